From an optimization exercise on the open Yosys and OpenROAD flow, aimed at small area; shortcuts taken in it are not production practice.
At most, simulation tests tie the RTL to the original design; equivalence was not proved.
The runs stand in the order in which they began. Some may have run side by side, so a run need not build on the results above it, and the first need not be the original design.
Not every run is shown, and edits may drop behaviour that the tests do not exercise.
The RTL of run 9 was laid out without a check of its function.
No driver is modelled on the clock port, so clocking that relies on it looks cheaper here than on a real chip.

==> design/flow/design.v <==
`timescale 1ns / 1ns
module HD44780U_phy #(
    parameter int DATA_WIDTH             = 8,
    parameter int INSTR_WIDTH            = 10,
    parameter int PRESCALER_WIDTH        = 16,
    parameter int CHECK_BUSY_ERROR_WIDTH = 16
) (
    input clk_i,
    input rst_ni,
    input        [PRESCALER_WIDTH-1:0] prescaler_10ns_i,
    input                              phy_enable_i,
    output logic [     DATA_WIDTH-1:0] lcd_data_o,
    input        [INSTR_WIDTH-1:0] lcd_instr_i,     
    input                          valid_instr_i,
    output logic                   ready_instr_o,
    output logic [DATA_WIDTH-1:0] data_out_o,
    input        [DATA_WIDTH-1:0] data_in_i,
    output logic                  rs_o,
    output logic                  rwb_o,
    output logic                  e_o,
    output logic                  data_oe_o
);
  localparam bit [6:0] AddrSetupCnt  = 6;
  localparam bit [6:0] EnPwCnt       = 45;
  localparam bit [6:0] EnCycleCnt    = 100;
  localparam bit [6:0] RDataDelayCnt = 36;
  logic [6:0] cnt;
  logic [PRESCALER_WIDTH-1:0] prescaler_cnt;
  typedef enum {
    IDLE,
    ADDR_PHASE,
    WDATA_PHASE,
    RDATA_PHASE,
    CAPTURE_RDATA,
    E_HOLD
  } state_e;
  state_e curr_state, next_state;
  logic [           1:0] lcd_addr;
  logic [DATA_WIDTH-1:0] data_out_d;
  logic                  e_d;
  logic                  data_oe_d;
  always_ff @(posedge clk_i or negedge rst_ni) begin
    if (!rst_ni) begin
      rs_o       <= 1'b0;
      rwb_o      <= 1'b0;
      e_o        <= 1'b0;
      data_out_o <= '0;
      data_oe_o  <= '0;
    end else begin
      {rs_o, rwb_o} <= lcd_addr;
      e_o           <= e_d;
      data_out_o    <= data_out_d;
      data_oe_o     <= data_oe_d;
    end
  end
  always_ff @(posedge clk_i or negedge rst_ni) begin
    if (!rst_ni) begin
      lcd_data_o <= '0;
    end else if (next_state == CAPTURE_RDATA) begin
      lcd_data_o <= data_in_i;
    end
  end
  logic pipe_in_advance;
  logic pipe_in_valid;
  assign pipe_in_advance = valid_instr_i & ready_instr_o;
  assign ready_instr_o   = pipe_in_valid & phy_enable_i;
  always_ff @(posedge clk_i or negedge rst_ni) begin
    if (!rst_ni) begin
      pipe_in_valid <= 1'b1;
    end else if (pipe_in_advance) begin
      pipe_in_valid <= 1'b0;
    end else if (curr_state == E_HOLD && (cnt == (EnCycleCnt - EnPwCnt) - 1)) begin
      pipe_in_valid <= 1'b1;
    end
  end
  logic rs_instr;
  logic rwb_instr;
  logic [INSTR_WIDTH-3:0] wdata_instr;
  always_ff @(posedge clk_i or negedge rst_ni) begin
    if (!rst_ni) begin
      rs_instr    <= '0;
      rwb_instr   <= '0;
      wdata_instr <= '0;
    end else if (pipe_in_advance) begin
      rs_instr    <= lcd_instr_i[INSTR_WIDTH-1];
      rwb_instr   <= lcd_instr_i[INSTR_WIDTH-2];
      wdata_instr <= lcd_instr_i[INSTR_WIDTH-3:0];
    end
  end
  always_ff @(posedge clk_i or negedge rst_ni) begin
    if (!rst_ni) begin
      cnt           <= '0;
      prescaler_cnt <= '0;
    end else if ((next_state == IDLE) || (next_state != curr_state)) begin
      cnt           <= '0;
      prescaler_cnt <= '0;
    end else if (prescaler_cnt == prescaler_10ns_i - 1) begin
      cnt           <= cnt + 1;
      prescaler_cnt <= '0;
    end else begin
      prescaler_cnt <= prescaler_cnt + 1;
    end
  end
  always_ff @(posedge clk_i or negedge rst_ni) begin
    if (!rst_ni) begin
      curr_state <= IDLE;
    end else begin
      curr_state <= next_state;
    end
  end
  always_comb begin
    e_d = 1'b0;
    lcd_addr   = {rs_o, rwb_o};
    data_out_d = data_out_o;
    data_oe_d  = data_oe_o;
    next_state = curr_state;
    case (curr_state)
      IDLE: begin
        data_oe_d = 1'b0;
        if (pipe_in_advance) begin
          next_state = ADDR_PHASE;
        end
      end
      ADDR_PHASE: begin
        lcd_addr = {rs_instr, rwb_instr};
        if (cnt == AddrSetupCnt) begin
          next_state = WDATA_PHASE;
          if (rwb_instr) begin
            next_state = RDATA_PHASE;
          end
        end
      end
      WDATA_PHASE: begin
        e_d = 1'b1;
        data_out_d = wdata_instr;
        data_oe_d = 1'b1;
        if (cnt == EnPwCnt) begin
          next_state = E_HOLD;
        end
      end
      RDATA_PHASE: begin
        e_d       = 1'b1;
        data_oe_d = 1'b0;
        if (cnt == RDataDelayCnt) begin
          next_state = CAPTURE_RDATA;
        end
      end
      CAPTURE_RDATA: begin
        e_d = 1'b1;
        if (cnt == (EnPwCnt - RDataDelayCnt)) begin
          next_state = E_HOLD;
        end
      end
      E_HOLD: begin
        if (cnt == (EnCycleCnt - EnPwCnt)) begin
          next_state = IDLE;
          if (pipe_in_advance) begin
            next_state = ADDR_PHASE;
          end
        end
      end
      default: begin
        next_state = IDLE;
      end
    endcase
  end
endmodule
`timescale 1ns / 1ns
module lcd_cntrl_cfg #(
    parameter int DATA_WIDTH      = 8,
    parameter int INSTR_WIDTH     = 10,
    parameter int PRESCALER_WIDTH = 16
) (
    input clk_i,
    input rst_ni,
    input        [11:0] haddr_i,
    input        [31:0] hwdata_i,
    input               hwrite_i,
    input        [ 1:0] htrans_i,
    output logic [31:0] hrdata_o,
    output logic        hready_out_o,
    output logic        hresp_o,
    input        [     DATA_WIDTH-1:0] lcd_rdata_i,
    output logic [PRESCALER_WIDTH-1:0] prescaler_10ns_o,
    output logic                       phy_enable_o,
    output logic [    INSTR_WIDTH-1:0] lcd_instr_o,
    input  logic                       phy_ready_i,
    output logic                       valid_instr_o
);
  logic        read_trans;
  logic        write_trans;
  logic        wait_trans;
  logic        ahblite_error_state;
  logic        invalid_trans;
  logic [11:0] haddr_capture;
  logic        hwrite_capture;
  logic        valid_trans;
  logic        lcd_instr_overwritten;
  typedef enum bit [1:0] {
    OKAY   = 2'b10,
    ERROR1 = 2'b01,
    ERROR2 = 2'b11
  } resp_state_e;
  resp_state_e curr_resp_state, next_resp_state;
  always_ff @(posedge clk_i) begin
    if (!rst_ni) begin
      haddr_capture  <= '0;
      hwrite_capture <= '0;
    end else if (htrans_i[1]) begin
      haddr_capture  <= haddr_i;
      hwrite_capture <= hwrite_i;
    end else begin
      hwrite_capture <= 1'b0;
    end
  end
  assign invalid_trans = (
    htrans_i[1] &
    (
        (haddr_i >= 12'hc + 4) |
        (haddr_i == 12'h4) & hwrite_i & !phy_ready_i
    )
);
  always_ff @(posedge clk_i) begin : sm_sync
    if (!rst_ni) begin
      curr_resp_state <= OKAY;
    end else begin
      curr_resp_state <= next_resp_state;
    end
  end
  assign hresp_o      = curr_resp_state[0];
  assign hready_out_o = curr_resp_state[1];
  always_comb begin
    next_resp_state = curr_resp_state;
    case (curr_resp_state)
      OKAY: begin
        if (invalid_trans) begin
          next_resp_state = ERROR1;
        end
      end
      ERROR1: begin
        next_resp_state = ERROR2;
      end
      ERROR2: begin
        next_resp_state = OKAY;
      end
      default: next_resp_state = OKAY;
    endcase
  end
  logic lcd_ctrl_wen;
  logic lcd_ctrl_ren;
  logic lcd_instr_ren;
  logic lcd_instr_wen;
  logic prescaler_wen;
  logic prescaler_ren;
  assign lcd_ctrl_wen  = (haddr_capture == 12'h0) & hwrite_capture & !hresp_o;
  assign lcd_ctrl_ren  = (haddr_capture == 12'h0) & !hwrite_capture & !hresp_o;
  assign lcd_instr_wen = (haddr_capture == 12'h4) & hwrite_capture & !hresp_o;
  assign lcd_instr_ren = (haddr_capture == 12'h4) & !hwrite_capture & !hresp_o;
  assign prescaler_wen = (haddr_capture == 12'hc) & hwrite_capture & !hresp_o;
  assign prescaler_ren = (haddr_capture == 12'hc) & !hwrite_capture & !hresp_o;
  logic lcd_rdata_ren;
  assign lcd_rdata_ren = (haddr_capture == 12'h8) & !hwrite_capture & !hresp_o;
  always_ff @(posedge clk_i) begin : lcd_ctrl_write_reg
    if (!rst_ni) begin
      phy_enable_o <= '0;
    end else if (lcd_ctrl_wen) begin
      phy_enable_o <= hwdata_i[0];
    end
  end
  always_ff @(posedge clk_i) begin : lcd_instr_write_reg
    if (!rst_ni) begin
      lcd_instr_o   <= '0;
      valid_instr_o <= 1'b0;
    end else if (valid_instr_o) begin
      valid_instr_o <= 1'b0;
    end else if (lcd_instr_wen) begin
      lcd_instr_o   <= hwdata_i[INSTR_WIDTH-1:0];
      valid_instr_o <= 1'b1;
    end
  end
  always_ff @(posedge clk_i) begin : prescaler_100n_reg
    if (!rst_ni) begin
      prescaler_10ns_o <= 'd10;
    end else if (prescaler_wen) begin
      prescaler_10ns_o <= hwdata_i[PRESCALER_WIDTH-1:0];
    end
  end
  always_comb begin : read_reg
    case (1)
      lcd_ctrl_ren:  hrdata_o = {30'h0, phy_ready_i, phy_enable_o};
      lcd_instr_ren: hrdata_o = {{(32 - INSTR_WIDTH) {1'b0}}, lcd_instr_o};
      lcd_rdata_ren: hrdata_o = {{(32 - DATA_WIDTH) {1'b0}}, lcd_rdata_i};
      prescaler_ren: hrdata_o = {{(32 - PRESCALER_WIDTH) {1'b0}}, prescaler_10ns_o};
      default:       hrdata_o = 32'h0;
    endcase
  end
endmodule
`timescale 1ns / 1ns
module lcd_cntrl_top #(
    parameter int DATA_WIDTH = 8,
    parameter int INSTR_WIDTH = 10,
    parameter int PRESCALER_WIDTH = 16
) (
    input clk_i,
    input rst_ni,
    input        [11:0] haddr_i,
    input        [ 1:0] htrans_i,
    input        [31:0] hwdata_i,
    input               hwrite_i,
    output logic [31:0] hrdata_o,
    output logic        hready_out_o,
    output logic        hresp_o,
    input  [DATA_WIDTH-1:0] data_in_i,
    output [DATA_WIDTH-1:0] data_out_o,
    output                  data_oe_o,
    output                  rs_o,
    output                  rwb_o,
    output                  e_o
);
  localparam bit [INSTR_WIDTH-1:0] NopCmd = {INSTR_WIDTH{1'b1}};
  logic                       output_en;
  logic [    INSTR_WIDTH-1:0] lcd_instr;   
  logic                       phy_ready;
  logic                       valid_instr;
  logic [PRESCALER_WIDTH-1:0] prescaler_10ns;
  logic [     DATA_WIDTH-1:0] lcd_rdata;
  logic                       phy_enable;
  logic                       pc_clear;
  lcd_cntrl_cfg #(
      .DATA_WIDTH(DATA_WIDTH),
      .INSTR_WIDTH(INSTR_WIDTH),
      .PRESCALER_WIDTH(PRESCALER_WIDTH)
  ) lcd_cntrl_cfg (
      .clk_i (clk_i),
      .rst_ni(rst_ni),
      .haddr_i     (haddr_i),
      .hrdata_o    (hrdata_o),
      .hresp_o     (hresp_o),
      .htrans_i    (htrans_i),
      .hwdata_i    (hwdata_i),
      .hwrite_i    (hwrite_i),
      .hready_out_o(hready_out_o),
      .prescaler_10ns_o(prescaler_10ns),
      .phy_enable_o    (phy_enable),
      .lcd_instr_o     (lcd_instr),
      .phy_ready_i     (phy_ready),
      .valid_instr_o   (valid_instr),
      .lcd_rdata_i     (lcd_rdata)
  );
  HD44780U_phy #(
      .DATA_WIDTH(DATA_WIDTH),
      .INSTR_WIDTH(INSTR_WIDTH),
      .PRESCALER_WIDTH(PRESCALER_WIDTH)
  ) lcd_phy (
      .clk_i (clk_i),
      .rst_ni(rst_ni),
      .prescaler_10ns_i(prescaler_10ns),
      .phy_enable_i    (phy_enable),
      .lcd_data_o      (lcd_rdata),
      .lcd_instr_i  (lcd_instr),
      .valid_instr_i(valid_instr),
      .ready_instr_o(phy_ready),
      .data_in_i (data_in_i),
      .data_out_o(data_out_o),
      .data_oe_o (data_oe_o),
      .rs_o      (rs_o),
      .rwb_o     (rwb_o),
      .e_o       (e_o)
  );
endmodule
==> design/flow/run.sh <==
#!/bin/bash
# synth_recipe.tcl (not shown) runs the flow's synth.tcl, then flattens the netlist and writes it again
# the make line also repeats each setting of config.mk as NAME=value (left out here)
make -C /OpenROAD-flow-scripts/flow DESIGN_CONFIG=/design/flow/config.mk WORK_HOME=/design/flow/orfs CLKGATE_MAP_FILE= SYNTH_SCRIPT=/design/flow/synth_recipe.tcl finish
==> design/flow/config.mk <==
export PLATFORM = sky130hd
export DESIGN_NAME = lcd_cntrl_top
export DESIGN_NICKNAME = lcd_cntrl_top
export VERILOG_FILES = /design/flow/design.v
export SDC_FILE = /design/flow/constraint.sdc
export NUM_CORES = 4
export LEC_CHECK = 0
export CAP_MARGIN = 20
export CORE_MARGIN = 2
export CORE_UTILIZATION = 40
export PLACE_DENSITY = 0.6
export SLEW_MARGIN = 20
==> design/flow/constraint.sdc <==
create_clock -name core_clock -period 10.0 [get_ports {clk_i}]
set_input_delay 2.0000 -clock core_clock [delete_from_list [all_inputs] [get_ports {clk_i}]]
set_output_delay 2.0000 -clock core_clock [all_outputs]
set_load 0.01 [all_outputs]
==> run notes, run 1 <==
Layout Nets 738; number of distinct library cells after synthesis 61; Ys Warns 2; TritonCTS Buffers 17; Worst Path Max Fanout 14; GRT Util Overall a little under a fifth; Non-Filler Instances 871; die height ~130 µm; core footprint 0.0146 mm²; sequential cell area 0.00301 mm²; maximum clock frequency 0.188 GHz; full die area between 0.015 and 0.02 mm²; FF-to-FF Start lcd_cntrl_cfg.prescaler_10ns_o[0]; Final period util 53.1%; placed cells around 840; worst setup path startpoint lcd_cntrl_cfg.haddr_capture[0]; synth top area cells dfrtp_1 (36%), dfxtp_1 (14%), mux2i_1 (6.5%), mux2_2 (5.5%), nor2_1 (5.0%); CTS Hold Bufs 0; post-cts resize count 0; Slew headroom 28.7%; total gr overflow 0; maxcap violations 0; Post-synth top cells dfrtp_1 (85), nor2_1 (79), dfxtp_1 (43); Final Hold Viols 0; n_diodes 0; CP Class reg -> out; count leader, synth dfrtp_1; Filler Cell Count 1,297; H-tree depth 4; status no timing/DRC/antenna violations; Synth Area in Compound Gates 8.90%; main flop type after synthesis dfrtp_1; FF+latch count, synth between 100 and 150; crit-path max cell delay 0.80 ns; post-route minimum period 5.31 ns; Worst-Skew Late Latency 0.42 ns; DP Worst Slack 5.18 ns; area leader, netlist dfrtp_1; first-pass GRT wire length 23.1 mm; I/O pin total 103; Post-DRT Antenna Nets 0; final wirelength 13.5 mm; CP max-delay cell nor2_1; Core Util, Final 51.4%; critical hold path startpoint lcd_phy.data_oe_o; vias per cell 5.22; Post-Synth Simple-Gate Area 17.3%; mux cell area share after synthesis 12.0%; FP Rows 44; Initial DRT Pass Iterations 6; sequential area share after synthesis 50.3%; Area growth syn-to-layout 25.2%; Max Buffers Root-to-Sink 2; clock slew at reported path FFs 0.06 ns; worst slew pin tran 1.07 ns; Initial DRC Count 236; gpl congestion 0.844; Avg Cell Area, Syn 10.4 µm²; postcts setup bufs 0; critical path data required time around 8 ns; Adder-Cell Fraction of Synth Area under 10%; async set or reset register ratio after synthesis 66.7%; synthesized instance count 576; Worst Setup Slack, final 4.69 ns; share of cells above drive strength 1 10.6%; largest net degree at the start of global routing 67; CP delay by family, top simple AND/OR/NAND/NOR gates; initial antenna violation count 0; top-area cell type share of the netlist area 35.5%; CP Buf/Inv Count 1; Post-synth EDFFs 0; Die W approximately 130 µm; Slew Limit Fails 0; RSZ-0062 raised after global routing no; vias in the first global route 4,626; CTS Sinks 129; CP cell instances nor4_1 -> nand4_1 -> nor2_1 -> a222oi_1 -> mux2i_1 -> clkdlybuf4s50_1; Post-Synth XOR/XNOR Area roughly 4.7%; DRC 0; crit end category output pin; routed length per instance approximately 15 µm; area occupied by multi-input gates 0.00283 mm²; initial core utilization 41.0%; crit path DAT 3.31 ns; Post-DP HPWL 9.83 mm; main combinational cell family by area after synthesis simple AND/OR/NAND/NOR gates; critical path startpoint category flip-flop; setup TNS 0 ns; skew final between 0.007 and 0.008 ns; via count between 4k and 5k; worst min-delay path category reg -> reg; Synth Cell Area ~0.006 mm²; Final Setup Violations 0; IO Port Bufs 69; CTS tree built; CTS root buf clkbuf_16
-- metrics by stage --
step / hold slack [ns] / instance area [µm²]
detailed placement: 0.488 / 6910
floorplan: 0.403 / 6150
global placement: 0.477 / 6880
global route: 0.514 / 7500
CTS: 0.495 / 7500
finish: 0.496 / 7500
-- final timing paths --
check,to,slack [ns],cells past startpoint
max,hrdata_o[0],4.69,6
min reg2reg,lcd_phy.data_oe_o,0.50,2
min in group asynchronous,lcd_phy.data_out_o[4],1.47,1
max in group asynchronous,lcd_phy.prescaler_cnt[12],7.41,2
min,lcd_phy.data_oe_o,0.50,2
max reg2reg,lcd_phy.cnt[5],6.38,9
-- registers in the layout, summed over array words and instances, names as in the netlist, 2 cells and up --
register                        cells
lcd_cntrl_cfg.curr_resp_state       2
lcd_cntrl_cfg.haddr_capture        12
lcd_cntrl_cfg.lcd_instr_o          10
lcd_cntrl_cfg.prescaler_10ns_o     16
lcd_phy.cnt                         7
lcd_phy.curr_state                 32
lcd_phy.data_out_o                  8
lcd_phy.lcd_data_o                  8
lcd_phy.prescaler_cnt              16
lcd_phy.wdata_instr                 8
-- metal layers --
layer | global-route usage (%) | share of wire [%]
met1 | 24.1 | 47
met2 | 28.6 | 48
met3 | 4.18 | 4.1
met4 | 7.05 | 1.8
met5 | 0 | 0
-- kinds of logic after synthesis --
group / Yosys count
and+or+nand+nor: 204
DFF: 129
AOI/OAI and AO/OA: 71
muxes: 68
buffers and inverters: 64
xor gates and xnor gates: 32
adders and majority gates: 7
other: 1
-- final cells by class --
class                   instances  share of cell area [%]
well taps                     184                    3.07
clock buffers                  20                    6.09
repair buffers                 74                    9.94
inverters                      25                    1.25
clock inverters                12                    1.75
multi-input cells             427                    37.7
flip-flops and latches        129                    40.2
-- worst min-delay path, cell delays in order, from the launching register on --
cell	delay, ns
dfrtp_1	0.34
o41ai_1	0.07
nand2_1	0.05
-- layout by cell type, fill, tap and decap left out, drive strengths merged, types with 27 or more instances in the layout --
master and instances:
clkdlybuf4s50 68, conb 45, dfrtp 85, dfxtp 43
inv 27, mux2 29, mux2i 39, nand3 27
nor2 79
Power of run 1 is not shown: the default activity estimate is doubtful for this run.
==> run 2: changes to the inputs <==
==> design/flow/design.v (replaced) <==
`timescale 1ns / 1ns
module lcd_cntrl_top #(
    parameter int DATA_WIDTH = 8,
    parameter int INSTR_WIDTH = 10,
    parameter int PRESCALER_WIDTH = 16
) (
    input clk_i,
    input rst_ni,
    input        [11:0] haddr_i,
    input        [ 1:0] htrans_i,
    input        [31:0] hwdata_i,
    input               hwrite_i,
    output logic [31:0] hrdata_o,
    output logic        hready_out_o,
    output logic        hresp_o,
    input  [DATA_WIDTH-1:0] data_in_i,
    output logic [DATA_WIDTH-1:0] data_out_o,
    output logic                  data_oe_o,
    output logic                  rs_o,
    output logic                  rwb_o,
    output logic                  e_o
);
  logic        a_ok;     
  logic [ 1:0] a_idx;    
  logic        a_wr;     
  logic        err;      
  logic        err1;     
  logic        phy_en;
  logic [ 9:0] instr;
  logic        valid;
  logic [15:0] presc;
  logic [ 7:0] rdata;
  logic        phy_ready;
  logic        addr_hi;
  logic        invalid_trans;
  assign addr_hi       = |haddr_i[11:4];
  assign invalid_trans = htrans_i[1] & (addr_hi |
                         ((haddr_i[3:0] == 4'h4) & hwrite_i & !phy_ready));
  assign hresp_o      = err;
  assign hready_out_o = !err1;
  always_ff @(posedge clk_i) begin
    if (!rst_ni) begin
      a_ok <= 1'b0;
      err  <= 1'b0;
      err1 <= 1'b0;
    end else begin
      if (htrans_i[1]) a_ok <= !addr_hi & (haddr_i[1:0] == 2'b00);
      err1 <= !err & invalid_trans;
      err  <= err1 | (!err & invalid_trans);
    end
  end
  always_ff @(posedge clk_i) begin
    if (htrans_i[1]) begin
      a_idx <= haddr_i[3:2];
      a_wr  <= hwrite_i;
    end else begin
      a_wr  <= 1'b0;
    end
  end
  logic wsel, rsel;
  assign wsel = a_ok & a_wr & !err;
  assign rsel = a_ok & !a_wr & !err;
  always_ff @(posedge clk_i) begin
    if (!rst_ni) begin
      phy_en <= 1'b0;
    end else if (wsel && a_idx == 2'd0) begin
      phy_en <= hwdata_i[0];
    end
  end
  always_ff @(posedge clk_i) begin
    if (!rst_ni) begin
      instr <= '0;
      valid <= 1'b0;
    end else if (valid) begin
      valid <= 1'b0;
    end else if (wsel && a_idx == 2'd1) begin
      instr <= hwdata_i[9:0];
      valid <= 1'b1;
    end
  end
  always_ff @(posedge clk_i) begin
    if (!rst_ni) begin
      presc <= 16'd10;
    end else if (wsel && a_idx == 2'd3) begin
      presc <= hwdata_i[15:0];
    end
  end
  always_comb begin
    hrdata_o = 32'h0;
    if (rsel) begin
      case (a_idx)
        2'd0: hrdata_o[1:0] = {phy_ready, phy_en};
        2'd1: hrdata_o[9:0] = instr;
        2'd2: hrdata_o[7:0] = rdata;
        2'd3: hrdata_o[15:0] = presc;
      endcase
    end
  end
  localparam logic [2:0] S_IDLE = 3'd0;
  localparam logic [2:0] S_AF   = 3'd1;   
  localparam logic [2:0] S_ADDR = 3'd2;
  localparam logic [2:0] S_WD   = 3'd3;
  localparam logic [2:0] S_RD   = 3'd4;
  localparam logic [2:0] S_CAP  = 3'd5;
  localparam logic [2:0] S_EH   = 3'd6;
  logic [ 2:0] state;
  logic [ 5:0] cnt;
  logic [15:0] pcnt;
  logic        piv;       
  logic [ 7:0] wdata;
  logic        adv;
  assign phy_ready = piv & phy_en;
  assign adv       = valid & phy_ready;
  logic        term;
  always_comb begin
    case (state)
      S_ADDR:  term = (cnt == 6'd6);
      S_WD:    term = (cnt == 6'd45);
      S_RD:    term = (cnt == 6'd36);
      S_CAP:   term = (cnt == 6'd9);
      S_EH:    term = (cnt == 6'd55);
      default: term = 1'b0;
    endcase
  end
  logic [16:0] pinc;
  logic        tick, clr;
  assign pinc = {1'b0, pcnt} + 17'd1;
  assign tick = (pinc == {1'b0, presc});
  assign clr  = (state == S_IDLE) | term;
  always_ff @(posedge clk_i) begin
    if (clr) begin
      cnt  <= '0;
      pcnt <= '0;
    end else if (tick) begin
      cnt  <= cnt + 6'd1;
      pcnt <= '0;
    end else begin
      pcnt <= pinc[15:0];
    end
  end
  always_ff @(posedge clk_i or negedge rst_ni) begin
    if (!rst_ni) begin
      state <= S_IDLE;
    end else begin
      case (state)
        S_IDLE:  if (adv) state <= S_AF;
        S_AF:    state <= S_ADDR;
        S_ADDR:  if (term) state <= rwb_o ? S_RD : S_WD;
        S_WD:    if (term) state <= S_EH;
        S_RD:    if (term) state <= S_CAP;
        S_CAP:   if (term) state <= S_EH;
        S_EH:    if (term) state <= adv ? S_AF : S_IDLE;
        default: state <= S_IDLE;
      endcase
    end
  end
  always_ff @(posedge clk_i or negedge rst_ni) begin
    if (!rst_ni) begin
      piv <= 1'b1;
    end else if (adv) begin
      piv <= 1'b0;
    end else if (state == S_EH && cnt == 6'd54) begin
      piv <= 1'b1;
    end
  end
  always_ff @(posedge clk_i) begin
    if (state == S_AF) wdata <= instr[7:0];
  end
  always_ff @(posedge clk_i or negedge rst_ni) begin
    if (!rst_ni) begin
      rs_o       <= 1'b0;
      rwb_o      <= 1'b0;
      e_o        <= 1'b0;
      data_out_o <= '0;
      data_oe_o  <= 1'b0;
    end else begin
      if (state == S_AF) {rs_o, rwb_o} <= instr[9:8];
      e_o <= (state == S_WD) | (state == S_RD) | (state == S_CAP);
      if (state == S_WD) data_out_o <= wdata;
      if (state == S_IDLE || state == S_RD) data_oe_o <= 1'b0;
      else if (state == S_WD) data_oe_o <= 1'b1;
    end
  end
  always_ff @(posedge clk_i or negedge rst_ni) begin
    if (!rst_ni) begin
      rdata <= '0;
    end else if ((state == S_RD && term) || (state == S_CAP && !term)) begin
      rdata <= data_in_i;
    end
  end
endmodule
==> run notes, run 2 <==
Post-synth top cells dfxtp_1 (54), nor2_1 (49), nand2_1 (48); post-cts resize count 0 (unchanged); Final Hold Viols 0 (unchanged); Post-DP HPWL 7.95 mm (-19%); Regs by FF count pcnt x16, presc x16, instr x10; most common cell after layout, fill and taps aside clkdlybuf4s50_1; maximum clock frequency 0.220 GHz (+17%); postcts setup bufs 0 (unchanged); synth top area cells dfxtp_1 (24%), dfrtp_1 (13%), edfxtp_1 (6.5%), mux2_2 (6.1%), nor2_1 (4.0%); vias per cell 5.30 (+1.5%); final wirelength 10.7 mm (-20%); dpl cell area 0.00531 mm² (-23%); Post-DRT Antenna Nets 0 (unchanged); FF+latch count, synth 88 (-32%); Filler Cell Count 1,053 (-19%); main flop type after synthesis dfxtp_1; post-route minimum period 4.54 ns (-0.775 ns); worst slew pin tran 0.791 ns (-0.278 ns); sequential area share after synthesis 43.2% (-7.2 points); Max Buffers Root-to-Sink 2 (unchanged); Avg Cell Area, Syn 9.53 µm² (-8.3%); crit path DAT 2.54 ns (-0.77 ns); routed length per instance 15.6 µm (+1.0%); n_diodes 0 (unchanged); total gr overflow 0 (unchanged); count leader, synth dfxtp_1; share of cells above drive strength 1 11.2% (+0.61 points); top-area cell type share of the netlist area 23.5% (-12 points); I/O pin total 103 (unchanged); largest net degree at the start of global routing 30 (-55%); sequential cell area 0.00198 mm² (-34%); Slew headroom 47.0% (+18 points); H-tree depth 3 (-1); Area growth syn-to-layout 22.4%; initial core utilization 40.6% (-0.47 points); Post-synth EDFFs 10 (+10); Layout Nets 598 (-19%); Initial DRC Count 184 (-22%); DRC 0 (unchanged); Final period util 45.4% (-7.8 points); vias in the first global route 3,514 (-24%); critical path data required time 8.00 ns (about the same); GRT Util Overall 17.8% (-0.19 points); FP Rows 39 (-11%); Synth Cell Area 0.00459 mm² (-23%); CTS Hold Bufs 0 (unchanged); CTS Sinks 88 (-32%); gpl congestion 0.864 (+2.4%); area occupied by multi-input gates 0.00239 mm² (-15%); crit end category output pin; initial antenna violation count 0 (unchanged); fin area 0.00562 mm² (-25%); placed cells 670 (-20%); Core Util, Final 49.7% (-1.7 points); Ys Warns 1 (-1); area leader, netlist dfxtp_1; die height 111 µm (-12%); Slew Limit Fails 0 (unchanged); Worst Path Max Fanout 16 (+2); maxcap violations 0 (unchanged); setup TNS 0 ns (unchanged); CTS root buf clkbuf_16; CP Class reg -> out; CTS tree built; worst min-delay path category reg -> reg; commonest non-fill, non-tap cells in the layout clkdlybuf4s50_1 (69), dfxtp_1 (54), nor2_1 (49); RSZ-0062 raised after global routing no; core footprint 0.0113 mm² (-22%); Initial DRT Pass Iterations 7 (+1); Worst-Skew Late Latency 0.34 ns (-0.08 ns); synthesized instance count 482 (-16%); status no timing/DRC/antenna violations; number of distinct library cells after synthesis 71 (+16%); full die area 0.0124 mm² (-23%); async set or reset register ratio after synthesis 27.3% (-39 points); IO Port Bufs 69 (unchanged); via count 3,636 (-20%); Die W 111 µm (-12%); skew final 0.00922 ns (+0.00147 ns); Final Setup Violations 0 (unchanged); clock slew at reported path FFs 0.07 ns (about the same); Non-Filler Instances 686 (-21%); critical path startpoint category flip-flop; r2r setup slk 6.35 ns (-0.03 ns); first-pass GRT wire length 17.7 mm (-23%); TritonCTS Buffers 9 (-8)
[run 2: changes by cell type after synthesis, moves of 8 or more]
cell      delta
dfxtp_1     +11
a222oi_1     -8
dfrtp_1     -62
inv_1       -10
xor2_1       -9
mux2i_1     -24
a21oi_1     +14
nor2_1      -30
nor4_1      -10
nand3_1     -11
edfxtp_1    +10
nand2_1     +28
[run 2: worst max-delay path: stages, from the launching register on]
cell	delay [ns]
edfxtp_1	0.77
nor2b_1	0.49
a22oi_1	0.17
nor2_1	0.19
clkdlybuf4s50_1	0.56
[run 2: cells by family (layout without fill, tap and decap cells)]
family          Yosys count  after routing  synth area share (%)
simple gates            191            191                  21.7
flops                    88             88                  43.2
compound gates           75             75                  11.0
buf+inv                  56            102                  6.07
xor+xnor                 27             27                  7.30
other cells               1             16                0.0816
mux                      41             41                  9.89
fa+ha+maj                 3              3                 0.817
[run 2: final cells by class]
cell class / count / share of cell area, %
clock buffers: 9 / 4.01
clock inverters: 7 / 1.51
inverters: 16 / 1.07
multi-input cells: 353 / 42.5
flip-flops and latches: 88 / 35.3
well taps: 143 / 3.18
repair buffers: 70 / 12.4
[run 2: worst paths after layout]
path | cells after the start | end | startpoint
min reg2reg | 1 | piv | valid
max reg2reg | 8 | cnt[3] | pcnt[0]
max | 4 | hrdata_o[3] | a_idx[0]
min in group asynchronous | 2 | rdata[7] | rst_ni
max in group asynchronous | 2 | piv | rst_ni
min | 1 | piv | valid
[run 2: metrics by stage]
stage / setup WS (ns) / hold slack (ns)
final: 5.46 / 0.446
after global routing: 5.36 / 0.465
after CTS: 5.52 / 0.457
after detailed placement: 5.90 / 0.445
after global placement: 5.91 / 0.437
after floorplan: 6.59 / 0.402
[run 2: metal layers]
metal / vias up / wire length (µm) / global-route usage, %
met1: 1747 / 4960 / 23.5
met4: 0 / 222 / 6.67
met5: - / 0 / 0
li1: 1801 / - / -
met2: 69 / 5160 / 29.1
met3: 19 / 391 / 3.61
Power of run 2 is not shown: the default activity estimate is doubtful for this run.
==> run 3: changes to the inputs <==
==> design/flow/flow/run.sh (new file) <==
#!/bin/bash
set -euo pipefail
export BUFFER_PORTS_ARGS="-buffer_cell sky130_fd_sc_hd__buf_1"
export CTS_ARGS="-sink_clustering_enable -sink_clustering_size 100 -sink_clustering_max_diameter 500 -buf_list sky130_fd_sc_hd__clkbuf_16 -dont_use_dummy_load -repair_clock_nets"
bash standard.sh > standard_flow.log 2>&1
==> design/flow/standard.sh (new file) <==
#!/bin/bash
# synth_recipe.tcl (not shown) runs the flow's synth.tcl, then flattens the netlist and writes it again
# the make line also repeats each setting of config.mk as NAME=value (left out here)
make -C /OpenROAD-flow-scripts/flow DESIGN_CONFIG=/design/flow/config.mk WORK_HOME=/design/flow/orfs CLKGATE_MAP_FILE= SYNTH_SCRIPT=/design/flow/synth_recipe.tcl "${@:-finish}"
removed: design/flow/run.sh
==> run notes, run 3 <==
initial antenna violation count 0 (unchanged); Initial DRC Count 226 (+23%); postcts setup bufs 0 (unchanged); CP cell instances nor2b_1 -> a22oi_1 -> nor2_1 -> buf_1; largest net degree at the start of global routing 30 (unchanged); Die W 111 µm (unchanged); full die area 0.0124 mm² (unchanged); gpl congestion 0.887 (+2.6%); n_diodes 0 (unchanged); routed length per instance 15.4 µm (-1.4%); dpl cell area 0.00488 mm² (-8.0%); Final Hold Viols 0 (unchanged); clock slew at reported path FFs 0.07 ns (about the same); FF-to-FF Start pcnt[0]; worst setup path startpoint a_idx[0]; post-route minimum period 4.08 ns (-0.459 ns); critical path data required time 8.00 ns (about the same); Initial DRT Pass Iterations 5 (-2); final wirelength 10.5 mm (-2.2%); async set or reset register ratio after synthesis 27.3% (unchanged); GRT Util Overall 17.3% (-0.55 points); area leader, netlist dfxtp_1; Synth Cell Area 0.00459 mm² (unchanged); share of cells above drive strength 1 10.2% (-0.99 points); Worst-Skew Late Latency 0.35 ns (about the same); hold path cells 1 (unchanged); CTS Sinks 88 (unchanged); IO Port Bufs 69 (unchanged); main flop type after synthesis dfxtp_1; top-area cell type share of the netlist area 23.5% (unchanged); initial core utilization 40.6% (unchanged); Slew headroom 47.2% (+0.25 points); Slew Limit Fails 0 (unchanged); crit end category output pin; core footprint 0.0113 mm² (unchanged); most common cell after layout, fill and taps aside buf_1; FP Rows 39 (unchanged); status no timing/DRC/antenna violations; setup TNS 0 ns (unchanged); crit-path max cell delay 0.75 ns (-0.02 ns); post-cts resize count 0 (unchanged); total gr overflow 0 (unchanged); r2r setup slk 6.32 ns (-0.03 ns); FF+latch count, synth 88 (unchanged); Core Util, Final 45.1% (-4.5 points); Area growth syn-to-layout 11.3%; Avg Cell Area, Syn 9.53 µm² (unchanged); Regs by FF count pcnt x16, presc x16, instr x10; CTS root buf clkbuf_16; RSZ-0062 raised after global routing no; Final period util 40.8% (-4.6 points); sequential area share after synthesis 43.2% (unchanged); Worst Path Max Fanout 16 (unchanged); vias per cell 5.28 (-0.42%); synth top area cells dfxtp_1 (24%), dfrtp_1 (13%), edfxtp_1 (6.5%), mux2_2 (6.1%), nor2_1 (4.0%); Ys Warns 1 (unchanged); critical path startpoint category flip-flop; vias in the first global route 3,397 (-3.3%); number of distinct library cells after synthesis 71 (unchanged); TritonCTS Buffers 9 (unchanged); CP Class reg -> out; count leader, synth dfxtp_1; DRC 0 (unchanged); synthesized instance count 482 (unchanged); skew final 0.0194 ns (+0.0102 ns); hold endpoint piv; fin area 0.00511 mm² (-9.1%); die height 111 µm (unchanged); H-tree depth 3 (unchanged); I/O pin total 103 (unchanged); CTS Hold Bufs 0 (unchanged); maxcap violations 0 (unchanged); first-pass GRT wire length 17.1 mm (-3.5%); worst slew pin tran 0.788 ns (-0.00235 ns); Reg2Reg Capture Point cnt[3]; Final Setup Violations 0 (unchanged); maximum clock frequency 0.245 GHz (+11%); Post-DRT Antenna Nets 0 (unchanged); CTS tree built; CP max-delay cell edfxtp_1; Post-synth top cells dfxtp_1 (54), nor2_1 (49), nand2_1 (48); via count 3,589 (-1.3%); critical hold path startpoint valid; Max Buffers Root-to-Sink 2 (unchanged); crit path DAT 2.08 ns (-0.46 ns); commonest non-fill, non-tap cells in the layout buf_1 (68), dfxtp_1 (54), nor2_1 (49); worst min-delay path category reg -> reg; worst hold slack 0.439 ns (-0.00758 ns); FF-to-FF path depth 8 (unchanged); Layout Nets 599 (+0.17%); Post-synth EDFFs 10 (unchanged); Post-DP HPWL 7.79 mm (-2.1%)
-- run 3: cell counts after synthesis --
No cell type changed its count.
-- run 3: final cells by class --
| type | count | area, µm² |
|---|---|---|
| Sequential cell | 88 | 1980 |
| Inverter | 16 | 60.1 |
| Tap cell | 143 | 179 |
| Multi-Input combinational cell | 353 | 2390 |
| Fill cell | 1129 | 6210 |
| Clock buffer | 9 | 225 |
| Timing Repair Buffer | 71 | 275 |
-- run 3: kinds of logic (layout without fill, tap and decap cells) --
family	Yosys count	after routing	synth area share [%]
and+or+nand+nor	191	191	21.7
DFF	88	88	43.2
AOI/OAI and AO/OA	75	75	11.0
buffers and inverters	56	96	6.07
muxes	41	41	9.89
xor gates and xnor gates	27	27	7.30
adders and majority gates	3	3	0.817
other	1	16	0.0816
-- run 3: worst max-delay path by stage --
stage | end | slack [ns] | depth (start not counted)
final | hrdata_o[3] | 5.92 | 4
after global routing | hrdata_o[7] | 5.85 | 4
after CTS | hrdata_o[3] | 5.96 | 4
after detailed placement | cnt[4] | 6.31 | 8
after global placement | hrdata_o[3] | 6.35 | 4
after floorplan | hrdata_o[5] | 6.59 | 5
-- run 3: per-layer routing --
metal	up-vias	part of all wire [%]	GRT usage, %
met5	-	0	0
met4	0	2.5	7.41
met3	22	3.7	3.17
met2	70	49	28.1
met1	1708	45	22.6
li1	1789	-	-
-- run 3: metrics by stage --
stage          setup slack (ns)  std cells
2_1_floorplan              6.59        497
3_3_place_gp               6.35        671
3_5_place_dp               6.31        671
4_1_cts                    5.96        680
5_1_grt                    5.85        680
6_report                   5.92        680
-- run 3: worst max-delay path, delay by kind of cell, from the launching register on --
kind	cells	cell delay [ns]
flops	1	0.75
buf+inv	1	0.17
compound gates	1	0.16
simple gates	2	0.66
Power of run 3 is not shown: the default activity estimate is doubtful for this run.
==> run 4: changes to the inputs <==
--- a/design/flow/design.v
+++ b/design/flow/design.v
@@ -114,10 +114,11 @@
   logic        term;
+  logic [ 5:0] cnt_ld;
+  assign term = (cnt == 6'd0);
   always_comb begin
     case (state)
-      S_ADDR:  term = (cnt == 6'd6);
-      S_WD:    term = (cnt == 6'd45);
-      S_RD:    term = (cnt == 6'd36);
-      S_CAP:   term = (cnt == 6'd9);
-      S_EH:    term = (cnt == 6'd55);
-      default: term = 1'b0;
+      S_ADDR:  cnt_ld = rwb_o ? 6'd36 : 6'd45;
+      S_RD:    cnt_ld = 6'd9;
+      S_WD:    cnt_ld = 6'd55;
+      S_CAP:   cnt_ld = 6'd55;
+      default: cnt_ld = 6'd6;
     endcase
@@ -131,6 +132,6 @@
     if (clr) begin
-      cnt  <= '0;
+      cnt  <= cnt_ld;
       pcnt <= '0;
     end else if (tick) begin
-      cnt  <= cnt + 6'd1;
+      cnt  <= cnt - 6'd1;
       pcnt <= '0;
@@ -161,3 +162,3 @@
       piv <= 1'b0;
-    end else if (state == S_EH && cnt == 6'd54) begin
+    end else if (state == S_EH && cnt == 6'd1) begin
       piv <= 1'b1;
==> design/flow/flow/run.sh (replaced) <==
#!/bin/bash
set -euo pipefail
export BUFFER_PORTS_ARGS="-buffer_cell sky130_fd_sc_hd__buf_1"
export CTS_ARGS="-sink_clustering_enable -buf_list sky130_fd_sc_hd__clkbuf_8 -dont_use_dummy_load -repair_clock_nets"
bash standard.sh > standard_flow.log 2>&1
--- a/design/flow/config.mk
+++ b/design/flow/config.mk
@@ -9,4 +9,4 @@
 export CORE_MARGIN = 2
-export CORE_UTILIZATION = 40
-export PLACE_DENSITY = 0.6
+export CORE_UTILIZATION = 65
+export PLACE_DENSITY = 0.75
 export SLEW_MARGIN = 20
==> run notes, run 4 <==
Post-synth top cells nand2_1 (54), dfxtp_1 (48), nor2_1 (41); setup TNS 0 ns (unchanged); Final period util 41.2% (+0.44 points); IO Port Bufs 69 (unchanged); CP delay by family, top flip-flops; DRC 0 (unchanged); CP Class reg -> out; FP Rows 30 (-23%); final wirelength 9.23 mm (-12%); I/O pin total 103 (unchanged); die height 87.6 µm (-21%); Worst Path Max Fanout 16 (unchanged); Slew headroom 47.0% (-0.25 points); Area growth syn-to-layout 7.68%; status no timing/DRC/antenna violations; CP Buf/Inv Count 1 (unchanged); count leader, synth nand2_1; routed length per instance 15.2 µm (-1.4%); Post-DP HPWL 6.75 mm (-13%); Synth Cell Area 0.00455 mm² (-1.0%); sequential area share after synthesis 44.9% (+1.8 points); number of distinct library cells after synthesis 61 (-14%); post-cts resize count 0 (unchanged); via count 3,402 (-5.2%); most common cell after layout, fill and taps aside buf_1; Regs by FF count pcnt x16, presc x16, instr x10; CTS Hold Bufs 0 (unchanged); initial core utilization 66.9% (+26 points); Max Buffers Root-to-Sink 2 (unchanged); initial antenna violation count 0 (unchanged); critical path startpoint category flip-flop; crit end category output pin; area leader, netlist dfxtp_1; worst slew pin tran 0.793 ns (+0.00525 ns); H-tree depth 3 (unchanged); RSZ-0062 raised after global routing no; Final Setup Violations 0 (unchanged); crit path DAT 2.12 ns (+0.04 ns); synthesized instance count 456 (-5.4%); Initial DRT Pass Iterations 5 (unchanged); share of cells above drive strength 1 11.9% (+1.7 points); postcts setup bufs 0 (unchanged); core footprint 0.00679 mm² (-40%); Post-synth EDFFs 16 (+6); met2 WL 4.54 mm (-11%); total gr overflow 0 (unchanged); gpl congestion 0.825 (-7.0%); CTS Sinks 88 (unchanged); first-pass GRT wire length 15.1 mm (-11%); M1 wire length 4.16 mm (-12%); top-area cell type share of the netlist area 21.1% (-2.4 points); vias in the first global route 3,177 (-6.5%); maxcap violations 0 (unchanged); GRT Util Overall 25.5% (+8.2 points); crit-path max cell delay 0.73 ns (-0.02 ns); commonest non-fill, non-tap cells in the layout buf_1 (69), nand2_1 (54), dfxtp_1 (48); Core Util, Final 72.1% (+27 points); maximum clock frequency 0.243 GHz (-1.1%); Die W 87.6 µm (-21%); largest net degree at the start of global routing 30 (unchanged); skew final 0.0275 ns (+0.00811 ns); full die area 0.00768 mm² (-38%); TritonCTS Buffers 9 (unchanged); Slew Limit Fails 0 (unchanged); CTS root buf clkbuf_8; clock slew at reported path FFs 0.08 ns (about the same); Final Hold Viols 0 (unchanged); Ys Warns 1 (unchanged); FF+latch count, synth 88 (unchanged); Avg Cell Area, Syn 9.97 µm² (+4.6%); CP cell instances nor2b_1 -> a22oi_1 -> nor2_1 -> buf_1; Worst-Skew Late Latency 0.35 ns (about the same); critical path data required time 8.00 ns (about the same); max layer used met4; n_diodes 0 (unchanged); CTS tree built; async set or reset register ratio after synthesis 27.3% (unchanged); worst min-delay path category reg -> reg; post-route minimum period 4.12 ns (+0.0443 ns); Initial DRC Count 151 (-33%); Layout Nets 574 (-4.2%); Post-DRT Antenna Nets 0 (unchanged); metal3 WL 389 µm (+0.52%); CP max-delay cell edfxtp_1; vias per cell 5.60 (+6.2%); synth top area cells dfxtp_1 (21%), dfrtp_1 (13%), edfxtp_1 (11%), mux2_2 (5.9%), nand2_1 (4.5%); main flop type after synthesis dfxtp_1
==> run 4: area by class of cell <==
cell class / count / area [µm²]
Tap cell: 96 / 120
Fill cell: 543 / 1900
Timing Repair Buffer: 71 / 274
Inverter: 9 / 33.8
Multi-Input combinational cell: 334 / 2300
Sequential cell: 88 / 2040
Clock buffer: 9 / 124
==> run 4: logic make-up (layout without fill, tap and decap cells) <==
logic type                 count (synthesis)  count (layout)  synth area share, %
DFF                                       88              88                 44.9
muxes                                     41              41                 9.96
AOI/OAI and AO/OA                         56              56                 7.90
other                                      1              16               0.0825
buffers and inverters                     49              89                 5.70
adders and majority gates                  4               4                 1.10
xor gates and xnor gates                  38              38                 9.41
and+or+nand+nor                          179             179                 20.9
==> run 4: metal layers <==
layer	vias up	global-route usage, %
li1	1660	-
met1	1629	34.2
met2	100	42.2
met3	13	3.77
met4	0	8.95
met5	-	0
==> run 4: worst paths after layout <==
| kind | start | to | slack [ns] | depth (start not counted) |
|---|---|---|---|---|
| max in group asynchronous | rst_ni | piv | 8.02 | 2 |
| min in group asynchronous | rst_ni | data_out_o[4] | 1.64 | 2 |
| min reg2reg | err1 | err | 0.46 | 1 |
| min | err1 | err | 0.46 | 1 |
| max reg2reg | pcnt[0] | cnt[2] | 7.21 | 8 |
| max | a_idx[0] | hrdata_o[6] | 5.88 | 4 |
==> run 4: per-stage QoR <==
stage	hold slack [ns]	worst slack (ns)	area, µm²	cells
after detailed placement	0.443	6.25	4770	598
final	0.462	5.88	4900	607
after global routing	0.486	5.68	4900	607
after CTS	0.460	5.87	4900	607
after global placement	0.437	6.26	4770	598
after floorplan	0.425	6.59	4600	471
Power of run 4 is not shown: the default activity estimate is doubtful for this run.
==> run 5: changes to the inputs <==
==> design/flow/flow/run.sh (replaced) <==
#!/bin/bash
# The standard layout (standard.sh, unchanged synthesis) with three changes:
#  - ports are buffered with the smallest buffer (buf_1);
#  - the clock is distributed by four clock buffers, one per group of nearby
#    registers, inserted before CTS (flow/cts_pre.tcl), so TritonCTS adds none;
#  - constant outputs share one tie cell.
set -euo pipefail
export BUFFER_PORTS_ARGS="-buffer_cell sky130_fd_sc_hd__buf_1"
export PRE_CTS_TCL="$PWD/flow/cts_pre.tcl"
export CLK_GROUPS=4
export CLK_BUF=sky130_fd_sc_hd__buf_12
export CTS_ARGS="-sink_clustering_enable -dont_use_dummy_load"
export SKIP_REPAIR_TIE_FANOUT=1
bash standard.sh > standard_flow.log 2>&1
==> design/flow/flow/cts_pre.tcl (new file) <==
# Clock distribution: split the clock sinks into NGRP groups by position and
# drive each group from its own clock buffer placed at the group's centre; the
# clock port drives only these buffers. TritonCTS then finds the clock net
# already buffered and leaves it alone.
set ngrp [expr {[info exists ::env(CLK_GROUPS)] ? $::env(CLK_GROUPS) : 4}]
set bcell [expr {[info exists ::env(CLK_BUF)] ? $::env(CLK_BUF) : "sky130_fd_sc_hd__buf_12"}]
set block [ord::get_db_block]
set net [$block findNet clk_i]
set items {}
foreach it [$net getITerms] {
  set inst [$it getInst]
  set loc [$inst getLocation]
  lappend items [list [lindex $loc 0] [lindex $loc 1] "[$inst getName]/[[$it getMTerm] getName]"]
}
proc split_groups {items n} {
  if {$n <= 1 || [llength $items] < 2} { return [list $items] }
  set xs [lmap i $items {lindex $i 0}]; set ys [lmap i $items {lindex $i 1}]
  set dx [expr {[tcl::mathfunc::max {*}$xs] - [tcl::mathfunc::min {*}$xs]}]
  set dy [expr {[tcl::mathfunc::max {*}$ys] - [tcl::mathfunc::min {*}$ys]}]
  set k [expr {$dx >= $dy ? 0 : 1}]
  set s [lsort -integer -index $k $items]
  set h [expr {[llength $s] / 2}]
  set n1 [expr {$n / 2}]
  return [concat [split_groups [lrange $s 0 [expr {$h - 1}]] $n1] [split_groups [lrange $s $h end] [expr {$n - $n1}]]]
}
set dbu [$block getDbUnitsPerMicron]
set g 0
foreach grp [split_groups $items $ngrp] {
  set sx 0; set sy 0; set pins {}
  foreach i $grp { set sx [expr {$sx + [lindex $i 0]}]; set sy [expr {$sy + [lindex $i 1]}]; lappend pins [get_pins [lindex $i 2]] }
  set cx [expr {$sx / double([llength $grp]) / $dbu}]; set cy [expr {$sy / double([llength $grp]) / $dbu}]
  insert_buffer -buffer_cell $bcell -net clk_i -load_pins $pins -location [list $cx $cy] -buffer_name clkbuf_g$g -net_name clk_g$g
  puts "clock group $g: [llength $grp] sinks, buffer at $cx $cy"
  incr g
}
==> run notes, run 5 <==
worst slew pin tran 0.804 ns (+0.0108 ns); number of distinct library cells after synthesis 61 (unchanged); critical path data required time 8.00 ns (about the same); Slew Limit Fails 0 (unchanged); gpl congestion 0.826 (about the same); n_diodes 0 (unchanged); final wirelength 9.83 mm (+6.4%); count leader, synth nand2_1; top-area cell type share of the netlist area 21.1% (unchanged); Slew headroom 46.3% (-0.72 points); vias per cell 5.76 (+2.8%); worst min-delay path category reg -> reg; Worst-Skew Late Latency 0.61 ns (+0.26 ns); post-cts resize count 0 (unchanged); Post-DRT Antenna Nets 0 (unchanged); Die W 87.6 µm (unchanged); Final Setup Violations 0 (unchanged); FF+latch count, synth 88 (unchanged); share of cells above drive strength 1 14.0% (+2.1 points); FP Rows 30 (unchanged); post-route minimum period 4.40 ns (+0.276 ns); postcts setup bufs 0 (unchanged); GRT Util Overall 27.2% (+1.7 points); die height 87.6 µm (unchanged); first-pass GRT wire length 16.2 mm (+6.9%); routed length per instance 16.3 µm (+7.3%); Post-synth EDFFs 16 (unchanged); maximum clock frequency 0.227 GHz (-6.3%); Avg Cell Area, Syn 9.97 µm² (unchanged); clock slew at reported path FFs 0.07 ns (about the same); crit end category output pin; main flop type after synthesis dfxtp_1; commonest non-fill, non-tap cells in the layout buf_1 (69), nand2_1 (54), dfxtp_1 (48); Final period util 44.0% (+2.8 points); Post-synth top cells nand2_1 (54), dfxtp_1 (48), nor2_1 (41); sequential area share after synthesis 44.9% (unchanged); hold path cells 0 (-1); via count 3,468 (+1.9%); synth top area cells dfxtp_1 (21%), dfrtp_1 (13%), edfxtp_1 (11%), mux2_2 (5.9%), nand2_1 (4.5%); maxcap violations 0 (unchanged); Initial DRT Pass Iterations 5 (unchanged); I/O pin total 103 (unchanged); vias in the first global route 3,418 (+7.6%); Worst Path Max Fanout 16 (unchanged); Ys Warns 1 (unchanged); Final Hold Viols 0 (unchanged); Layout Nets 569 (-0.87%); IO Port Bufs 69 (unchanged); largest net degree at the start of global routing 30 (unchanged); CP Class reg -> out; full die area 0.00768 mm² (unchanged); status no timing/DRC/antenna violations; skew final 0.0159 ns (-0.0116 ns); RSZ-0062 raised after global routing no; Synth Cell Area 0.00455 mm² (unchanged); CTS tree built; Area growth syn-to-layout 10.0%; core footprint 0.00679 mm² (unchanged); initial antenna violation count 0 (unchanged); FF-to-FF path depth 4 (-4); Post-DP HPWL 6.81 mm (+0.80%); setup TNS 0 ns (unchanged); async set or reset register ratio after synthesis 27.3% (unchanged); CTS Hold Bufs 0 (unchanged); total gr overflow 0 (unchanged); Regs by FF count pcnt x16, presc x16, instr x10; critical path startpoint category flip-flop; initial core utilization 66.9% (unchanged); DRC 0 (unchanged); most common cell after layout, fill and taps aside buf_1; crit path DAT 2.40 ns (+0.28 ns); Initial DRC Count 174 (+15%); area leader, netlist dfxtp_1; synthesized instance count 456 (unchanged)
-- run 5: changes by cell type in the layout (fill, tap and decap cells not counted) --
cell | previous run | this run
buf_12 | 0 | 4
clkbuf_8 | 9 | 15
conb_1 | 16 | 1
-- run 5: worst paths after layout --
kind	start	end	slack, ns
worst max-delay path	a_idx[0]	hrdata_o[6]	5.60
worst min-delay path	instr[6]	wdata[6]	0.46
worst max register to register	cnt[3]	cnt[4]	7.36
max in group asynchronous	rst_ni	piv	8.28
worst min register to register	instr[6]	wdata[6]	0.46
min in group asynchronous	rst_ni	data_out_o[6]	1.39
-- run 5: area by class of cell, without the clock buffers --
cell class | instances | area [µm²]
tap | 96 | 120
timing repair buffer | 71 | 274
sequential | 88 | 2040
fill | 528 | 1790
inverter | 9 | 33.8
multi-input combinational | 319 | 2240
-- run 5: logic make-up (layout without fill, tap and decap cells) --
logic type                 Yosys count  after routing  synth area share [%]
xor gates and xnor gates            38             38                  9.41
other                                1              1                0.0825
adders and majority gates            4              4                  1.10
muxes                               41             41                  9.96
buffers and inverters               49             99                  5.70
DFF                                 88             88                  44.9
AOI/OAI and AO/OA                   56             56                  7.90
and+or+nand+nor                    179            179                  20.9
-- run 5: through the flow --
| step | cells | cell area [µm²] | hold WS, ns | setup slack, ns | utilization, % |
|---|---|---|---|---|---|
| 2_1_floorplan | 456 | 4550 | 0.425 | 6.59 | - |
| 3_3_place_gp | 583 | 4720 | 0.442 | 6.29 | 69.4 |
| 3_5_place_dp | 583 | 4720 | 0.445 | 6.25 | 69.4 |
| 4_1_cts | 602 | 5000 | 0.463 | 5.60 | 73.6 |
| 5_1_grt | 602 | 5000 | 0.482 | 5.44 | 73.6 |
| 6_report | 602 | 5000 | 0.464 | 5.60 | 73.6 |
-- run 5: per-layer routing --
layer  vias to the layer above  global-route usage, %  wire length (µm)  part of all wire [%]
li1                       1662                      -                 -                     -
met1                      1663                   34.5              4260                    43
met2                       118                   44.8              4780                    49
met3                        25                   5.66               530                   5.4
met4                         0                   12.3               260                   2.6
met5                         -                      0                 0                     0
-- run 5: critical path: stages (launching register included) --
cell	delay (ns)
edfxtp_1	0.75
nor2b_1	0.54
a22oi_1	0.17
nor2_1	0.16
buf_1	0.17
Power of run 5 is not shown: the default activity estimate is doubtful for this run.
==> run 6: changes to the inputs <==
--- a/design/flow/flow/run.sh
+++ b/design/flow/flow/run.sh
@@ -1,3 +1,6 @@
 #!/bin/bash
-# The standard layout (standard.sh, unchanged synthesis) with three changes:
+# The standard layout (standard.sh) with these changes:
+#  - synthesis is the standard flow's (synth_recipe.tcl, ORFS synth.tcl), except that ABC maps
+#    the combinational logic with an area-oriented script (flow/abc_area.script);
+#    flip-flop mapping, names and everything else are unchanged;
 #  - ports are buffered with the smallest buffer (buf_1);
@@ -7,4 +10,12 @@
 set -euo pipefail
+W=$PWD
+sed "s#^source \$::env(SCRIPTS_DIR)/synth_preamble.tcl\$#&\nset abc_args [lreplace \$abc_args 1 1 $W/flow/abc_area.script]#" \
+  "$FLOW_HOME/scripts/synth.tcl" > "$W/flow_orfs_synth.tcl"
+grep -q "abc_area.script" "$W/flow_orfs_synth.tcl"
+sed "s#^source \$::env(SCRIPTS_DIR)/synth.tcl\$#source $W/flow_orfs_synth.tcl#" synth_recipe.tcl > "$W/flow_synth.tcl"
+grep -q "flow_orfs_synth.tcl" "$W/flow_synth.tcl"
+sed "s#SYNTH_SCRIPT=[^ ]*#SYNTH_SCRIPT=$W/flow_synth.tcl#" standard.sh > "$W/flow_standard.sh"
+grep -q "flow_synth.tcl" "$W/flow_standard.sh"
 export BUFFER_PORTS_ARGS="-buffer_cell sky130_fd_sc_hd__buf_1"
-export PRE_CTS_TCL="$PWD/flow/cts_pre.tcl"
+export PRE_CTS_TCL="$W/flow/cts_pre.tcl"
 export CLK_GROUPS=4
@@ -13,2 +24,2 @@
 export SKIP_REPAIR_TIE_FANOUT=1
-bash standard.sh > standard_flow.log 2>&1
+bash "$W/flow_standard.sh" > flow_standard.log 2>&1
==> design/flow/flow/abc_area.script (new file) <==
strash; dch -f; amap -F 4 -A 4; topo; stime -c
--- a/design/flow/flow/cts_pre.tcl
+++ b/design/flow/flow/cts_pre.tcl
@@ -35 +35,6 @@
 }
+# Keep TritonCTS from rebuilding these nets.
+set skip [list clk_i]
+foreach it [[$block findNet clk_i] getITerms] { lappend skip [[[[$it getInst] findITerm X] getNet] getName] }
+puts "CTS skips: $skip"
+set_cts_config -skip_nets $skip
==> run notes, run 6 <==
Die W 81.2 µm (-7.4%); Post-synth top cells nor2_1 (68), clkinv_1 (48), dfxtp_1 (48); sequential cell area 0.00204 mm² (unchanged); FP Rows 28 (-6.7%); skew final 0.00829 ns (-0.00759 ns); post-route minimum period 4.17 ns (-0.231 ns); Slew Limit Fails 0 (unchanged); core footprint 0.00585 mm² (-14%); Slew headroom 29.8% (-16 points); total gr overflow 0 (unchanged); hold endpoint err; synthesized instance count 409 (-10%); first-pass GRT wire length 14.1 mm (-13%); DP Worst Slack 5.85 ns (-0.402 ns); top-area cell type share of the netlist area 24.8% (+3.7 points); Worst Path Max Fanout 15 (-1); r2r setup slk 5.92 ns (-1.44 ns); area leader, netlist dfxtp_1; initial antenna violation count 0 (unchanged); crit-path max cell delay 0.80 ns (+0.05 ns); Worst-Skew Late Latency 0.13 ns (-0.48 ns); worst min-delay path category reg -> reg; commonest non-fill, non-tap cells in the layout nor2_1 (68), buf_1 (68), clkinv_1 (48), dfxtp_1 (48), dfrtp_1 (23); I/O pin total 103 (unchanged); CP Class reg -> out; critical path data required time 8.00 ns (about the same); status no timing/DRC/antenna violations; crit path DAT 2.17 ns (-0.23 ns); Initial DRC Count 243 (+40%); DRC 0 (unchanged); Reg2Reg Capture Point pcnt[13]; area occupied by multi-input gates 0.00153 mm² (-32%); Final Setup Violations 0 (unchanged); FF-to-FF Start pcnt[0]; CP max-delay cell nor2_1; CP delay by family, top simple AND/OR/NAND/NOR gates; Non-Filler Instances 545 (-9.5%); largest net degree at the start of global routing 40 (+33%); Regs by FF count pcnt x16, presc x16, instr x10; async set or reset register ratio after synthesis 27.3% (unchanged); routed length per instance 15.8 µm (-3.2%); CP cell instances clkinv_1 -> nor2_1 -> a222oi_1 -> a221oi_1 -> buf_1; gpl congestion 0.860 (+4.2%); initial core utilization 66.1% (-0.80 points); Post-synth EDFFs 16 (unchanged); maximum clock frequency 0.240 GHz (+5.5%); vias per cell 6.00 (+4.1%); post-cts resize count 0 (unchanged); crit end category output pin; setup TNS 0 ns (unchanged); RSZ-0062 raised after global routing no; Area growth syn-to-layout 8.89%; Worst Setup Slack, final 5.83 ns (+0.231 ns); vias in the first global route 3,016 (-12%); critical hold path startpoint err1; Synth Cell Area 0.00387 mm² (-15%); placed cells 541 (-7.2%); FF-to-FF path depth 15 (+11); clock slew at reported path FFs 0.09 ns (+0.02 ns); FF+latch count, synth 88 (unchanged); sequential area share after synthesis 52.8% (+7.9 points); hold path cells 2 (+2); GRT Util Overall 26.7% (-0.42 points); Post-DRT Antenna Nets 0 (unchanged); number of distinct library cells after synthesis 33 (-46%); worst slew pin tran 1.05 ns (+0.245 ns); Avg Cell Area, Syn 9.46 µm² (-5.1%); IO Port Bufs 69 (unchanged); Layout Nets 533 (-6.3%); Final Hold Viols 0 (unchanged); critical path startpoint category flip-flop; count leader, synth nor2_1; via count 3,269 (-5.7%); n_diodes 0 (unchanged); Post-DP HPWL 6.53 mm (-4.1%); Final period util 41.7% (-2.3 points); Initial DRT Pass Iterations 5 (unchanged); die height 81.2 µm (-7.4%); postcts setup bufs 0 (unchanged); share of cells above drive strength 1 2.13% (-12 points); synth top area cells dfxtp_1 (25%), dfrtp_1 (15%), edfxtp_1 (12%), nor2_1 (6.6%), clkinv_1 (4.7%); CP Buf/Inv Count 2 (+1); maxcap violations 0 (unchanged); Filler Cell Count 465 (-12%); main flop type after synthesis dfxtp_1; CTS Hold Bufs 0 (unchanged); full die area 0.00659 mm² (-14%); Ys Warns 1 (unchanged); final wirelength 8.62 mm (-12%)
[run 6: per-layer routing]
metal  track usage (%)  vias up  part of all wire (%)
li1                  -     1622                     -
met1              36.0     1524                    44
met2              47.8      113                    48
met3              2.67       10                   6.4
met4              3.90        0                  0.92
met5                 0        -                     0
[run 6: how the worst max path moves through the flow]
stage / startpoint / end / slack [ns] / depth (start not counted)
final: a_idx[1] / hrdata_o[1] / 5.83 / 5
after global placement: rst_ni / err / 5.94 / 4
after detailed placement: rst_ni / err / 5.85 / 4
after CTS: rst_ni / err / 5.86 / 4
after floorplan: pcnt[0] / cnt[0] / 5.78 / 13
after global routing: pcnt[0] / pcnt[13] / 5.28 / 15
[run 6: area by class of cell, without the clock buffers]
cell class / count / share of cell area, %
repair buffers: 73 / 6.89
inverters: 48 / 4.28
multi-input cells: 257 / 36.2
well taps: 75 / 2.23
flip-flops and latches: 88 / 48.5
[run 6: per-stage QoR]
step / cell area, µm² / util [%] / hold slack [ns]
2_1_floorplan: 3870 / - / 0.429
3_3_place_gp: 4130 / 70.6 / 0.427
3_5_place_dp: 4130 / 70.6 / 0.451
4_1_cts: 4210 / 72.0 / 0.453
5_1_grt: 4210 / 72.0 / 0.482
6_report: 4210 / 72.0 / 0.460
[run 6: logic make-up (layout without fill, tap and decap cells)]
kind of cell,after synthesis,after routing,synth area share (%)
AOI/OAI and AO/OA,118,118,22.5
adders and majority gates,4,4,1.29
buffers and inverters,64,125,7.76
DFF,88,88,52.8
other,1,1,0.0969
and+or+nand+nor,134,134,15.5
[run 6: tightest hold or removal path, stage by stage, from the launching register on]
cell      delay [ns]
dfxtp_1         0.31
clkinv_1        0.05
o21bai_1        0.06
Power of run 6 is not shown: the default activity estimate is doubtful for this run.
==> run 7: changes to the inputs <==
--- a/design/flow/design.v
+++ b/design/flow/design.v
@@ -26,3 +26,3 @@
   logic        err;      
-  logic        err1;     
+  logic        hready;   
   logic        phy_en;
@@ -39,3 +39,3 @@
   assign hresp_o      = err;
-  assign hready_out_o = !err1;
+  assign hready_out_o = hready;
   always_ff @(posedge clk_i) begin
@@ -43,8 +43,8 @@
       a_ok <= 1'b0;
-      err  <= 1'b0;
-      err1 <= 1'b0;
+      err    <= 1'b0;
+      hready <= 1'b1;
     end else begin
       if (htrans_i[1]) a_ok <= !addr_hi & (haddr_i[1:0] == 2'b00);
-      err1 <= !err & invalid_trans;
-      err  <= err1 | (!err & invalid_trans);
+      hready <= err | !invalid_trans;
+      err    <= !hready | (!err & invalid_trans);
     end
@@ -108,6 +108,6 @@
   logic [15:0] pcnt;
-  logic        piv;       
+  logic        busy;      
   logic [ 7:0] wdata;
   logic        adv;
-  assign phy_ready = piv & phy_en;
+  assign phy_ready = !busy & phy_en;
   assign adv       = valid & phy_ready;
@@ -115,2 +115,7 @@
   logic [ 5:0] cnt_ld;
+  logic [ 5:0] cby;      
+  always_comb begin
+    cby[0] = 1'b1;
+    for (int i = 1; i < 6; i++) cby[i] = cby[i-1] & !cnt[i-1];
+  end
   assign term = (cnt == 6'd0);
@@ -125,6 +130,10 @@
   end
-  logic [16:0] pinc;
+  logic [15:0] pcy, pinc;
   logic        tick, clr;
-  assign pinc = {1'b0, pcnt} + 17'd1;
-  assign tick = (pinc == {1'b0, presc});
+  always_comb begin
+    pcy[0] = 1'b1;
+    for (int i = 1; i < 16; i++) pcy[i] = pcy[i-1] & pcnt[i-1];
+  end
+  assign pinc = pcnt ^ pcy;
+  assign tick = (pinc == presc) & !(pcy[15] & pcnt[15]);
   assign clr  = (state == S_IDLE) | term;
@@ -135,6 +144,6 @@
     end else if (tick) begin
-      cnt  <= cnt - 6'd1;
+      cnt  <= cnt ^ cby;
       pcnt <= '0;
     end else begin
-      pcnt <= pinc[15:0];
+      pcnt <= pinc;
     end
@@ -159,7 +168,7 @@
     if (!rst_ni) begin
-      piv <= 1'b1;
+      busy <= 1'b0;
     end else if (adv) begin
-      piv <= 1'b0;
+      busy <= 1'b1;
     end else if (state == S_EH && cnt == 6'd1) begin
-      piv <= 1'b1;
+      busy <= 1'b0;
     end
--- a/design/flow/flow/run.sh
+++ b/design/flow/flow/run.sh
@@ -24,2 +24,3 @@
 export SKIP_REPAIR_TIE_FANOUT=1
+export REMOVE_ABC_BUFFERS=1
 bash "$W/flow_standard.sh" > flow_standard.log 2>&1
--- a/design/flow/config.mk
+++ b/design/flow/config.mk
@@ -7,6 +7,7 @@
 export LEC_CHECK = 0
-export CAP_MARGIN = 20
+export CAP_MARGIN = 0
 export CORE_MARGIN = 2
-export CORE_UTILIZATION = 65
-export PLACE_DENSITY = 0.75
-export SLEW_MARGIN = 20
+export CORE_UTILIZATION = 80
+export GPL_TIMING_DRIVEN = 0
+export PLACE_DENSITY = 0.88
+export SLEW_MARGIN = 0
==> run notes, run 7 <==
Initial DRT Pass Iterations 9 (+4); gpl congestion 0.992 (+15%); vias in the first global route 3,115 (+3.3%); share of cells above drive strength 1 1.89% (-0.24 points); Regs by FF count pcnt x16, presc x16, instr x10; CTS Hold Bufs 0 (unchanged); crit path DAT 4.90 ns (+2.73 ns); final wirelength 9.24 mm (+7.3%); critical path startpoint category flip-flop; Final period util 51.4% (+9.8 points); FP Rows 24 (-14%); Slew headroom 15.1% (-15 points); maximum clock frequency 0.194 GHz (-19%); FF-to-FF path depth 21 (+6); critical path depth in cells 21 (+16); Area growth syn-to-layout 8.08%; initial core utilization 84.7% (+19 points); Die W 72.6 µm (-11%); first-pass GRT wire length 14.8 mm (+5.2%); worst slew pin tran 1.26 ns (+0.211 ns); Final Setup Violations 0 (unchanged); end of the critical path cnt[0]; top-area cell type share of the netlist area 25.5% (+0.69 points); Final Hold Viols 0 (unchanged); synth top area cells dfxtp_1 (26%), dfrtp_1 (16%), edfxtp_1 (13%), ha_1 (6.6%), nor2_1 (5.0%); Filler Cell Count 169 (-64%); main flop type after synthesis dfxtp_1; DRC 0 (unchanged); postcts setup bufs 0 (unchanged); I/O pin total 103 (unchanged); CP Buf/Inv Count 0 (-2); post-route minimum period 5.14 ns (+0.976 ns); die height 72.6 µm (-11%); RSZ-0062 raised after global routing no; crit end category flip-flop; skew final 0.00606 ns (-0.00223 ns); full die area 0.00527 mm² (-20%); via count 3,262 (-0.21%); area leader, netlist dfxtp_1; Ys Warns 1 (unchanged); CP cell instances ha_1 -> ha_1 -> ha_1 -> ha_1 -> ha_1 -> ha_1 -> ha_1 -> ha_1 -> ha_1 -> ha_1 -> ha_1 -> ha_1 -> ha_1 -> ha_1 -> ha_1 -> o22ai_1 -> nor4_1 -> nand3_1 -> nor4_1 -> nand4_1 -> nand2_1; Avg Cell Area, Syn 10.3 µm² (+8.7%); Post-DP HPWL 6.64 mm (+1.7%); Initial DRC Count 484 (+99%); DP Worst Slack 4.97 ns (-0.882 ns); clock slew at reported path FFs 0.09 ns (about the same); worst min-delay path category reg -> reg; Reg2Reg Capture Point cnt[0]; worst setup path startpoint pcnt[0]; critical path data required time 9.76 ns (+1.76 ns); CP Class reg -> reg; routed length per instance 19.4 µm (+23%); async set or reset register ratio after synthesis 27.3% (unchanged); r2r setup slk 4.86 ns (-1.06 ns); count leader, synth nor2_1; Worst-Skew Late Latency 0.12 ns (about the same); core footprint 0.00444 mm² (-24%); CP delay by family, top adder cells; Slew Limit Fails 0 (unchanged); initial antenna violation count 0 (unchanged); n_diodes 0 (unchanged); setup TNS 0 ns (unchanged); post-cts resize count 0 (unchanged); sequential area share after synthesis 54.2% (+1.4 points); vias per cell 6.85 (+14%); Post-synth top cells nor2_1 (50), dfxtp_1 (48), clkinv_1 (43); Worst Setup Slack, final 4.86 ns (-0.976 ns); critical path's most frequent cell ha_1; CP max-delay cell nand2_1; commonest non-fill, non-tap cells in the layout buf_1 (68), nor2_1 (50), dfxtp_1 (48); synthesized instance count 366 (-11%); Synth Cell Area 0.00376 mm² (-2.7%); Layout Nets 503 (-5.6%); FF+latch count, synth 88 (unchanged); GRT Util Overall 35.4% (+8.7 points); crit-path max cell delay 0.61 ns (-0.19 ns); Worst Path Max Fanout 22 (+7); Post-synth EDFFs 16 (unchanged); hold path cells 1 (-1); FF-to-FF Start pcnt[0]; maxcap violations 0 (unchanged); number of distinct library cells after synthesis 32 (-3.0%); largest net degree at the start of global routing 40 (unchanged); total gr overflow 0 (unchanged); Post-DRT Antenna Nets 0 (unchanged); IO Port Bufs 69 (unchanged); most common cell after layout, fill and taps aside buf_1; worst hold slack 0.452 ns (-0.00808 ns); status no timing/DRC/antenna violations
run 7: changes by cell type in the layout (fill, tap and decap cells not counted), moves of 5 or more:
| cell | change |
|---|---|
| nor4_1 | -5 |
| ha_1 | +16 |
| a21oi_1 | -8 |
| nor2_1 | -18 |
| nand2_1 | -6 |
| a2111oi_0 | -5 |
| nor3_1 | -6 |
| clkinv_1 | -5 |
run 7: final cells by class, without the clock buffers:
| class | count | area (µm²) | area share [%] |
|---|---|---|---|
| inverter | 43 | 161 | 3.97 |
| sequential | 88 | 2040 | 50.2 |
| tap | 52 | 65.1 | 1.60 |
| timing repair buffer | 70 | 268 | 6.58 |
| multi-input combinational | 219 | 1450 | 35.7 |
run 7: stage by stage:
step | util [%] | instance area (µm²) | std cells
4_1_cts | 91.4 | 4060 | 476
2_1_floorplan | - | 3640 | 350
6_report | 91.6 | 4070 | 476
5_1_grt | 91.6 | 4070 | 476
3_3_place_gp | 89.3 | 3970 | 471
3_5_place_dp | 89.6 | 3980 | 472
run 7: cell families (layout without fill, tap and decap cells):
logic type               Yosys count  count (layout)  share of synthesized area (%)
XOR/XNOR                           1               1                          0.233
other                              1               1                         0.0996
adder cells (fa/ha/maj)           20              20                           6.65
AND/OR/NAND/NOR                   96              96                           11.5
flip-flops                        88              88                           54.2
AO/OA/AOI/OAI                    101             101                           19.8
buffers and inverters             59             117                           7.48
run 7: worst min path at each step:
stage / from / to / slack, ns
floorplan: pcnt[0] / pcnt[0] / 0.43
global placement: hready / err / 0.42
detailed placement: hready / err / 0.44
CTS: hready / err / 0.44
global route: hready / err / 0.48
finish: hready / err / 0.45
run 7: metal layers:
| layer | vias to the layer above | global-route usage, % | wire [µm] |
|---|---|---|---|
| met5 | - | 0 | 0 |
| met4 | 0 | 8.85 | 294 |
| met2 | 266 | 65.2 | 4770 |
| met1 | 1506 | 45.9 | 3340 |
| met3 | 41 | 2.07 | 833 |
| li1 | 1449 | - | - |
Power of run 7 is not shown: the default activity estimate is doubtful for this run.
==> run 8: changes to the inputs <==
--- a/design/flow/config.mk
+++ b/design/flow/config.mk
@@ -9,5 +9,5 @@
 export CORE_MARGIN = 2
-export CORE_UTILIZATION = 80
+export CORE_UTILIZATION = 65
 export GPL_TIMING_DRIVEN = 0
-export PLACE_DENSITY = 0.88
+export PLACE_DENSITY = 0.75
 export SLEW_MARGIN = 0
==> run notes, run 8 <==
Avg Cell Area, Syn 10.3 µm² (unchanged); worst min-delay path category reg -> reg; Die W 80.1 µm (+10%); critical path data required time 9.76 ns (about the same); Layout Nets 503 (unchanged); Post-DRT Antenna Nets 0 (unchanged); via count 3,091 (-5.2%); Core Util, Final 73.9% (-18 points); crit-path max cell delay 0.62 ns (about the same); clock slew at reported path FFs 0.08 ns (about the same); core footprint 0.00554 mm² (+25%); crit end category flip-flop; total gr overflow 0 (unchanged); FF+latch count, synth 88 (unchanged); Final Hold Viols 0 (unchanged); I/O pin total 103 (unchanged); synth top area cells dfxtp_1 (26%), dfrtp_1 (16%), edfxtp_1 (13%), ha_1 (6.6%), nor2_1 (5.0%); Slew headroom 17.1% (+2.0 points); post-cts resize count 0 (unchanged); routed length per instance 16.5 µm (-15%); top-area cell type share of the netlist area 25.5% (unchanged); initial core utilization 68.0% (-17 points); skew final 0.0123 ns (+0.00622 ns); gpl congestion 0.894 (-9.8%); Initial DRC Count 293 (-39%); Final Setup Violations 0 (unchanged); vias per cell 6.23 (-9.1%); status no timing/DRC/antenna violations; count leader, synth nor2_1; GRT Util Overall 25.7% (-9.8 points); sequential area share after synthesis 54.2% (unchanged); async set or reset register ratio after synthesis 27.3% (unchanged); commonest non-fill, non-tap cells in the layout buf_1 (68), nor2_1 (50), dfxtp_1 (48); vias in the first global route 2,772 (-11%); first-pass GRT wire length 13.2 mm (-11%); setup TNS 0 ns (unchanged); number of distinct library cells after synthesis 32 (unchanged); Post-synth EDFFs 16 (unchanged); initial antenna violation count 0 (unchanged); share of cells above drive strength 1 1.89% (unchanged); full die area 0.00642 mm² (+22%); CP max-delay cell nand2_1; CP Class reg -> reg; maximum clock frequency 0.200 GHz (+3.1%); FP Rows 27 (+13%); RSZ-0062 raised after global routing no; post-route minimum period 4.99 ns (-0.153 ns); Ys Warns 1 (unchanged); CTS Hold Bufs 0 (unchanged); Post-DP HPWL 6.12 mm (-7.7%); crit path DAT 4.75 ns (-0.15 ns); critical path's most frequent cell ha_1; Area growth syn-to-layout 8.74%; Worst-Skew Late Latency 0.13 ns (about the same); final wirelength 8.21 mm (-11%); synthesized instance count 366 (unchanged); worst slew pin tran 1.23 ns (-0.0259 ns); Worst Path Max Fanout 22 (unchanged); DRC 0 (unchanged); Synth Cell Area 0.00376 mm² (unchanged); Slew Limit Fails 0 (unchanged); most common cell after layout, fill and taps aside buf_1; Regs by FF count pcnt x16, presc x16, instr x10; postcts setup bufs 0 (unchanged); Final period util 49.9% (-1.5 points); critical path startpoint category flip-flop; CP delay by family, top adder cells; Initial DRT Pass Iterations 5 (-4); CP Buf/Inv Count 0 (unchanged); n_diodes 0 (unchanged); area leader, netlist dfxtp_1; maxcap violations 0 (unchanged); Post-synth top cells nor2_1 (50), dfxtp_1 (48), clkinv_1 (43); IO Port Bufs 69 (unchanged); largest net degree at the start of global routing 40 (unchanged); die height 80.1 µm (+10%); main flop type after synthesis dfxtp_1; CP cell instances ha_1 -> ha_1 -> ha_1 -> ha_1 -> ha_1 -> ha_1 -> ha_1 -> ha_1 -> ha_1 -> ha_1 -> ha_1 -> ha_1 -> ha_1 -> ha_1 -> ha_1 -> o22ai_1 -> nor4_1 -> nand3_1 -> nor4_1 -> nand4_1 -> nand2_1
[run 8: area by class of cell, without the clock buffers]
class | instances | area [µm²]
multi-input combinational | 219 | 1450
inverter | 43 | 161
sequential | 88 | 2040
timing repair buffer | 70 | 268
fill | 425 | 1450
tap | 72 | 90.1
[run 8: final timing paths]
path                            cells after the start       end  startpoint  slack [ns]
max in group asynchronous                           1      rs_o      rst_ni        7.53
worst max register to register                     21    cnt[2]     pcnt[0]        5.01
worst max-delay path                               21    cnt[2]     pcnt[0]        5.01
worst min register to register                      1       err      hready        0.46
worst min-delay path                                1       err      hready        0.46
min in group asynchronous                           1  rdata[4]      rst_ni        1.96
[run 8: cells by family after synthesis]
kind of cell               share of synthesized area (%)
AOI/OAI and AO/OA                                   19.8
buffers and inverters                               7.48
adders and majority gates                           6.65
other                                             0.0996
and+or+nand+nor                                     11.5
DFF                                                 54.2
xor gates and xnor gates                           0.233
[run 8: metrics by stage]
step | hold slack, ns | cells | setup slack [ns] | cell area, µm²
floorplan | 0.429 | 350 | 5.50 | 3640
global placement | 0.420 | 491 | 4.61 | 3990
detailed placement | 0.444 | 492 | 4.99 | 4010
CTS | 0.448 | 496 | 4.98 | 4090
global route | 0.487 | 496 | 4.64 | 4090
finish | 0.459 | 496 | 5.01 | 4090
[run 8: metal layers]
layer	part of all wire [%]	GRT usage (%)	wire length [µm]	up-vias
met5	0	0	0	-
met4	2.3	4.92	186	0
met3	7.2	1.24	589	18
met2	49	44.4	4030	169
met1	41	36.2	3400	1454
li1	-	-	-	1450
Power of run 8 is not shown: the default activity estimate is doubtful for this run.
==> run 9: changes to the inputs <==
--- a/design/flow/design.v
+++ b/design/flow/design.v
@@ -52,8 +52,4 @@
   always_ff @(posedge clk_i) begin
-    if (htrans_i[1]) begin
-      a_idx <= haddr_i[3:2];
-      a_wr  <= hwrite_i;
-    end else begin
-      a_wr  <= 1'b0;
-    end
+    a_idx <= ({2{htrans_i[1]}} & haddr_i[3:2]) | ({2{!htrans_i[1]}} & a_idx);
+    a_wr  <= htrans_i[1] & hwrite_i;
   end
@@ -62,26 +58,16 @@
   assign rsel = a_ok & !a_wr & !err;
+  logic ld_ctrl, hd_ctrl, ld_instr, hd_instr, ld_presc, hd_presc;
+  logic instr_wen;
+  assign instr_wen = wsel & (a_idx == 2'd1) & !valid;
+  assign ld_ctrl   = rst_ni & wsel & (a_idx == 2'd0);
+  assign hd_ctrl   = rst_ni & !(wsel & (a_idx == 2'd0));
+  assign ld_instr  = rst_ni & instr_wen;
+  assign hd_instr  = rst_ni & !instr_wen;
+  assign ld_presc  = rst_ni & wsel & (a_idx == 2'd3);
+  assign hd_presc  = rst_ni & !(wsel & (a_idx == 2'd3));
   always_ff @(posedge clk_i) begin
-    if (!rst_ni) begin
-      phy_en <= 1'b0;
-    end else if (wsel && a_idx == 2'd0) begin
-      phy_en <= hwdata_i[0];
-    end
-  end
-  always_ff @(posedge clk_i) begin
-    if (!rst_ni) begin
-      instr <= '0;
-      valid <= 1'b0;
-    end else if (valid) begin
-      valid <= 1'b0;
-    end else if (wsel && a_idx == 2'd1) begin
-      instr <= hwdata_i[9:0];
-      valid <= 1'b1;
-    end
-  end
-  always_ff @(posedge clk_i) begin
-    if (!rst_ni) begin
-      presc <= 16'd10;
-    end else if (wsel && a_idx == 2'd3) begin
-      presc <= hwdata_i[15:0];
-    end
+    phy_en <= (ld_ctrl & hwdata_i[0]) | (hd_ctrl & phy_en);
+    instr  <= ({10{ld_instr}} & hwdata_i[9:0]) | ({10{hd_instr}} & instr);
+    presc  <= ({16{ld_presc}} & hwdata_i[15:0]) | ({16{hd_presc}} & presc) | {12'd0, !rst_ni, 1'b0, !rst_ni, 1'b0};
+    valid  <= rst_ni & instr_wen;
   end
@@ -140,11 +126,4 @@
   always_ff @(posedge clk_i) begin
-    if (clr) begin
-      cnt  <= cnt_ld;
-      pcnt <= '0;
-    end else if (tick) begin
-      cnt  <= cnt ^ cby;
-      pcnt <= '0;
-    end else begin
-      pcnt <= pinc;
-    end
+    cnt  <= ({6{clr}} & cnt_ld) | ({6{!clr}} & (cnt ^ ({6{tick}} & cby)));
+    pcnt <= {16{!(clr | tick)}} & pinc;
   end
@@ -175,4 +154,8 @@
   end
+  logic st_af, st_wd, ld_rdata;
+  assign st_af    = (state == S_AF);
+  assign st_wd    = (state == S_WD);
+  assign ld_rdata = (state == S_RD && term) || (state == S_CAP && !term);
   always_ff @(posedge clk_i) begin
-    if (state == S_AF) wdata <= instr[7:0];
+    wdata <= ({8{st_af}} & instr[7:0]) | ({8{!st_af}} & wdata);
   end
@@ -186,5 +169,5 @@
     end else begin
-      if (state == S_AF) {rs_o, rwb_o} <= instr[9:8];
+      {rs_o, rwb_o} <= ({2{st_af}} & instr[9:8]) | ({2{!st_af}} & {rs_o, rwb_o});
       e_o <= (state == S_WD) | (state == S_RD) | (state == S_CAP);
-      if (state == S_WD) data_out_o <= wdata;
+      data_out_o <= ({8{st_wd}} & wdata) | ({8{!st_wd}} & data_out_o);
       if (state == S_IDLE || state == S_RD) data_oe_o <= 1'b0;
@@ -196,4 +179,4 @@
       rdata <= '0;
-    end else if ((state == S_RD && term) || (state == S_CAP && !term)) begin
-      rdata <= data_in_i;
+    end else begin
+      rdata <= ({8{ld_rdata}} & data_in_i) | ({8{!ld_rdata}} & rdata);
     end
==> run notes, run 9 <==
status no timing/DRC/antenna violations; setup TNS 0 ns (unchanged); core footprint 0.00551 mm² (-0.61%); commonest non-fill, non-tap cells in the layout clkinv_1 (70), buf_1 (68), dfxtp_1 (54); I/O pin total 103 (unchanged); Worst Setup Slack, final 3.62 ns (-1.39 ns); total gr overflow 0 (unchanged); synth top area cells dfxtp_1 (29%), dfrtp_1 (16%), edfxtp_1 (8.1%), clkinv_1 (7.1%), ha_1 (5.4%); postcts setup bufs 0 (unchanged); Initial DRT Pass Iterations 7 (+2); maxcap violations 0 (unchanged); first-pass GRT wire length 13.8 mm (+4.2%); Final Hold Viols 0 (unchanged); count leader, synth clkinv_1; number of distinct library cells after synthesis 31 (-3.1%); Avg Cell Area, Syn 9.48 µm² (-7.8%); Post-DRT Antenna Nets 0 (unchanged); sequential area share after synthesis 53.5% (-0.78 points); worst min-delay path category reg -> reg; critical path data required time 10.02 ns (+0.26 ns); routed length per instance 15.8 µm (-4.4%); initial antenna violation count 0 (unchanged); Ys Warns 1 (unchanged); Post-synth top cells clkinv_1 (70), dfxtp_1 (54), nor2_1 (48); post-route minimum period 6.38 ns (+1.39 ns); maximum clock frequency 0.157 GHz (-22%); critical path startpoint category flip-flop; n_diodes 0 (unchanged); Post-DP HPWL 6.26 mm (+2.3%); Area growth syn-to-layout 8.81% (about the same); CTS Hold Bufs 0 (unchanged); full die area 0.00632 mm² (-1.5%); Post-synth EDFFs 10 (-6); share of cells above drive strength 1 1.56% (-0.33 points); FP Rows 27 (unchanged); largest net degree at the start of global routing 29 (-28%); main flop type after synthesis dfxtp_1; gpl congestion 0.928 (+3.7%); Die W 79.5 µm (-0.73%); Final period util 63.8% (+14 points); most common cell after layout, fill and taps aside clkinv_1; IO Port Bufs 69 (unchanged); area leader, netlist dfxtp_1; CP Class reg -> reg; post-cts resize count 0 (unchanged); vias per cell 5.88 (-5.7%); RSZ-0062 raised after global routing no; DRC 0 (unchanged); final wirelength 8.24 mm (+0.41%); Worst Path Max Fanout 4 (-82%); placed cells 517 (+5.1%); async set or reset register ratio after synthesis 27.3% (unchanged); DP Worst Slack 3.67 ns (-1.32 ns); Layout Nets 524 (+4.2%); crit end category flip-flop; Core Util, Final 73.3% (-0.64 points); Initial DRC Count 192 (-34%); Slew headroom 21.8% (+4.8 points); skew final 0.00895 ns (-0.00333 ns); Non-Filler Instances 521 (+5.0%); worst slew pin tran 1.16 ns (-0.0708 ns); clock slew at reported path FFs 0.09 ns (about the same); vias in the first global route 2,977 (+7.4%); crit path DAT 6.39 ns (+1.64 ns); top-area cell type share of the netlist area 29.2% (+3.6 points); FF+latch count, synth 88 (unchanged); Final Setup Violations 0 (unchanged); GRT Util Overall 26.8% (+1.2 points); synthesized instance count 391 (+6.8%); die height 79.5 µm (-0.73%); Slew Limit Fails 0 (unchanged); Worst-Skew Late Latency 0.13 ns (about the same); via count 3,063 (-0.91%); initial core utilization 67.3% (-0.63 points); Synth Cell Area 0.00371 mm² (-1.5%)
==> run 9: cell count changes after synthesis, moves of 6 or more <==
cell and delta:
clkinv_1 +27, o221a_1 -7, a22oi_1 -9, o22ai_1 +16, dfxtp_1 +6, nand2_1 +10
edfxtp_1 -6
==> run 9: worst max-delay path, cell delays in order (launching register included) <==
cell and delay [ns]:
dfxtp_1 0.34, ha_1 0.20, ha_1 0.19, ha_1 0.18, ha_1 0.20, ha_1 0.19
ha_1 0.19, ha_1 0.20, ha_1 0.18, ha_1 0.18, ha_1 0.18, ha_1 0.18
ha_1 0.21, ha_1 0.19, ha_1 0.19, ha_1 0.29, clkinv_1 0.06, o221ai_1 0.10
or3_1 0.32, or4_1 0.42, or4_1 0.40, a2111oi_0 0.70, clkinv_1 0.33, nor2_1 0.23
clkinv_1 0.08, a211oi_1 0.25, a31oi_1 0.06
==> run 9: routing by layer <==
layer	global-route usage [%]	part of all wire, %
met1	36.5	42
met4	6.38	2.7
met2	47.3	49
met3	1.24	5.9
met5	0	0
==> run 9: final timing paths <==
kind	from	to	slack [ns]	depth (start not counted)
min	hready	err	0.44	1
max	pcnt[0]	cnt[3]	3.62	26
max in group asynchronous	rst_ni	async pin	7.73	1
min in group asynchronous	rst_ni	async pin	1.88	1
max reg2reg	pcnt[0]	cnt[3]	3.62	26
min reg2reg	hready	err	0.44	1
==> run 9: cell families (layout without fill, tap and decap cells) <==
family | after synthesis | count (layout) | share of synthesized area (%)
simple gates | 102 | 102 | 12.2
compound gates | 98 | 98 | 18.5
flops | 88 | 88 | 53.5
buf+inv | 86 | 144 | 10.3
fa+ha+maj | 16 | 16 | 5.40
other cells | 1 | 1 | 0.101
==> run 9: layout make-up, without the clock buffers <==
cell class	instances	area [µm²]
inverters	70	263
flip-flops and latches	88	1980
multi-input cells	217	1350
fillers	435	1470
well taps	72	90.1
repair buffers	70	272
==> run 9: per-stage QoR <==
step | cell area, µm² | hold slack (ns)
2_1_floorplan | 3590 | 0.429
3_3_place_gp | 3940 | 0.419
3_5_place_dp | 3950 | 0.419
4_1_cts | 4030 | 0.431
5_1_grt | 4030 | 0.463
6_report | 4030 | 0.442
Power of run 9 is not shown: the default activity estimate is doubtful for this run.
==> run 10: changes to the inputs <==
--- a/design/flow/design.v
+++ b/design/flow/design.v
@@ -52,4 +52,8 @@
   always_ff @(posedge clk_i) begin
-    a_idx <= ({2{htrans_i[1]}} & haddr_i[3:2]) | ({2{!htrans_i[1]}} & a_idx);
-    a_wr  <= htrans_i[1] & hwrite_i;
+    if (htrans_i[1]) begin
+      a_idx <= haddr_i[3:2];
+      a_wr  <= hwrite_i;
+    end else begin
+      a_wr  <= 1'b0;
+    end
   end
@@ -58,4 +62,3 @@
   assign rsel = a_ok & !a_wr & !err;
-  logic ld_ctrl, hd_ctrl, ld_instr, hd_instr, ld_presc, hd_presc;
-  logic instr_wen;
+  logic ld_ctrl, hd_ctrl, ld_instr, hd_instr, ld_presc, hd_presc, instr_wen;
   assign instr_wen = wsel & (a_idx == 2'd1) & !valid;
@@ -67,6 +70,16 @@
   assign hd_presc  = rst_ni & !(wsel & (a_idx == 2'd3));
-  always_ff @(posedge clk_i) begin
-    phy_en <= (ld_ctrl & hwdata_i[0]) | (hd_ctrl & phy_en);
-    instr  <= ({10{ld_instr}} & hwdata_i[9:0]) | ({10{hd_instr}} & instr);
-    presc  <= ({16{ld_presc}} & hwdata_i[15:0]) | ({16{hd_presc}} & presc) | {12'd0, !rst_ni, 1'b0, !rst_ni, 1'b0};
+  logic        phy_en_d;
+  logic [ 9:0] instr_d;
+  logic [15:0] presc_d;
+  lcd_sel u_en_sel (.a(hwdata_i[0]), .sa(ld_ctrl), .b(phy_en), .sb(hd_ctrl), .y(phy_en_d));
+  for (genvar i = 0; i < 10; i++) begin : g_instr
+    lcd_sel u_sel (.a(hwdata_i[i]), .sa(ld_instr), .b(instr[i]), .sb(hd_instr), .y(instr_d[i]));
+  end
+  for (genvar i = 0; i < 16; i++) begin : g_presc
+    lcd_sel u_sel (.a(hwdata_i[i]), .sa(ld_presc), .b(presc[i]), .sb(hd_presc), .y(presc_d[i]));
+  end
+  always_ff @(posedge clk_i) begin
+    phy_en <= phy_en_d;
+    instr  <= instr_d;
+    presc  <= presc_d | {12'd0, !rst_ni, 1'b0, !rst_ni, 1'b0};   
     valid  <= rst_ni & instr_wen;
@@ -85,8 +98,8 @@
   localparam logic [2:0] S_IDLE = 3'd0;
-  localparam logic [2:0] S_AF   = 3'd1;   
-  localparam logic [2:0] S_ADDR = 3'd2;
-  localparam logic [2:0] S_WD   = 3'd3;
-  localparam logic [2:0] S_RD   = 3'd4;
+  localparam logic [2:0] S_AF   = 3'd2;   
+  localparam logic [2:0] S_ADDR = 3'd3;
+  localparam logic [2:0] S_WD   = 3'd1;
+  localparam logic [2:0] S_RD   = 3'd7;
   localparam logic [2:0] S_CAP  = 3'd5;
-  localparam logic [2:0] S_EH   = 3'd6;
+  localparam logic [2:0] S_EH   = 3'd4;
   logic [ 2:0] state;
@@ -126,4 +139,11 @@
   always_ff @(posedge clk_i) begin
-    cnt  <= ({6{clr}} & cnt_ld) | ({6{!clr}} & (cnt ^ ({6{tick}} & cby)));
-    pcnt <= {16{!(clr | tick)}} & pinc;
+    if (clr) begin
+      cnt  <= cnt_ld;
+      pcnt <= '0;
+    end else if (tick) begin
+      cnt  <= cnt ^ cby;
+      pcnt <= '0;
+    end else begin
+      pcnt <= pinc;
+    end
   end
@@ -154,8 +174,4 @@
   end
-  logic st_af, st_wd, ld_rdata;
-  assign st_af    = (state == S_AF);
-  assign st_wd    = (state == S_WD);
-  assign ld_rdata = (state == S_RD && term) || (state == S_CAP && !term);
-  always_ff @(posedge clk_i) begin
-    wdata <= ({8{st_af}} & instr[7:0]) | ({8{!st_af}} & wdata);
+  always_ff @(posedge clk_i) begin
+    if (state == S_AF) wdata <= instr[7:0];
   end
@@ -169,5 +185,5 @@
     end else begin
-      {rs_o, rwb_o} <= ({2{st_af}} & instr[9:8]) | ({2{!st_af}} & {rs_o, rwb_o});
+      if (state == S_AF) {rs_o, rwb_o} <= instr[9:8];
       e_o <= (state == S_WD) | (state == S_RD) | (state == S_CAP);
-      data_out_o <= ({8{st_wd}} & wdata) | ({8{!st_wd}} & data_out_o);
+      if (state == S_WD) data_out_o <= wdata;
       if (state == S_IDLE || state == S_RD) data_oe_o <= 1'b0;
@@ -179,4 +195,4 @@
       rdata <= '0;
-    end else begin
-      rdata <= ({8{ld_rdata}} & data_in_i) | ({8{!ld_rdata}} & rdata);
+    end else if ((state == S_RD && term) || (state == S_CAP && !term)) begin
+      rdata <= data_in_i;
     end
@@ -184 +200,10 @@
 endmodule
+module lcd_sel (
+    input  a,
+    input  sa,
+    input  b,
+    input  sb,
+    output y
+);
+  assign y = (a & sa) | (b & sb);
+endmodule
--- a/design/flow/flow/run.sh
+++ b/design/flow/flow/run.sh
@@ -8,3 +8,5 @@
 #    registers, inserted before CTS (flow/cts_pre.tcl), so TritonCTS adds none;
-#  - constant outputs share one tie cell.
+#  - constant outputs share one tie cell;
+#  - the register-select cells (module lcd_sel) are mapped on their own
+#    (SYNTH_KEEP_MODULES) and flattened at the end as synth_recipe.tcl does.
 set -euo pipefail
@@ -25,2 +27,3 @@
 export REMOVE_ABC_BUFFERS=1
+export SYNTH_KEEP_MODULES=lcd_sel
 bash "$W/flow_standard.sh" > flow_standard.log 2>&1
==> run notes, run 10 <==
Area growth syn-to-layout 8.77% (about the same); sequential area share after synthesis 55.1% (+1.6 points); crit path DAT 4.57 ns (-1.82 ns); Die W 79.5 µm (unchanged); postcts setup bufs 0 (unchanged); worst slew pin tran 1.19 ns (+0.0217 ns); post-cts resize count 0 (unchanged); RSZ-0062 raised after global routing no; async set or reset register ratio after synthesis 27.3% (unchanged); via count 2,859 (-6.7%); count leader, synth dfxtp_1; worst setup path startpoint pcnt[0]; maxcap violations 0 (unchanged); FF+latch count, synth 88 (unchanged); commonest non-fill, non-tap cells in the layout buf_1 (68), dfxtp_1 (48), nor2_1 (37); I/O pin total 103 (unchanged); main flop type after synthesis dfxtp_1; core footprint 0.00551 mm² (unchanged); Worst-Skew Late Latency 0.13 ns (about the same); top-area cell type share of the netlist area 25.9% (-3.2 points); synthesized instance count 343 (-12%); FP Rows 27 (unchanged); largest net degree at the start of global routing 26 (-10%); first-pass GRT wire length 13.1 mm (-4.7%); skew final 0.00541 ns (-0.00354 ns); share of cells above drive strength 1 2.00% (+0.44 points); clock slew at reported path FFs 0.09 ns (about the same); Final period util 48.1% (-16 points); Layout Nets 479 (-8.6%); number of distinct library cells after synthesis 34 (+9.7%); Initial DRC Count 209 (+8.9%); Slew headroom 20.4% (-1.5 points); GRT Util Overall 25.9% (-0.89 points); area leader, netlist dfxtp_1; setup TNS 0 ns (unchanged); Ys Warns 1 (unchanged); initial antenna violation count 0 (unchanged); initial core utilization 67.3% (unchanged); Initial DRT Pass Iterations 7 (unchanged); final wirelength 7.91 mm (-4.0%); CTS Hold Bufs 0 (unchanged); FF-to-FF Start pcnt[0]; vias in the first global route 2,766 (-7.1%); DP Worst Slack 4.71 ns (+1.04 ns); DRC 0 (unchanged); n_diodes 0 (unchanged); routed length per instance 16.8 µm (+6.0%); synth top area cells dfxtp_1 (26%), dfrtp_1 (16%), edfxtp_1 (13%), ha_1 (6.7%), a22o_1 (6.4%); crit end category flip-flop; Avg Cell Area, Syn 10.8 µm² (+14%); Worst Setup Slack, final 5.19 ns (+1.57 ns); Final Hold Viols 0 (unchanged); vias per cell 6.06 (+3.0%); gpl congestion 0.871 (-6.1%); die height 79.5 µm (unchanged); Post-DP HPWL 5.89 mm (-5.9%); IO Port Bufs 69 (unchanged); maximum clock frequency 0.208 GHz (+33%); Worst Path Max Fanout 22 (+18); most common cell after layout, fill and taps aside buf_1; full die area 0.00632 mm² (unchanged); Synth Cell Area 0.00371 mm² (unchanged); critical hold path startpoint hready; total gr overflow 0 (unchanged); critical path startpoint category flip-flop; worst min-delay path category reg -> reg; CP Class reg -> reg; post-route minimum period 4.81 ns (-1.57 ns); Final Setup Violations 0 (unchanged); Slew Limit Fails 0 (unchanged); Post-synth top cells dfxtp_1 (48), nor2_1 (37), clkinv_1 (36); Post-DRT Antenna Nets 0 (unchanged); Post-synth EDFFs 16 (+6); status no timing/DRC/antenna violations; Regs by FF count pcnt x16, presc x16, instr x10; critical path data required time 9.76 ns (-0.26 ns)
run 10: critical path: stages (launching register included):
cell and delay (ns):
dfxtp_1 0.34, ha_1 0.21, ha_1 0.18, ha_1 0.17
ha_1 0.18, ha_1 0.18, ha_1 0.18, ha_1 0.19
ha_1 0.19, ha_1 0.20, ha_1 0.18, ha_1 0.18
ha_1 0.19, ha_1 0.18, ha_1 0.29, clkinv_1 0.07
o22ai_1 0.09, nor4_1 0.35, nand4_1 0.16, o21ai_2 0.72
run 10: cells by family (layout without fill, tap and decap cells):
family / Yosys count / count (layout) / synth area share (%)
buffers and inverters: 52 / 109 / 6.89
XOR/XNOR: 1 / 1 / 0.236
other: 1 / 1 / 0.101
flip-flops: 88 / 88 / 55.1
AO/OA/AOI/OAI: 99 / 99 / 20.5
AND/OR/NAND/NOR: 82 / 82 / 10.5
adder cells (fa/ha/maj): 20 / 20 / 6.75
run 10: metal layers:
| metal | vias to the layer above | GRT usage, % | part of all wire (%) |
|---|---|---|---|
| met2 | 111 | 46.6 | 50 |
| met3 | 10 | 1.81 | 6.1 |
| li1 | 1385 | - | - |
| met1 | 1353 | 35.6 | 43 |
| met5 | - | 0 | 0 |
| met4 | 0 | 2.93 | 1.5 |
run 10: final timing paths:
path	end	slack, ns	cells after the start
worst max-delay path	cnt[4]	5.19	19
worst min-delay path	err	0.44	1
worst max register to register	cnt[4]	5.19	19
worst min register to register	err	0.44	1
max in group asynchronous	state[0]	7.70	1
min in group asynchronous	rdata[7]	1.88	1
run 10: stage by stage:
| step | cells | utilization [%] | cell area, µm² | hold WS, ns |
|---|---|---|---|---|
| final | 472 | 73.2 | 4030 | 0.438 |
| after detailed placement | 468 | 71.6 | 3950 | 0.426 |
| after global routing | 472 | 73.2 | 4030 | 0.469 |
| after global placement | 468 | 71.5 | 3940 | 0.420 |
| after CTS | 472 | 73.1 | 4030 | 0.428 |
| after floorplan | 327 | - | 3590 | 0.430 |
run 10: area by class of cell, without the clock buffers:
cell class / count / area (µm²)
flip-flops and latches: 88 / 2040
fillers: 421 / 1470
multi-input cells: 203 / 1430
repair buffers: 69 / 260
inverters: 36 / 135
well taps: 72 / 90.1
run 10: modules after synthesis (local to each module, per instance):
module | copies in the design | flip-flops and latches
lcd_sel | 27 | 0
lcd_cntrl_top | 1 | 88
Power of run 10 is not shown: the default activity estimate is doubtful for this run.
==> run 11: changes to the inputs <==
--- a/design/flow/flow/run.sh
+++ b/design/flow/flow/run.sh
@@ -23,3 +23,3 @@
 export CLK_GROUPS=4
-export CLK_BUF=sky130_fd_sc_hd__buf_12
+export CLK_BUF=sky130_fd_sc_hd__buf_8
 export CTS_ARGS="-sink_clustering_enable -dont_use_dummy_load"
--- a/design/flow/config.mk
+++ b/design/flow/config.mk
@@ -11,3 +11,3 @@
 export GPL_TIMING_DRIVEN = 0
-export PLACE_DENSITY = 0.75
+export PLACE_DENSITY = 0.95
 export SLEW_MARGIN = 0
==> run notes, run 11 <==
number of distinct library cells after synthesis 34 (unchanged); Worst Setup Slack, final 5.16 ns (-0.0307 ns); post-cts resize count 0 (unchanged); total gr overflow 0 (unchanged); IO Port Bufs 69 (unchanged); CP Class reg -> reg; dpl cell area 0.00395 mm² (unchanged); Layout Nets 479 (unchanged); vias per cell 6.31 (+4.2%); Synth Cell Area 0.00371 mm² (unchanged); area occupied by multi-input gates 0.00143 mm² (unchanged); synth top area cells dfxtp_1 (26%), dfrtp_1 (16%), edfxtp_1 (13%), ha_1 (6.7%), a22o_1 (6.4%); post-route minimum period 4.84 ns (+0.0307 ns); CP cell instances ha_1 -> ha_1 -> ha_1 -> ha_1 -> ha_1 -> ha_1 -> ha_1 -> ha_1 -> ha_1 -> ha_1 -> ha_1 -> ha_1 -> ha_1 -> ha_1 -> ha_1 -> a2111oi_0 -> nand3_1 -> o21ai_2; FF+latch count, synth 88 (unchanged); DP Worst Slack 4.68 ns (-0.0223 ns); top-area cell type share of the netlist area 25.9% (unchanged); gpl congestion 0.915 (+5.1%); Worst Path Max Fanout 22 (unchanged); Post-synth top cells dfxtp_1 (48), nor2_1 (37), clkinv_1 (36); Initial DRT Pass Iterations 5 (-2); Regs by FF count pcnt x16, presc x16, instr x10; CTS Hold Bufs 0 (unchanged); critical path startpoint category flip-flop; initial core utilization 67.3% (unchanged); Final period util 48.4% (+0.31 points); sequential area share after synthesis 55.1% (unchanged); Final Hold Viols 0 (unchanged); crit end category flip-flop; Ys Warns 1 (unchanged); area leader, netlist dfxtp_1; Slew headroom 18.1% (-2.3 points); routed length per instance 17.2 µm (+2.7%); Slew Limit Fails 0 (unchanged); setup TNS 0 ns (unchanged); skew final 0.00862 ns (+0.00321 ns); crit path DAT 4.62 ns (+0.05 ns); Filler Cell Count 394 (-6.4%); I/O pin total 103 (unchanged); Final Setup Violations 0 (unchanged); FP Rows 27 (unchanged); Post-synth EDFFs 16 (unchanged); most common cell after layout, fill and taps aside buf_1; postcts setup bufs 0 (unchanged); count leader, synth dfxtp_1; sequential cell area 0.00204 mm² (unchanged); async set or reset register ratio after synthesis 27.3% (unchanged); status no timing/DRC/antenna violations; via count 2,980 (+4.2%); final wirelength 8.13 mm (+2.7%); synthesized instance count 343 (unchanged); crit-path max cell delay 0.78 ns (+0.06 ns); Worst-Skew Late Latency 0.14 ns (about the same); first-pass GRT wire length 13.2 mm (+0.74%); core footprint 0.00551 mm² (unchanged); n_diodes 0 (unchanged); Post-DP HPWL 6.09 mm (+3.4%); maxcap violations 0 (unchanged); worst slew pin tran 1.22 ns (+0.0344 ns); worst min-delay path category reg -> reg; share of cells above drive strength 1 2.00% (unchanged); clock slew at reported path FFs 0.11 ns (+0.02 ns); critical path's most frequent cell ha_1; full die area 0.00632 mm² (unchanged); vias in the first global route 2,895 (+4.7%); Initial DRC Count 260 (+24%); Avg Cell Area, Syn 10.8 µm² (unchanged); largest net degree at the start of global routing 26 (unchanged); critical path data required time 9.78 ns (+0.02 ns); Area growth syn-to-layout 8.23%; die height 79.5 µm (unchanged); RSZ-0062 raised after global routing no; maximum clock frequency 0.207 GHz (-0.63%); Die W 79.5 µm (unchanged); initial antenna violation count 0 (unchanged); commonest non-fill, non-tap cells in the layout buf_1 (68), dfxtp_1 (48), nor2_1 (37); GRT Util Overall 25.9% (-0.075 points); Post-DRT Antenna Nets 0 (unchanged); DRC 0 (unchanged); CP max-delay cell o21ai_2; main flop type after synthesis dfxtp_1; fin area 0.00401 mm² (-0.50%)
==> run 11: cell counts after synthesis <==
Identical to the previous run, type by type.
==> run 11: final cells by class, without the clock buffers <==
cell class                      instances  share of cell area, %
Sequential cell                        88                   50.9
Multi-Input combinational cell        203                   35.5
Timing Repair Buffer                   69                   6.49
Tap cell                               72                   2.25
Inverter                               36                   3.37
==> run 11: kinds of logic after synthesis <==
logic type,after synthesis,share of synthesized area [%]
DFF,88,55.1
other,1,0.101
AOI/OAI and AO/OA,99,20.5
buffers and inverters,52,6.89
xor gates and xnor gates,1,0.236
adders and majority gates,20,6.75
and+or+nand+nor,82,10.5
==> run 11: worst paths after layout <==
path,cells past startpoint,slack (ns),end,startpoint
max,18,5.16,cnt[0],pcnt[0]
min,1,0.46,err,hready
max reg2reg,18,5.16,cnt[0],pcnt[0]
min reg2reg,1,0.46,err,hready
max in group asynchronous,1,7.74,data_out_o[2],rst_ni
min in group asynchronous,1,1.85,rdata[0],rst_ni
==> run 11: metrics by stage <==
step / std cells / util [%] / hold WS, ns
floorplan: 327 / - / 0.430
global placement: 468 / 71.5 / 0.420
detailed placement: 468 / 71.6 / 0.422
CTS: 472 / 72.7 / 0.436
global route: 472 / 72.9 / 0.475
finish: 472 / 72.9 / 0.462
==> run 11: Yosys stat by module, one instance, submodules excluded <==
module,area [µm²],flops+latches
lcd_cntrl_top,3470,88
lcd_sel,8.76,0
==> run 11: layer usage <==
layer  track usage, %  routed length (µm)  up-vias
met5                0                   0        -
met4             5.34                 139        0
met3             1.81                 678       16
met2             47.6                4100      165
met1             33.3                3210     1416
li1                 -                   -     1383
==> run 11: critical path: cells and delay by family (launching register included) <==
kind | cells | cell delay [ns]
AND/OR/NAND/NOR | 1 | 0.15
flip-flops | 1 | 0.36
adder cells (fa/ha/maj) | 15 | 2.75
AO/OA/AOI/OAI | 2 | 1.21
Power of run 11 is not shown: the default activity estimate is doubtful for this run.
==> run 12: changes to the inputs <==
--- a/design/flow/design.v
+++ b/design/flow/design.v
@@ -113,2 +113,3 @@
   logic        term;
+  logic        tick;      
   logic [ 5:0] cnt_ld;
@@ -116,3 +117,3 @@
   always_comb begin
-    cby[0] = 1'b1;
+    cby[0] = tick;
     for (int i = 1; i < 6; i++) cby[i] = cby[i-1] & !cnt[i-1];
@@ -130,3 +131,3 @@
   logic [15:0] pcy, pinc;
-  logic        tick, clr;
+  logic        clr;
   always_comb begin
@@ -139,11 +140,4 @@
   always_ff @(posedge clk_i) begin
-    if (clr) begin
-      cnt  <= cnt_ld;
-      pcnt <= '0;
-    end else if (tick) begin
-      cnt  <= cnt ^ cby;
-      pcnt <= '0;
-    end else begin
-      pcnt <= pinc;
-    end
+    cnt  <= clr ? cnt_ld : cnt ^ cby;
+    pcnt <= (clr | tick) ? 16'd0 : pinc;
   end
--- a/design/flow/flow/run.sh
+++ b/design/flow/flow/run.sh
@@ -23,3 +23,3 @@
 export CLK_GROUPS=4
-export CLK_BUF=sky130_fd_sc_hd__buf_8
+export CLK_BUF=sky130_fd_sc_hd__buf_12
 export CTS_ARGS="-sink_clustering_enable -dont_use_dummy_load"
--- a/design/flow/config.mk
+++ b/design/flow/config.mk
@@ -11,3 +11,3 @@
 export GPL_TIMING_DRIVEN = 0
-export PLACE_DENSITY = 0.95
+export PLACE_DENSITY = 0.75
 export SLEW_MARGIN = 0
==> run notes, run 12 <==
setup TNS 0 ns (unchanged); critical path data required time 10.00 ns (+0.22 ns); most common cell after layout, fill and taps aside buf_1; count leader, synth dfxtp_1; maxcap violations 0 (unchanged); Core Util, Final 73.1% (+0.27 points); Worst-Skew Late Latency 0.13 ns (about the same); area occupied by multi-input gates 0.00142 mm² (-0.26%); Ys Warns 1 (unchanged); crit path DAT 6.07 ns (+1.45 ns); n_diodes 0 (unchanged); Adder-Cell Fraction of Synth Area 6.81% (+0.057 points); CP max-delay cell or4_1; vias per cell 5.94 (-5.9%); post-cts resize count 0 (unchanged); skew final 0.00814 ns (-0.000475 ns); routed length per instance 16.5 µm (-4.1%); GRT Util Overall 25.8% (about the same); initial antenna violation count 0 (unchanged); CP Class reg -> reg; Area growth syn-to-layout 8.88%; metal3 WL 480 µm (-29%); RSZ-0062 raised after global routing no; top-area cell type share of the netlist area 29.4% (+3.5 points); main combinational cell family by area after synthesis compound AO/OA/AOI/OAI gates; Synth Area in Compound Gates 20.0% (-0.44 points); total gr overflow 0 (unchanged); Layout Nets 489 (+2.1%); share of cells above drive strength 1 1.71% (-0.29 points); sequential cell area 0.00198 mm² (-2.9%); CTS Hold Bufs 0 (unchanged); critical path's most frequent cell ha_1; Synth Cell Area 0.00368 mm² (-0.84%); end of the critical path cnt[5]; worst hold slack 0.451 ns (-0.0113 ns); Regs by FF count pcnt x16, presc x16, instr x10; FP Rows 27 (unchanged); Avg Cell Area, Syn 10.4 µm² (-3.4%); critical path startpoint category flip-flop; area leader, netlist dfxtp_1; Die W 79.2 µm (-0.40%); r2r setup slk 3.94 ns (-1.22 ns); async set or reset register ratio after synthesis 27.3% (unchanged); Post-DRT Antenna Nets 0 (unchanged); full die area 0.00627 mm² (-0.80%); FF-to-FF Start pcnt[0]; Post-Synth XOR/XNOR Area 0.238% (+0.0020 points); DP Worst Slack 3.94 ns (-0.744 ns); Reg2Reg Capture Point cnt[5]; Worst Path Max Fanout 3 (-86%); FF-to-FF path depth 28 (+10); Initial DRC Count 142 (-45%); clock slew at reported path FFs 0.09 ns (-0.02 ns); die height 79.2 µm (-0.40%); Slew Limit Fails 0 (unchanged); via count 2,864 (-3.9%); first-pass GRT wire length 13.1 mm (-0.99%); maximum clock frequency 0.165 GHz (-20%); initial core utilization 67.2% (-0.16 points); Post-synth EDFFs 10 (-6); core footprint 0.00547 mm² (-0.61%); Final Hold Viols 0 (unchanged); FF+latch count, synth 88 (unchanged); Initial DRT Pass Iterations 4 (-1); crit-path max cell delay 0.42 ns (-0.36 ns); Slew headroom 25.3% (+7.2 points); Final Setup Violations 0 (unchanged); IO Port Bufs 69 (unchanged); post-route minimum period 6.06 ns (+1.22 ns); Worst Setup Slack, final 3.94 ns (-1.22 ns); met2 WL 3.84 mm (-6.3%); worst setup path startpoint pcnt[0]; Final period util 60.6% (+12 points); crit end category flip-flop; max layer used met4; I/O pin total 103 (unchanged); worst min-delay path category reg -> reg; postcts setup bufs 0 (unchanged); largest net degree at the start of global routing 26 (unchanged); sequential area share after synthesis 53.9% (-1.2 points); gpl congestion 0.818 (-11%); mux cell area share after synthesis 0% (unchanged); main flop type after synthesis dfxtp_1; vias in the first global route 2,725 (-5.9%); M1 wire length 3.56 mm (+11%); worst slew pin tran 1.12 ns (-0.103 ns); Post-DP HPWL 6.07 mm (-0.35%); number of distinct library cells after synthesis 33 (-2.9%); DRC 0 (unchanged); status no timing/DRC/antenna violations; synth top area cells dfxtp_1 (29%), dfrtp_1 (16%), edfxtp_1 (8.2%), a22o_1 (7.1%), ha_1 (6.8%); final wirelength 7.96 mm (-2.1%); Post-synth top cells dfxtp_1 (54), clkinv_1 (42), nor2_1 (41); commonest non-fill, non-tap cells in the layout buf_1 (68), dfxtp_1 (54), clkinv_1 (42); Filler Cell Count 437 (+11%); synthesized instance count 352 (+2.6%); Post-Synth Simple-Gate Area 11.3% (+0.87 points)
## run 12: layout make-up, without the clock buffers
class | count | share of cell area (%)
Timing Repair Buffer | 70 | 6.78
Sequential cell | 88 | 49.5
Tap cell | 72 | 2.25
Multi-Input combinational cell | 206 | 35.5
Inverter | 42 | 3.94
## run 12: per-layer routing
metal | GRT usage [%] | up-vias
li1 | - | 1406
met5 | 0 | -
met4 | 3.97 | 0
met3 | 2.84 | 12
met1 | 35.7 | 1336
met2 | 44.9 | 110
## run 12: worst min path at each step
stage / startpoint / to / slack, ns / depth (start not counted)
6_report: hready / err / 0.45 / 1
3_3_place_gp: hready / err / 0.42 / 1
5_1_grt: hready / err / 0.48 / 1
2_1_floorplan: pcnt[0] / pcnt[0] / 0.43 / 1
3_5_place_dp: hready / err / 0.44 / 1
4_1_cts: hready / err / 0.44 / 1
## run 12: kinds of logic (layout without fill, tap and decap cells)
kind of cell / after synthesis / in the layout
AOI/OAI and AO/OA: 95 / 95
xor gates and xnor gates: 1 / 1
and+or+nand+nor: 89 / 89
adders and majority gates: 20 / 20
buffers and inverters: 58 / 116
other: 1 / 1
DFF: 88 / 88
## run 12: through the flow
step / area, µm² / instances
after CTS: 4000 / 482
after global placement: 3910 / 477
after floorplan: 3560 / 336
final: 4000 / 482
after global routing: 4000 / 482
after detailed placement: 3920 / 478
## run 12: critical path: cells and delay by family, from the launching register on
kind,cells,cell delay (ns)
AO/OA/AOI/OAI,3,0.40
adder cells (fa/ha/maj),19,3.51
buffers and inverters,1,0.09
flip-flops,1,0.34
AND/OR/NAND/NOR,5,1.60
## run 12: modules after synthesis (local to each module, per instance)
module,cell area [µm²],flops+latches
lcd_sel,8.76,0
lcd_cntrl_top,3440,88
Power of run 12 is not shown: the default activity estimate is doubtful for this run.
==> run 13: changes to the inputs <==
--- a/design/flow/flow/run.sh
+++ b/design/flow/flow/run.sh
@@ -23,3 +23,3 @@
 export CLK_GROUPS=4
-export CLK_BUF=sky130_fd_sc_hd__buf_12
+export CLK_BUF=sky130_fd_sc_hd__buf_8
 export CTS_ARGS="-sink_clustering_enable -dont_use_dummy_load"
--- a/design/flow/config.mk
+++ b/design/flow/config.mk
@@ -11,3 +11,3 @@
 export GPL_TIMING_DRIVEN = 0
-export PLACE_DENSITY = 0.75
+export PLACE_DENSITY = 0.95
 export SLEW_MARGIN = 0
==> run notes, run 13 <==
crit-path max cell delay 0.45 ns (+0.03 ns); CTS Hold Bufs 0 (unchanged); initial antenna violation count 0 (unchanged); postcts setup bufs 0 (unchanged); critical path data required time 10.03 ns (+0.03 ns); Initial DRC Count 288 (+100%); critical path's most frequent cell ha_1; Post-synth top cells dfxtp_1 (54), clkinv_1 (42), nor2_1 (41); Final period util 61.3% (+0.70 points); most common cell after layout, fill and taps aside buf_1; CP delay by family, top adder cells; commonest non-fill, non-tap cells in the layout buf_1 (68), dfxtp_1 (54), clkinv_1 (42); GRT Util Overall 25.5% (-0.31 points); Die W 79.2 µm (unchanged); area leader, netlist dfxtp_1; FF+latch count, synth 88 (unchanged); skew final 0.00975 ns (+0.00161 ns); Slew headroom 19.9% (-5.4 points); final wirelength 8.03 mm (+0.89%); Post-synth EDFFs 10 (unchanged); maximum clock frequency 0.163 GHz (-1.1%); CP Class reg -> reg; count leader, synth dfxtp_1; clock slew at reported path FFs 0.12 ns (+0.03 ns); CP max-delay cell or4_1; synth top area cells dfxtp_1 (29%), dfrtp_1 (16%), edfxtp_1 (8.2%), a22o_1 (7.1%), ha_1 (6.8%); Final Hold Viols 0 (unchanged); Slew Limit Fails 0 (unchanged); Worst-Skew Late Latency 0.14 ns (about the same); post-cts resize count 0 (unchanged); CP Buf/Inv Count 1 (unchanged); Initial DRT Pass Iterations 6 (+2); largest net degree at the start of global routing 26 (unchanged); number of distinct library cells after synthesis 33 (unchanged); Ys Warns 1 (unchanged); critical path startpoint category flip-flop; first-pass GRT wire length 13.0 mm (-0.90%); vias per cell 6.13 (+3.2%); DRC 0 (unchanged); post-route minimum period 6.13 ns (+0.0703 ns); top-area cell type share of the netlist area 29.4% (unchanged); synthesized instance count 352 (unchanged); sequential area share after synthesis 53.9% (unchanged); routed length per instance 16.7 µm (+0.89%); n_diodes 0 (unchanged); async set or reset register ratio after synthesis 27.3% (unchanged); share of cells above drive strength 1 1.71% (unchanged); core footprint 0.00547 mm² (unchanged); crit end category flip-flop; die height 79.2 µm (unchanged); Layout Nets 489 (unchanged); total gr overflow 0 (unchanged); initial core utilization 67.2% (unchanged); main flop type after synthesis dfxtp_1; Post-DRT Antenna Nets 0 (unchanged); worst min-delay path category reg -> reg; I/O pin total 103 (unchanged); Regs by FF count pcnt x16, presc x16, instr x10; Final Setup Violations 0 (unchanged); Area growth syn-to-layout 8.34%; Avg Cell Area, Syn 10.4 µm² (unchanged); setup TNS 0 ns (unchanged); Worst Path Max Fanout 3 (unchanged); full die area 0.00627 mm² (unchanged); Filler Cell Count 398 (-8.9%); RSZ-0062 raised after global routing no; vias in the first global route 2,744 (+0.70%); via count 2,956 (+3.2%); FP Rows 27 (unchanged); Post-DP HPWL 6.05 mm (-0.30%); status no timing/DRC/antenna violations; Synth Cell Area 0.00368 mm² (unchanged); gpl congestion 0.899 (+9.9%); maxcap violations 0 (unchanged); crit path DAT 6.16 ns (+0.09 ns); IO Port Bufs 69 (unchanged); worst slew pin tran 1.20 ns (+0.0807 ns)
run 13: cell counts after synthesis:
No cell type changed its count.
run 13: path summary, 6_finish.rpt:
kind / from / endpoint / slack, ns / cells past startpoint
max: pcnt[0] / cnt[5] / 3.87 / 28
min: hready / err / 0.46 / 1
max reg2reg: pcnt[0] / cnt[5] / 3.87 / 28
min reg2reg: hready / err / 0.46 / 1
max in group asynchronous: rst_ni / data_out_o[7] / 7.73 / 1
min in group asynchronous: rst_ni / data_out_o[6] / 1.85 / 1
run 13: routing by layer:
metal  global-route usage [%]  part of all wire, %
met4                     3.79                  1.5
met3                     2.27                  8.5
met2                     43.6                   47
met5                        0                    0
met1                     36.3                   43
run 13: layout make-up, without the clock buffers:
type	instances	area, µm²	share of cell area (%)
flip-flops and latches	88	1980	49.8
multi-input cells	206	1420	35.7
repair buffers	70	272	6.82
inverters	42	158	3.96
well taps	72	90.1	2.26
run 13: cells by family after synthesis:
logic type / after synthesis / share of synthesized area, %
AOI/OAI and AO/OA: 95 / 20.0
xor gates and xnor gates: 1 / 0.238
adders and majority gates: 20 / 6.81
buffers and inverters: 58 / 7.56
DFF: 88 / 53.9
other: 1 / 0.102
and+or+nand+nor: 89 / 11.3
run 13: metrics by stage:
stage / hold WS (ns) / instances / util (%) / instance area [µm²] / setup slack, ns
after floorplan: 0.430 / 336 / - / 3560 / 4.56
after global placement: 0.418 / 477 / 71.4 / 3910 / 4.02
after detailed placement: 0.429 / 478 / 71.7 / 3920 / 3.93
after CTS: 0.439 / 482 / 72.7 / 3980 / 3.89
after global routing: 0.482 / 482 / 72.8 / 3980 / 3.49
final: 0.455 / 482 / 72.8 / 3980 / 3.87
run 13: Yosys stat by module, one instance, submodules excluded:
module	times used	flops+latches	cell area (µm²)
lcd_sel	27	0	8.76
lcd_cntrl_top	1	88	3440
Power of run 13 is not shown: the default activity estimate is doubtful for this run.
==> run 14: changes to the inputs <==
--- a/design/flow/flow/run.sh
+++ b/design/flow/flow/run.sh
@@ -11,2 +11,3 @@
 #    (SYNTH_KEEP_MODULES) and flattened at the end as synth_recipe.tcl does.
+#  - ABC also maps the counters' half adders (no extract_fa step, ADDER_MAP_FILE empty).
 set -euo pipefail
@@ -28,2 +29,3 @@
 export SYNTH_KEEP_MODULES=lcd_sel
+export ADDER_MAP_FILE=
 bash "$W/flow_standard.sh" > flow_standard.log 2>&1
==> run notes, run 14 <==
status no timing/DRC/antenna violations; I/O pin total 103 (unchanged); Ys Warns 1 (unchanged); maxcap violations 0 (unchanged); vias in the first global route 2,886 (+5.2%); Initial DRT Pass Iterations 6 (unchanged); Final period util 48.7% (-13 points); core footprint 0.00544 mm² (-0.62%); largest net degree at the start of global routing 26 (unchanged); post-cts resize count 0 (unchanged); postcts setup bufs 0 (unchanged); Die W 78.6 µm (-0.78%); Final Hold Viols 0 (unchanged); Worst-Skew Late Latency 0.14 ns (about the same); maximum clock frequency 0.205 GHz (+26%); crit end category flip-flop; DRC 0 (unchanged); CTS Hold Bufs 0 (unchanged); Core Util, Final 72.2% (-0.54 points); number of distinct library cells after synthesis 37 (+12%); critical path depth in cells 28 (unchanged); Layout Nets 497 (+1.6%); setup TNS 0 ns (unchanged); initial antenna violation count 0 (unchanged); Post-Synth Simple-Gate Area 14.2% (+2.8 points); total gr overflow 0 (unchanged); Post-synth EDFFs 10 (unchanged); top-area cell type share of the netlist area 29.9% (+0.49 points); final wirelength 8.02 mm (-0.12%); routed length per instance 15.7 µm (-5.6%); critical path's most frequent cell nand2_1; FP Rows 27 (unchanged); clock slew at reported path FFs 0.12 ns (about the same); crit-path max cell delay 0.58 ns (+0.13 ns); Slew headroom 9.66% (-10 points); die height 78.6 µm (-0.78%); main flop type after synthesis dfxtp_1; IO Port Bufs 69 (unchanged); Final Setup Violations 0 (unchanged); n_diodes 0 (unchanged); sequential area share after synthesis 54.8% (+0.90 points); FF+latch count, synth 88 (unchanged); critical path data required time 10.03 ns (about the same); synth top area cells dfxtp_1 (30%), dfrtp_1 (17%), edfxtp_1 (8.3%), a22o_1 (6.5%), nor2_1 (5.8%); Synth Area in Compound Gates 23.3% (+3.3 points); Avg Cell Area, Syn 9.52 µm² (-8.9%); mux cell area share after synthesis 0% (unchanged); worst min-delay path category reg -> reg; worst slew pin tran 1.35 ns (+0.153 ns); area leader, netlist dfxtp_1; share of cells above drive strength 1 1.83% (+0.12 points); initial core utilization 66.5% (-0.69 points); Regs by FF count pcnt x16, presc x16, instr x10; Post-synth top cells nor2_1 (56), dfxtp_1 (54), clkinv_1 (39); Post-Synth XOR/XNOR Area 0.242% (+0.0040 points); FF-to-FF path depth 28 (unchanged); post-route minimum period 4.87 ns (-1.26 ns); full die area 0.00618 mm² (-1.5%); RSZ-0062 raised after global routing no; Area growth syn-to-layout 8.65%; vias per cell 5.93 (-3.3%); gpl congestion 0.838 (-6.8%); count leader, synth nor2_1; first-pass GRT wire length 13.3 mm (+2.5%); CP max-delay cell or4_1; Post-DP HPWL 5.97 mm (-1.4%); commonest non-fill, non-tap cells in the layout buf_1 (68), nor2_1 (56), dfxtp_1 (54); CP Class reg -> reg; async set or reset register ratio after synthesis 27.3% (unchanged); synthesized instance count 380 (+8.0%); Slew Limit Fails 0 (unchanged); critical path startpoint category flip-flop; Worst Path Max Fanout 4 (+1); CP delay by family, top simple AND/OR/NAND/NOR gates; skew final 0.00774 ns (-0.00202 ns); Adder-Cell Fraction of Synth Area 0% (-6.8 points); Initial DRC Count 259 (-10%); Post-DRT Antenna Nets 0 (unchanged); hold path cells 1 (unchanged); via count 3,023 (+2.3%); crit path DAT 4.91 ns (-1.25 ns); main combinational cell family by area after synthesis compound AO/OA/AOI/OAI gates; GRT Util Overall 26.4% (+0.83 points); CP Buf/Inv Count 7 (+6); most common cell after layout, fill and taps aside buf_1; Synth Cell Area 0.00362 mm² (-1.6%)
-- run 14: per-stage QoR --
step / setup slack [ns] / hold WS (ns) / area, µm² / instances
4_1_cts: 4.94 / 0.428 / 3930 / 510
6_report: 5.13 / 0.437 / 3930 / 510
5_1_grt: 4.59 / 0.487 / 3930 / 510
3_3_place_gp: 4.34 / 0.420 / 3840 / 505
2_1_floorplan: 5.88 / 0.430 / 3500 / 364
3_5_place_dp: 4.99 / 0.426 / 3870 / 506
-- run 14: kinds of logic after synthesis --
kind of cell / Yosys count
AND/OR/NAND/NOR: 119
AO/OA/AOI/OAI: 116
flip-flops: 88
buffers and inverters: 55
XOR/XNOR: 1
other: 1
-- run 14: worst paths after layout --
check                             start  slack [ns]       endpoint
worst max register to register  pcnt[0]        5.13         cnt[5]
min in group asynchronous        rst_ni        1.86           busy
worst min register to register   hready        0.44            err
worst max-delay path            pcnt[0]        5.13         cnt[5]
worst min-delay path             hready        0.44            err
max in group asynchronous        rst_ni        7.73  data_out_o[2]
-- run 14: Yosys stat by module, one instance, submodules excluded --
module | area [µm²] | times used
lcd_cntrl_top | 3380 | 1
lcd_sel | 8.76 | 27
-- run 14: worst register-to-register path, delay by kind of cell (launching register included) --
| family | cells | cell delay, ns |
|---|---|---|
| buf+inv | 7 | 0.55 |
| simple gates | 14 | 2.34 |
| flops | 1 | 0.37 |
| compound gates | 7 | 1.53 |
-- run 14: final cells by class, without the clock buffers --
type / instances / area, µm²
fillers: 413 / 1510
inverters: 39 / 146
well taps: 72 / 90.1
multi-input cells: 237 / 1380
repair buffers: 70 / 272
flip-flops and latches: 88 / 1980
-- run 14: routing by layer --
metal	wire length, µm	vias up	GRT usage (%)
met5	0	-	0
met4	168	0	8.07
met3	603	22	2.30
met2	3870	136	44.9
met1	3380	1387	36.0
li1	-	1478	-
Power of run 14 is not shown: the default activity estimate is doubtful for this run.
==> run 15: changes to the inputs <==
==> design/flow/flow/abc_area.script (replaced) <==
strash; drw; drf; dch -f; amap -F 4 -A 4; topo; stime -c
==> run notes, run 15 <==
fin area 0.00391 mm² (-0.48%); core footprint 0.00544 mm² (unchanged); clock slew at reported path FFs 0.11 ns (about the same); largest net degree at the start of global routing 26 (unchanged); hold path cells 1 (unchanged); post-route minimum period 4.90 ns (+0.0288 ns); CTS Hold Bufs 0 (unchanged); placed cells 500 (-1.2%); critical path startpoint category flip-flop; die height 78.4 µm (-0.25%); skew final 0.00643 ns (-0.00131 ns); synth top area cells dfxtp_1 (30%), dfrtp_1 (17%), edfxtp_1 (8.3%), a22o_1 (6.6%), nor2_1 (5.7%); status no timing/DRC/antenna violations; I/O pin total 103 (unchanged); Filler Cell Count 401 (-2.9%); setup TNS 0 ns (unchanged); Area growth syn-to-layout 8.70% (about the same); initial core utilization 66.1% (-0.35 points); r2r setup slk 5.10 ns (-0.03 ns); sequential area share after synthesis 55.1% (+0.29 points); Post-synth top cells nor2_1 (55), dfxtp_1 (54), clkinv_1 (34), nand2_1 (34), a22o_1 (27); Avg Cell Area, Syn 9.62 µm² (+1.1%); postcts setup bufs 0 (unchanged); vias per cell 6.03 (+1.7%); critical path's most frequent cell nand2_1; CP Buf/Inv Count 7 (unchanged); Layout Nets 491 (-1.2%); area leader, netlist dfxtp_1; Final Hold Viols 0 (unchanged); CP Class reg -> reg; CP max-delay cell or4_1; Non-Filler Instances 504 (-1.2%); post-cts resize count 0 (unchanged); async set or reset register ratio after synthesis 27.3% (unchanged); most common cell after layout, fill and taps aside buf_1; Worst-Skew Late Latency 0.14 ns (about the same); Initial DRT Pass Iterations 6 (unchanged); Initial DRC Count 345 (+33%); Reg2Reg Capture Point cnt[5]; main flop type after synthesis dfxtp_1; final wirelength 8.13 mm (+1.4%); FF-to-FF path depth 28 (unchanged); Slew headroom 28.4% (+19 points); top-area cell type share of the netlist area 30.1% (+0.16 points); share of cells above drive strength 1 1.85% (+0.025 points); vias in the first global route 2,967 (+2.8%); Regs by FF count pcnt x16, presc x16, instr x10; crit-path max cell delay 0.59 ns (about the same); GRT Util Overall 27.0% (+0.69 points); Worst Path Max Fanout 5 (+1); RSZ-0062 raised after global routing no; worst setup path startpoint pcnt[0]; maxcap violations 0 (unchanged); Synth Cell Area 0.00360 mm² (-0.52%); FF-to-FF Start pcnt[0]; synthesized instance count 374 (-1.6%); FP Rows 27 (unchanged); Final Setup Violations 0 (unchanged); Post-DRT Antenna Nets 0 (unchanged); first-pass GRT wire length 13.5 mm (+1.6%); routed length per instance 16.1 µm (+2.6%); maximum clock frequency 0.204 GHz (-0.59%); Slew Limit Fails 0 (unchanged); dpl cell area 0.00384 mm² (-0.65%); critical path data required time 10.05 ns (+0.02 ns); count leader, synth nor2_1; DRC 0 (unchanged); initial antenna violation count 0 (unchanged); Final period util 49.0% (+0.29 points); n_diodes 0 (unchanged); total gr overflow 0 (unchanged); commonest non-fill, non-tap cells in the layout buf_1 (68), nor2_1 (55), dfxtp_1 (54); full die area 0.00614 mm² (-0.50%); FF+latch count, synth 88 (unchanged); worst slew pin tran 1.07 ns (-0.281 ns); IO Port Bufs 69 (unchanged); Ys Warns 1 (unchanged); crit end category flip-flop; Post-synth EDFFs 10 (unchanged); via count 3,039 (+0.53%); worst min-delay path category reg -> reg; CP delay by family, top simple AND/OR/NAND/NOR gates; gpl congestion 0.958 (+14%); crit path DAT 4.95 ns (+0.04 ns); Die W 78.4 µm (-0.25%); end of the critical path cnt[5]; critical path depth in cells 28 (unchanged); worst hold slack 0.453 ns (+0.0162 ns); number of distinct library cells after synthesis 36 (-2.7%); Post-DP HPWL 6.18 mm (+3.6%)
## run 15: cell count changes in the layout (fill, tap and decap cells not counted), sizes merged, moves of 2 or more
cell / change
a31oi: +2
o21ai: -2
o211ai: -3
a21oi: +2
o21a: -2
a32oi: +3
nand3: -2
clkinv: -5
## run 15: cell type report, without the clock buffers
type / count / area (µm²) / area share (%)
Inverter: 34 / 128 / 3.26
Sequential cell: 88 / 1980 / 50.7
Timing Repair Buffer: 70 / 272 / 6.94
Tap cell: 72 / 90.1 / 2.30
Multi-Input combinational cell: 236 / 1380 / 35.3
## run 15: stage by stage
stage | setup WS (ns) | util, %
2_1_floorplan | 5.71 | -
3_3_place_gp | 4.52 | 70.3
3_5_place_dp | 4.63 | 70.6
4_1_cts | 4.62 | 71.8
5_1_grt | 4.59 | 71.9
6_report | 5.10 | 71.9
## run 15: cell families (layout without fill, tap and decap cells)
family	count (synthesis)	after routing	synth area share, %
xor+xnor	1	1	0.244
other cells	1	1	0.104
simple gates	118	118	14.2
compound gates	116	116	23.4
buf+inv	50	108	6.89
flops	88	88	55.1
## run 15: routing by layer
| layer | share of wire (%) | global-route usage (%) | up-vias |
|---|---|---|---|
| met1 | 40 | 33.7 | 1399 |
| met3 | 7.2 | 3.10 | 22 |
| li1 | - | - | 1461 |
| met2 | 50 | 50.2 | 157 |
| met4 | 2.5 | 6.49 | 0 |
| met5 | 0 | 0 | - |
## run 15: how the worst min path moves through the flow
stage          slack, ns       end      from
2_1_floorplan       0.43  wdata[3]  instr[3]
3_3_place_gp        0.42       err    hready
3_5_place_dp        0.44       err    hready
4_1_cts             0.44       err    hready
5_1_grt             0.47       err    hready
6_report            0.45       err    hready
## run 15: modules after synthesis, one instance, submodules excluded
module | flip-flops and latches | copies in the design
lcd_cntrl_top | 88 | 1
lcd_sel | 0 | 27
Power of run 15 is not shown: the default activity estimate is doubtful for this run.

re-timing with driven ports:
The results above use ideal ports. As a check the final layouts listed here were re-extracted and re-timed, cells and wires unchanged.
Step 1, drivers: a clkbuf_16 drives clk_i and a buf_2 each remaining input, both assumed.
Step 2 also shifts input and output timing later by t, the mid clock arrival at the registers, as if the neighbouring blocks saw the same clock.
Slacks: no drivers / after step 1 / after step 2; pairs: no drivers / after step 1.
run | shift t [ns] | setup slack, ns | hold slack, ns | clock arrival spread, ns
run 1 | 0.455 | 4.688 / 4.646 / 5.101 | 0.496 / 0.496 / 0.496 | 0.008 / 0.008
run 2 | 0.377 | 5.463 / 5.425 / 5.802 | 0.446 / 0.446 / 0.446 | 0.010 / 0.010
run 3 | 0.377 | 5.922 / 5.884 / 6.261 | 0.439 / 0.439 / 0.439 | 0.019 / 0.020
run 4 | 0.366 | 5.877 / 5.847 / 6.213 | 0.462 / 0.462 / 0.462 | 0.028 / 0.028
run 5 | 0.635 | 5.601 / 5.568 / 6.203 | 0.464 / 0.464 / 0.464 | 0.016 / 0.016
run 6 | 0.204 | 5.832 / 5.750 / 5.918 | 0.460 / 0.460 / 0.460 | 0.008 / 0.008
run 7 | 0.201 | 4.855 / 4.855 / 4.855 | 0.452 / 0.452 / 0.452 | 0.006 / 0.007
run 8 | 0.204 | 5.009 / 5.009 / 5.009 | 0.459 / 0.459 / 0.459 | 0.013 / 0.013
run 9 | 0.204 | 3.621 / 3.621 / 3.621 | 0.442 / 0.442 / 0.442 | 0.010 / 0.010
run 10 | 0.207 | 5.192 / 5.192 / 5.192 | 0.438 / 0.438 / 0.438 | 0.006 / 0.006
run 11 | 0.207 | 5.161 / 5.161 / 5.161 | 0.462 / 0.462 / 0.462 | 0.010 / 0.010
run 12 | 0.208 | 3.939 / 3.938 / 3.938 | 0.451 / 0.451 / 0.451 | 0.008 / 0.008
run 13 | 0.212 | 3.868 / 3.868 / 3.868 | 0.455 / 0.455 / 0.455 | 0.011 / 0.010
run 14 | 0.208 | 5.129 / 5.129 / 5.129 | 0.437 / 0.437 / 0.437 | 0.008 / 0.008
run 15 | 0.207 | 5.100 / 5.100 / 5.100 | 0.453 / 0.453 / 0.453 | 0.007 / 0.008
After both steps setup and hold are still met in every run listed. For run 12, which loses most, drivers alone change the setup slack by -0.001 ns; drivers and shift together by -0.001 ns.
